Context: an optimization exercise on an open-source flow, tuned for small area and a short achievable clock period. The choices shown serve that exercise and are no tape-out recipe.
Where RTL was checked, it was by simulation tests only, not by an equivalence proof against the original.
Runs are listed by start time; runs that overlapped did not see each other's results, and the first one shown may already differ from the original design.
Not every run is shown, and edits may drop behaviour that the tests do not exercise.
Function not checked in runs 4 and 5: the RTL went through the layout flow alone.

File: config.mk
export PLATFORM = sky130hd
export DESIGN_NAME = sh4a_mac
export DESIGN_NICKNAME = sh4a_mac
export VERILOG_FILES = /design/flow/design.v
export SDC_FILE = /design/flow/constraint.sdc
export NUM_CORES = 4
export LEC_CHECK = 0
export CAP_MARGIN = 20
export CORE_MARGIN = 2
export CORE_UTILIZATION = 40
export SLEW_MARGIN = 20
File: constraint.sdc
create_clock -name core_clock -period 9.5 [get_ports {clk}]
set_input_delay 1.9000 -clock core_clock [delete_from_list [all_inputs] [get_ports {clk}]]
set_output_delay 1.9000 -clock core_clock [all_outputs]
set_load 0.01 [all_outputs]
File: design.v
module sh4a_mac(
    input clk,
    input [31:0] mul_src1,
    input [31:0] mul_src2,
    input [63:0] add_src1,
    input [63:0] add_src2,
    output reg [63:0] result
);
reg [63:0] add_src1_latch;
reg [63:0] add_src2_latch;
reg [63:0] result_stage1;
always @(posedge clk) begin
    result_stage1 <= (mul_src1 * mul_src2);
    add_src1_latch <= add_src1;
    add_src2_latch <= add_src2;
end
always @(posedge clk) begin
    result <= result_stage1 + add_src1_latch + add_src2_latch;
end
endmodule
File: run.sh
#!/bin/bash
# synth_recipe.tcl (not shown) runs the flow's synth.tcl, then flattens the netlist and writes it again
# the make line also repeats each setting of config.mk as NAME=value (left out here)
make -C /OpenROAD-flow-scripts/flow DESIGN_CONFIG=/design/flow/config.mk WORK_HOME=/design/flow/orfs CLKGATE_MAP_FILE= SYNTH_SCRIPT=/design/flow/synth_recipe.tcl finish
==> results of run 1 <==
## Yosys cell counts, drive strengths merged (3+ instances only)
master     n  area, um2
a21o      81        608
nor2b      8       52.6
fa       960      19200
o31ai     14        138
a31oi     23        186
and3      19        119
and2     581       3630
o221ai     3       26.3
o211ai    12        100
o41ai      3       41.3
o21a      11       82.6
o21bai    22        165
ha       325       4070
xor2      46        403
nor3      21        105
xnor2     75        657
nand3     26        130
a211oi     6       50.1
nor2      61        229
inv      886       3330
clkbuf   224        842
o21ai     69        372
a21oi    141        724
or3        5       36.3
nand2b     5       31.3
and4       6       52.6
o2bb2ai    3       26.3
a21boi     8       60.1
nand4     33        206
or2        5       31.3
a221oi     5       67.6
nor3b      3       33.8
a221o      3       30.0
dfxtp    256       5120
buf       12       58.8
nand2    550       2070
## per-layer routing
layer,vias up,share of wire (%)
li1,14100,-
met1,15600,48
met2,1005,43
met3,108,7.6
met4,12,1.3
met5,-,0.058
## final cells by class
type                            instances  area (um2)
Fill cell                           10200       58000
Multi-Input combinational cell       3167       34100
Sequential cell                       256        5120
Timing Repair Buffer                  423        4220
Inverter                              886        3330
Tap cell                             1403        1760
Clock buffer                           25         593
Clock inverter                         16         218
Antenna cell                            2        5.00
## how the worst max path moves through the flow
stage	from	to	slack, ns	cells past startpoint
after floorplan	mul_src1[25]	result_stage1[52]	0.98	23
after global placement	mul_src2[7]	result_stage1[57]	-0.14	25
after detailed placement	mul_src2[19]	result_stage1[52]	-0.12	23
after CTS	mul_src2[19]	result_stage1[52]	0.45	23
after global routing	mul_src2[19]	result_stage1[48]	0.06	23
final	mul_src2[19]	result_stage1[52]	0.40	23
## sequential cells by signal (all words and copies together), names as in the netlist
signal	count
add_src2_latch	64
result_stage1	64
result	64
add_src1_latch	64
## tightest hold or removal path: stages, from the launching register on
cell,delay (ns)
dfxtp_1,0.30
inv_1,0.06
fa_1,0.15
inv_1,0.04
## cell families after synthesis
kind of cell | Yosys count | share of synthesized area (%)
multiplexers | 1 | 0.0231
buffers and inverters | 1122 | 9.73
AND/OR/NAND/NOR | 1333 | 15.7
flip-flops | 256 | 11.8
AO/OA/AOI/OAI | 427 | 6.70
adder cells (fa/ha/maj) | 1285 | 53.6
XOR/XNOR | 121 | 2.44
## stage by stage
step | instance area [um2] | utilization, % | hold WS (ns)
2_1_floorplan | 43400 | - | 0.549
3_3_place_gp | 48500 | 45.2 | 0.561
3_5_place_dp | 48500 | 45.2 | 0.578
4_1_cts | 49300 | 45.9 | 0.587
5_1_grt | 49300 | 45.9 | 0.627
6_report | 49300 | 45.9 | 0.582
==> flow_summary.toml, run 1 <==
[critical_path]
cp_cell_sequence = "clkdlybuf4s50_1 > buf_4 > nand2_1 > fa_1 > fa_1 > inv_1 > fa_1 > fa_1 > fa_1 > fa_1 > fa_1 > inv_1 > fa_1 > inv_1 > ha_1 > a21o_1 > a21oi_1 > o21ai_0 > a221oi_1 > o31ai_4 > a221oi_4 > o31ai_1 > xor2_1"
crit_fanout = 17
r2r_slack_ns = 5.36
critPathTopFamily = "adder cells"
rr_worst_depth = 15
end_kind = "flip-flop"
crit_required_ns = 9.91
critical_path_class = "input pin to flip-flop"
path_buf_inv = 5
worstPathArrival_ns = 9.51
r2r-start = "add_src1_latch[0]"
critPathMaxStageDelay_ns = 0.85
path_common_cell = "fa_1"
r2r_end = "result[63]"
cp_slowest_cell = "clkdlybuf4s50_1"
start_kind = "input pin"

[worst_hold_path]
hold_end = "result[0]"
whs_path_depth = 3
holdCritPathClass = "flip-flop to flip-flop"
hold_start = "result_stage1[0]"

[clock_tree]
cts_buffer_depth = 3
cts_hold_buf = 0
clk_pin_slew_ns = 0.07
cts_sinks = 256
cts_tree = "yes"
cts-buffers-inserted = 23
root_buffer = "clkbuf_16"
cts.repair.resized = 0
htree_levels = 1
post_cts_buffers = 0
clk-insertion-delay-late_ns = 0.53

[sta]
tns_ns = 0
report.final.slew_viol_count = 0
layout_min_cycle_time_ns = 9.10
finalWorstSetupSlack_ns = 0.404
worst_pin_slew_ns = 0.659
min_period_over_period_pct = 95.7
hold_violations = 0
rsz0062_at_grt = "no"
max_freq_ghz = 0.110
max-slew-margin-rel_pct = 55.9
finalClockSkew_ns = 0.0101
finalSetupViolCount = 0

[cells_and_area]
nets = 6235
instances_no_fill = 6178
drive_gt1_share_pct = 5.17
final_cell_mix = "fa_1 (960), inv_1 (886), and2_1 (581)"
final_common_cell = "fa_1"
area_growth_pct = 13.6

[logic_synthesis]
syn_avg_cell_area_um2 = 9.55
ys_seq_area_share_pct = 11.8
async_reset_ff_share_pct = 0
synth_seq_cells = 256
synth-edff-count = 0
yosys_warnings = 1
synthesis.instances = 4545
ys.flop_type = "dfxtp_1"
syn_nets = 6023
yosysUniqueCellTypes = 83
syn_area_um2 = 43400

[global_route]
grt_pass1_wl_mm = 190
grt-busiest-layer = "met2"
grt_usage_pct = 21.8
grt_pass1_vias = 32800
grt.overflow.total = 0
grt.met2_usage_pct = 33.4
grt_max_degree = 33
grt_use_met3_pct = 3.56
antenna_found_initial = 8
met1_usage_pct = 32.9

[floorplanning]
die-area_um2 = 111000
rows = 120
floorplan.initialDensity_pct = 40.4
die_height_um = 333
ios = 257
die_w_um = 333
core_area_um2 = 107000

[detailed_routing]
firstDrtPassIters = 5
drt-initial-drc-count = 2201
drc = 0
wl_per_cell_um = 19.3
drt_wl_total_mm = 119
via_count = 30800
antenna_left = 0
vias_per_cell = 4.99

[placement]
port_buffers = 256
place_ws_ns = -0.117
gp_congestion = 0.886
placedCellCount = 6135
dp_hpwl_mm = 101

[run_status]
status = "complete, no violations"

[job]
cap_viol_max_count = 0
Power of run 1 is left out: the tool's default activity adds up to more than one toggle a clock period on the data nets, which glitch-free logic cannot reach.
==> run 2: too many edits to list; what changed since run 1 <==
design.v: 20 -> 2564 lines; modules unchanged: 0
  sh4a_mac: edited, 20 -> 2564 lines, shown in part
==> module sh4a_mac, changes in run 2, first 30 of 2567 lines <==
@@ -8,13 +8,2557 @@
 );
-reg [63:0] add_src1_latch;
-reg [63:0] add_src2_latch;
-reg [63:0] result_stage1;
+wire one0 = mul_src2[0] ^ 1'b0;
+wire two1 = (mul_src2[0] & 1'b0 & ~mul_src2[1]) | (~mul_src2[0] & ~1'b0 & mul_src2[1]);
+wire neg2 = mul_src2[1];
+wire pp3 = (((one0 & mul_src1[0])) ^ neg2);
+wire pp4 = (((one0 & mul_src1[1]) | (two1 & mul_src1[0])) ^ neg2);
+wire pp5 = (((one0 & mul_src1[2]) | (two1 & mul_src1[1])) ^ neg2);
+wire pp6 = (((one0 & mul_src1[3]) | (two1 & mul_src1[2])) ^ neg2);
+wire pp7 = (((one0 & mul_src1[4]) | (two1 & mul_src1[3])) ^ neg2);
+wire pp8 = (((one0 & mul_src1[5]) | (two1 & mul_src1[4])) ^ neg2);
+wire pp9 = (((one0 & mul_src1[6]) | (two1 & mul_src1[5])) ^ neg2);
+wire pp10 = (((one0 & mul_src1[7]) | (two1 & mul_src1[6])) ^ neg2);
+wire pp11 = (((one0 & mul_src1[8]) | (two1 & mul_src1[7])) ^ neg2);
+wire pp12 = (((one0 & mul_src1[9]) | (two1 & mul_src1[8])) ^ neg2);
+wire pp13 = (((one0 & mul_src1[10]) | (two1 & mul_src1[9])) ^ neg2);
+wire pp14 = (((one0 & mul_src1[11]) | (two1 & mul_src1[10])) ^ neg2);
+wire pp15 = (((one0 & mul_src1[12]) | (two1 & mul_src1[11])) ^ neg2);
+wire pp16 = (((one0 & mul_src1[13]) | (two1 & mul_src1[12])) ^ neg2);
+wire pp17 = (((one0 & mul_src1[14]) | (two1 & mul_src1[13])) ^ neg2);
+wire pp18 = (((one0 & mul_src1[15]) | (two1 & mul_src1[14])) ^ neg2);
+wire pp19 = (((one0 & mul_src1[16]) | (two1 & mul_src1[15])) ^ neg2);
+wire pp20 = (((one0 & mul_src1[17]) | (two1 & mul_src1[16])) ^ neg2);
+wire pp21 = (((one0 & mul_src1[18]) | (two1 & mul_src1[17])) ^ neg2);
+wire pp22 = (((one0 & mul_src1[19]) | (two1 & mul_src1[18])) ^ neg2);
+wire pp23 = (((one0 & mul_src1[20]) | (two1 & mul_src1[19])) ^ neg2);
+wire pp24 = (((one0 & mul_src1[21]) | (two1 & mul_src1[20])) ^ neg2);
removed: run.sh
==> flow/run.sh (new file) <==
#!/bin/bash
# Standard ORFS layout, with Yosys's pre-mapping ABC pass skipped (so the
# full-adder extraction sees clean polarities) and a tighter repair target.
set -euo pipefail
bash standard.sh SYNTH_ARGS=-noabc SETUP_SLACK_MARGIN=5 finish > standard.log 2>&1
==> standard.sh (new file) <==
#!/bin/bash
# synth_recipe.tcl (not shown) runs the flow's synth.tcl, then flattens the netlist and writes it again
# the make line also repeats each setting of config.mk as NAME=value (left out here)
make -C /OpenROAD-flow-scripts/flow DESIGN_CONFIG=/design/flow/config.mk WORK_HOME=/design/flow/orfs CLKGATE_MAP_FILE= SYNTH_SCRIPT=/design/flow/synth_recipe.tcl "${@:-finish}"
==> run 2 against run 1 <==
Compared with the run above:
- setup slack improved by 4.2 ns
- critical endpoint is now result[57]
- sequential share of layout area increased by 9.2 points
- final cell count decreased by 28%
==> flow_summary.toml, run 2 <==
[critical_path]
r2r-start = "r0_c38_2"
path_buf_inv = 1
r2r_end = "result[57]"
cp_slowest_cell = "fa_1"
path_common_cell = "fa_1"
critPathMaxStageDelay_ns = 0.52
worstPathArrival_ns = 5.39
critPathTopFamily = "adder cells"
r2r_slack_ns = 4.65
critical_path_class = "flip-flop to flip-flop"
crit_fanout = 8
rr_worst_depth = 16
start_kind = "flip-flop"
cp_cell_sequence = "fa_2 > fa_2 > fa_1 > fa_1 > fa_1 > ha_4 > and2_1 > and3_1 > a221oi_4 > nand3_1 > o31ai_2 > o21ai_4 > buf_12 > and3_4 > o22ai_2 > xnor2_1"
end_kind = "flip-flop"
crit_required_ns = 10.04

[clock_tree]
root_buffer = "clkbuf_16"
cts-buffers-inserted = 49
cts_sinks = 406
clk_pin_slew_ns = 0.06
htree_levels = 2
clk-insertion-delay-late_ns = 0.62
cts_tree = "yes"
cts_buffer_depth = 3

[floorplanning]
core_area_um2 = 87000
ios = 257
floorplan.initialDensity_pct = 40.5
die_height_um = 301
die_w_um = 301
rows = 108
die-area_um2 = 90600

[logic_synthesis]
synth_seq_cells = 406
syn_nets = 4116
synth-edff-count = 0
yosys_warnings = 1
synthesis.instances = 3210
synth.area.mux_share_pct = 0.479
synth_most_common_cell = "fa_1"
synth_top_area_share_pct = 33.3
yosys.area_share.xor_xnor_pct = 14.4
syn_area_um2 = 35300
syn_avg_cell_area_um2 = 11.0
ys.flop_type = "dfxtp_1"
synth_area_leaders = "fa_1 (33%), dfxtp_1 (23%), xnor2_1 (13%), a22oi_1 (9.9%), ha_1 (4.5%)"
async_reset_ff_share_pct = 0
synth-simple-area-share_pct = 3.35
synth_area_leader_cell = "fa_1"
synth_top_family_by_area = "adder cells"
ys_top_cells_by_count = "fa_1 (587), xnor2_1 (525), a22oi_1 (465), dfxtp_1 (406), clkbuf_1 (278)"
yosysUniqueCellTypes = 73
ys_seq_area_share_pct = 23.0
synthAdderAreaFrac_pct = 37.8
synth-compound-area-share_pct = 15.6

[detailed_routing]
vias_per_cell = 5.93
drt-initial-drc-count = 3091
drt_wl_total_mm = 131
drc = 0
via_count = 26500
wl_per_cell_um = 29.4
antenna_left = 0
firstDrtPassIters = 6

[cells_and_area]
largest_reg_flops = 64
drive_gt1_share_pct = 12.3
area_growth_pct = 17.4
fillers = 7939
final_common_cell = "fa_1"
instances_no_fill = 4466
top_register = "result"
final_cell_mix = "fa_1 (555), xnor2_1 (522), a22oi_1 (465)"
nets = 4177

[worst_hold_path]
hold_start = "r0_c0_1"
hold_end = "result[0]"
holdCritPathClass = "flip-flop to flip-flop"
whs_path_depth = 1

[sta]
max-slew-margin-rel_pct = 19.8
tns_ns = 0
report.final.slew_viol_count = 0
finalClockSkew_ns = 0.0229
hold_ws_ns = 0.473
finalSetupViolCount = 0
hold_violations = 0
max_freq_ghz = 0.206
worst_pin_slew_ns = 1.20
layout_min_cycle_time_ns = 4.85
min_period_over_period_pct = 51.1
rsz0062_at_grt = "yes"

[placement]
gp_congestion = 0.879
dp_hpwl_mm = 85.5
placedCellCount = 4331
port_buffers = 256

[global_route]
grt.overflow.total = 0
grt_pass1_wl_mm = 189
grt_pass1_vias = 27800
grt_usage_pct = 28.7
grt_max_degree = 65
antenna_found_initial = 2

[run_status]
status = "complete, no violations"

[job]
cap_viol_max_count = 0
-- run 2: cell count changes after synthesis, moves of 26 or more --
cell,change
buf_1,+31
fa_1,-373
dfxtp_1,+150
clkbuf_1,+55
a21o_1,-54
nand2_1,-449
inv_1,-709
xnor2_1,+450
a22oi_1,+464
o21ai_0,-26
and2_1,-541
ha_1,-199
a21oi_1,-46
-- run 2: layout make-up --
type | instances | area [um2] | area share (%)
antenna | 1 | 2.50 | 0.00604
clock buffer | 59 | 1330 | 3.22
clock inverter | 31 | 378 | 0.912
inverter | 177 | 664 | 1.60
multi-input combinational | 2302 | 26300 | 63.5
sequential | 406 | 8140 | 19.6
tap | 1155 | 1450 | 3.49
timing repair buffer | 335 | 3150 | 7.59
-- run 2: kinds of logic (layout without fill, tap and decap cells) --
| kind of cell | after synthesis | count (layout) |
|---|---|---|
| compound gates | 751 | 751 |
| xor+xnor | 578 | 578 |
| fa+ha+maj | 713 | 713 |
| buf+inv | 502 | 602 |
| flops | 406 | 406 |
| mux | 15 | 15 |
| other cells | 0 | 1 |
| simple gates | 245 | 245 |
-- run 2: stage by stage --
step	setup slack, ns	cell area (um2)	utilization, %
after floorplan	4.97	35300	-
after global placement	3.86	38200	43.9
after detailed placement	3.86	38200	43.9
after CTS	4.71	41100	47.2
after global routing	4.59	41400	47.6
final	4.65	41400	47.6
-- run 2: what timing repair did --
item / 4_1_cts / 5_1_grt
setup endpoints to repair: 277 / 166
cloned: 0 / 0
gates resized for setup: 186 / 48
hold buffers: 0 / 0
hold endpoints to repair: 0 / 0
buffers inserted: 34 / 10
pin swaps: 58 / 27
-- run 2: layer usage --
layer / track usage, % / routed length [um] / vias up
li1: - / - / 10900
met1: 37.1 / 51200 / 13400
met2: 44.0 / 58100 / 1796
met3: 8.05 / 14900 / 383
met4: 14.2 / 7040 / 2
met5: 0 / 11 / -
-- run 2: worst max path at each step --
stage                            end  cells after the start      from  slack, ns
after floorplan           result[62]                     15  r0_c31_0       4.97
after global placement    result[61]                     14  r0_c33_0       3.86
after CTS                 result[57]                     16  r0_c37_2       4.71
after global routing      result[57]                     16  r0_c37_2       4.59
after detailed placement  result[61]                     13  r0_c26_3       3.86
final                     result[57]                     16  r0_c38_2       4.65
-- run 2: worst register-to-register path: cells and delay by family (launching register included) --
family / cells / cell delay [ns]
buffers and inverters: 1 / 0.15
AO/OA/AOI/OAI: 4 / 0.88
adder cells (fa/ha/maj): 6 / 2.51
XOR/XNOR: 1 / 0.13
AND/OR/NAND/NOR: 4 / 0.68
flip-flops: 1 / 0.42
Power of run 2 is left out for the same reason.
==> run 3: changes to the inputs <==
==> run.sh (new file) <==
#!/bin/bash
# synth_recipe.tcl (not shown) runs the flow's synth.tcl, then flattens the netlist and writes it again
# the make line also repeats each setting of config.mk as NAME=value (left out here)
make -C /OpenROAD-flow-scripts/flow DESIGN_CONFIG=/design/flow/config.mk WORK_HOME=/design/flow/orfs CLKGATE_MAP_FILE= SYNTH_SCRIPT=/design/flow/synth_recipe.tcl finish
--- a/config.mk
+++ b/config.mk
@@ -10,2 +10,3 @@
 export CORE_UTILIZATION = 40
+export SETUP_SLACK_MARGIN = 5
 export SLEW_MARGIN = 20
removed: flow/run.sh
removed: standard.sh
==> run 3 against run 2 <==
Compared with the run above:
- still clean
- fmax is 3.2% higher
- synthesized cell count rose by 16%
- critical path depth shrank 2
- sequential share of layout area shrank 1.3 points
- clock skew shrank 0.0066 ns
- cell area rose by 7.2%
==> flow_summary.toml, run 3 <==
[run_status]
status = "complete, no violations"

[clock_tree]
root_buffer = "clkbuf_16"
cts_hold_buf = 0
clk-insertion-delay-late_ns = 0.63
cts-buffers-inserted = 49
cts_tree = "yes"
cts_sinks = 406
htree_levels = 2
clk_pin_slew_ns = 0.06
cts_buffer_depth = 3

[floorplanning]
die_height_um = 308
floorplan.initialDensity_pct = 40.4
die-area_um2 = 95100
rows = 111
ios = 257
core_area_um2 = 91700
die_w_um = 308

[worst_hold_path]
holdCritPathClass = "flip-flop to flip-flop"

[placement]
post_dp_cell_area_um2 = 40300
gp_congestion = 0.930
port_buffers = 256
place_ws_ns = 3.41
dp_hpwl_mm = 90.5

[cells_and_area]
top_register = "result"
multi_input_area_um2 = 26400
design_area_um2 = 44400
drive_gt1_share_pct = 11.3
area_growth_pct = 19.9
largest_reg_flops = 64
final_cell_mix = "inv_1 (669), fa_1 (562), xnor2_1 (521)"
utilization_pct = 48.5
final_common_cell = "inv_1"
regArea_um2 = 8140
fillers = 8385
nets = 4746

[detailed_routing]
wl_per_cell_um = 27.8
wl_met2_mm = 61.1
met3_length_mm = 17.6
vias_per_cell = 5.71
top_layer_used = "met4"
firstDrtPassIters = 6
via_count = 28900
drt_wl_total_mm = 141
drt-initial-drc-count = 3464
antenna_left = 0
m1WireLength_mm = 54.3
drc = 0

[logic_synthesis]
syn_avg_cell_area_um2 = 9.96
ys_seq_area_share_pct = 21.9
synth_area_leaders = "fa_1 (32%), dfxtp_1 (22%), xnor2_1 (12%), a22oi_1 (9.4%), inv_1 (6.9%)"
syn_nets = 4624
synth_most_common_cell = "inv_1"
synthesis.instances = 3718
synth_area_leader_cell = "fa_1"
async_reset_ff_share_pct = 0
ys.flop_type = "dfxtp_1"
synth-edff-count = 0
yosys_warnings = 1
ys_top_cells_by_count = "inv_1 (680), fa_1 (587), xnor2_1 (527), a22oi_1 (466), dfxtp_1 (406)"
syn_area_um2 = 37000
synth_seq_cells = 406
synth_top_area_share_pct = 31.7
yosysUniqueCellTypes = 61

[sta]
max-slew-margin-rel_pct = 30.0
rsz0062_at_grt = "yes"
max_freq_ghz = 0.213
hold_violations = 0
finalSetupViolCount = 0
worst_pin_slew_ns = 1.05
report.final.slew_viol_count = 0
min_period_over_period_pct = 49.5
finalWorstSetupSlack_ns = 4.80
finalClockSkew_ns = 0.0163
layout_min_cycle_time_ns = 4.70
tns_ns = 0

[critical_path]
worstPathArrival_ns = 5.20
crit_required_ns = 10.00
critical_path_class = "flip-flop to flip-flop"
r2r_slack_ns = 4.80
crit_fanout = 6
start_kind = "flip-flop"
end_kind = "flip-flop"

[global_route]
grt.overflow.total = 0
grt_pass1_vias = 29900
grt_usage_pct = 29.3
antenna_found_initial = 1
grt_max_degree = 65
grt_pass1_wl_mm = 202

[job]
cap_viol_max_count = 0
## run 3: logic make-up after synthesis
logic type	count (synthesis)	synth area share, %
DFF	406	21.9
xor gates and xnor gates	578	13.7
AOI/OAI and AO/OA	767	14.7
buffers and inverters	1013	10.3
and+or+nand+nor	226	2.97
muxes	15	0.456
adders and majority gates	713	36.0
## run 3: path summary, 6_finish.rpt
| kind | from | endpoint | depth (start not counted) |
|---|---|---|---|
| max | r0_c37_1 | result[55] | 14 |
| min | r0_c0_1 | result[0] | 1 |
| max reg2reg | r0_c37_1 | result[55] | 14 |
| min reg2reg | r0_c0_1 | result[0] | 1 |
## run 3: routing by layer
layer / up-vias / global-route usage, %
met5: - / 0
met4: 0 / 14.1
met3: 472 / 9.53
met2: 1976 / 44.4
met1: 14400 / 37.8
li1: 12000 / -
## run 3: worst max-delay path, stage by stage, from the launching register on
cell and delay [ns]:
dfxtp_2 0.32, fa_1 0.54, fa_2 0.38, fa_2 0.36
fa_1 0.52, inv_2 0.04, fa_2 0.61, inv_2 0.07
ha_4 0.31, nand4_1 0.14, or2_4 0.31, buf_4 0.16
o41ai_4 0.43, a41oi_2 0.20, xnor2_2 0.18
## run 3: what timing repair did
action	4_1_cts	5_1_grt
setup endpoints to repair	326	103
setup buffers	37	31
pin swaps	71	67
gates resized for setup	218	85
gates cloned	7	2
## run 3: area by class of cell
cell class | instances | area share (%)
Antenna cell | 2 | 0.0113
Clock buffer | 64 | 3.12
Clock inverter | 24 | 1.15
Inverter | 695 | 6.01
Multi-Input combinational cell | 2303 | 59.3
Sequential cell | 406 | 18.3
Tap cell | 1186 | 3.34
Timing Repair Buffer | 385 | 8.70
## run 3: per-stage QoR
stage          instances  hold slack [ns]
2_1_floorplan       3718            0.420
3_3_place_gp        4898            0.433
3_5_place_dp        4898            0.433
4_1_cts             5030            0.446
5_1_grt             5064            0.454
6_report            5065            0.444
Power of run 3 is left out for the same reason.
==> run 4: changes to the inputs <==
--- a/design.v
+++ b/design.v
@@ -6,3 +6,3 @@
     input [63:0] add_src2,
-    output reg [63:0] result
+    output [63:0] result
 );
@@ -2562,3 +2562,109 @@
 wire [63:0] t_c = {w1865, w1862, w1861, w1856, w1855, w1848, w1847, w1838, w1837, w1826, w1825, w1814, w1813, w1800, w1799, w1782, w1781, w1764, w1763, w1744, w1743, w1722, w1721, w1698, w1697, w1672, w1671, w1644, w1643, w1629, w1615, w1601, w1587, w1575, w1563, w1551, w1539, w1529, w1519, w1509, w1499, w1491, w1483, w1475, w1467, w1459, w1453, w1447, w1441, w1435, w1429, w1425, w1421, w1417, w1413, w1411, w1409, w1407, r0_c5_1, r0_c4_1, r0_c3_1, r0_c2_1, r0_c1_1, r0_c0_1};
-always @(posedge clk) result <= t_s + t_c;
+wire [40:0] lo_sum = {1'b0, t_s[39:0]} + {1'b0, t_c[39:0]};
+reg [39:0] res_lo;
+reg res_cin;
+reg hs_40;
+reg hs_41;
+reg hs_42;
+reg hs_43;
+reg hs_44;
+reg hs_45;
+reg hs_46;
+reg hs_47;
+reg hs_48;
+reg hs_49;
+reg hs_50;
+reg hs_51;
+reg hs_52;
+reg hs_53;
+reg hs_54;
+reg hs_55;
+reg hs_56;
+reg hs_57;
+reg hs_58;
+reg hs_59;
+reg hs_60;
+reg hs_61;
+reg hs_62;
+reg hs_63;
+reg hc_40;
+reg hc_41;
+reg hc_42;
+reg hc_43;
+reg hc_44;
+reg hc_45;
+reg hc_46;
+reg hc_47;
+reg hc_48;
+reg hc_49;
+reg hc_50;
+reg hc_51;
+reg hc_52;
+reg hc_53;
+reg hc_54;
+reg hc_55;
+reg hc_56;
+reg hc_57;
+reg hc_58;
+reg hc_59;
+reg hc_60;
+reg hc_61;
+reg hc_62;
+reg hc_63;
+always @(posedge clk) begin
+    res_lo <= lo_sum[39:0];
+    res_cin <= lo_sum[40];
+    hs_40 <= t_s[40];
+    hs_41 <= t_s[41];
+    hs_42 <= t_s[42];
+    hs_43 <= t_s[43];
+    hs_44 <= t_s[44];
+    hs_45 <= t_s[45];
+    hs_46 <= t_s[46];
+    hs_47 <= t_s[47];
+    hs_48 <= t_s[48];
+    hs_49 <= t_s[49];
+    hs_50 <= t_s[50];
+    hs_51 <= t_s[51];
+    hs_52 <= t_s[52];
+    hs_53 <= t_s[53];
+    hs_54 <= t_s[54];
+    hs_55 <= t_s[55];
+    hs_56 <= t_s[56];
+    hs_57 <= t_s[57];
+    hs_58 <= t_s[58];
+    hs_59 <= t_s[59];
+    hs_60 <= t_s[60];
+    hs_61 <= t_s[61];
+    hs_62 <= t_s[62];
+    hs_63 <= t_s[63];
+    hc_40 <= t_c[40];
+    hc_41 <= t_c[41];
+    hc_42 <= t_c[42];
+    hc_43 <= t_c[43];
+    hc_44 <= t_c[44];
+    hc_45 <= t_c[45];
+    hc_46 <= t_c[46];
+    hc_47 <= t_c[47];
+    hc_48 <= t_c[48];
+    hc_49 <= t_c[49];
+    hc_50 <= t_c[50];
+    hc_51 <= t_c[51];
+    hc_52 <= t_c[52];
+    hc_53 <= t_c[53];
+    hc_54 <= t_c[54];
+    hc_55 <= t_c[55];
+    hc_56 <= t_c[56];
+    hc_57 <= t_c[57];
+    hc_58 <= t_c[58];
+    hc_59 <= t_c[59];
+    hc_60 <= t_c[60];
+    hc_61 <= t_c[61];
+    hc_62 <= t_c[62];
+    hc_63 <= t_c[63];
+end
+wire [23:0] hi_s = {hs_63, hs_62, hs_61, hs_60, hs_59, hs_58, hs_57, hs_56, hs_55, hs_54, hs_53, hs_52, hs_51, hs_50, hs_49, hs_48, hs_47, hs_46, hs_45, hs_44, hs_43, hs_42, hs_41, hs_40};
+wire [23:0] hi_c = {hc_63, hc_62, hc_61, hc_60, hc_59, hc_58, hc_57, hc_56, hc_55, hc_54, hc_53, hc_52, hc_51, hc_50, hc_49, hc_48, hc_47, hc_46, hc_45, hc_44, hc_43, hc_42, hc_41, hc_40};
+wire [24:0] hi_sum = {hi_s, res_cin} + {hi_c, res_cin};
+assign result = {hi_sum[24:1], res_lo};
 endmodule
==> flow/run.sh (new file) <==
#!/bin/bash
# Standard ORFS layout, with Yosys's pre-mapping ABC pass skipped (so the
# full-adder extraction sees clean polarities) and a tighter repair target.
set -euo pipefail
bash standard.sh SYNTH_ARGS=-noabc SETUP_SLACK_MARGIN=5 finish > standard.log 2>&1
==> standard.sh (new file) <==
#!/bin/bash
# synth_recipe.tcl (not shown) runs the flow's synth.tcl, then flattens the netlist and writes it again
# the make line also repeats each setting of config.mk as NAME=value (left out here)
make -C /OpenROAD-flow-scripts/flow DESIGN_CONFIG=/design/flow/config.mk WORK_HOME=/design/flow/orfs CLKGATE_MAP_FILE= SYNTH_SCRIPT=/design/flow/synth_recipe.tcl "${@:-finish}"
--- a/config.mk
+++ b/config.mk
@@ -10,3 +10,2 @@
 export CORE_UTILIZATION = 40
-export SETUP_SLACK_MARGIN = 5
 export SLEW_MARGIN = 20
removed: run.sh
==> run 4 against run 3 <==
Compared with the run above:
- register-to-register slack better by 0.28 ns
- clock skew grew 0.0079 ns
- still clean
- critical endpoint is now result[57]
- clock-buffer cell count increased by 12
- hold slack got worse by 0.012 ns
- routed wire length down 10%
- global-route usage decreased by 1.6 points
- core utilization down 1.3 points
- first-iteration DRC count decreased by 23%
- setup slack got worse by 0.42 ns
==> flow_summary.toml, run 4 <==
[cells_and_area]
final_common_cell = "fa_1"
area_growth_pct = 16.3
drive_gt1_share_pct = 9.62
diodes = 0
largest_reg_flops = 40
top_register = "res_lo"
final_cell_mix = "fa_1 (584), xnor2_1 (528), a22oi_1 (466)"
nets = 4127

[clock_tree]
cts_sinks = 431
root_buffer = "clkbuf_16"
cts_hold_buf = 0
cts_buffer_depth = 3
clk_pin_slew_ns = 0.06
clk-insertion-delay-late_ns = 0.62
cts_tree = "yes"
cts-buffers-inserted = 54
htree_levels = 2

[sta]
tns_ns = 0
report.final.slew_viol_count = 0
min_period_over_period_pct = 54.0
hold_ws_ns = 0.433
max-slew-margin-rel_pct = 22.1
rsz0062_at_grt = "yes"
worst_pin_slew_ns = 1.17
max_freq_ghz = 0.195
finalSetupViolCount = 0
layout_min_cycle_time_ns = 5.13
hold_violations = 0
finalClockSkew_ns = 0.0242

[floorplanning]
rows = 108
ios = 257
core_area_um2 = 87200
die-area_um2 = 90700
floorplan.initialDensity_pct = 40.5
die_w_um = 301
die_height_um = 301

[critical_path]
crit_fanout = 3
rr_worst_depth = 14
worstPathArrival_ns = 3.23
r2r_slack_ns = 5.08
start_kind = "flip-flop"
end_kind = "primary output"
r2r_end = "res_cin"
crit_required_ns = 7.60
critical_path_class = "flip-flop to primary output"
r2r-start = "r0_c19_0"

[worst_hold_path]
hold_end = "hc_63"
whs_path_depth = 1
holdCritPathClass = "flip-flop to flip-flop"
hold_start = "r0_c63_0"

[logic_synthesis]
synthesis.instances = 3140
ys_seq_area_share_pct = 24.4
synth_seq_cells = 431
synth_area_leaders = "fa_1 (33%), dfxtp_1 (24%), xnor2_1 (13%), a22oi_1 (9.9%), ha_1 (4.5%)"
syn_nets = 4047
yosys_warnings = 1
syn_area_um2 = 35300
async_reset_ff_share_pct = 0
ys_top_cells_by_count = "fa_1 (588), xnor2_1 (529), a22oi_1 (466), dfxtp_1 (431), clkbuf_1 (279)"
ys.flop_type = "dfxtp_1"
synth_top_area_share_pct = 33.3
synth-edff-count = 0
synth_area_leader_cell = "fa_1"
syn_avg_cell_area_um2 = 11.3
yosysUniqueCellTypes = 69
synth_most_common_cell = "fa_1"

[run_status]
status = "complete, no violations"

[detailed_routing]
drc = 0
antenna_left = 0
vias_per_cell = 5.84
wl_per_cell_um = 28.7
firstDrtPassIters = 6
drt_wl_total_mm = 127
drt-initial-drc-count = 2662
via_count = 25800

[placement]
dp_hpwl_mm = 79.3
gp_congestion = 0.903
port_buffers = 256

[global_route]
grt_pass1_wl_mm = 185
grt.overflow.total = 0
grt_usage_pct = 27.7
grt_max_degree = 49
grt_pass1_vias = 27700
antenna_found_initial = 0

[job]
cap_viol_max_count = 0
## run 4: worst max-delay path by stage
stage	startpoint	cells after the start	end	slack [ns]
global placement	mul_src2[1]	9	r0_c33_6	3.72
detailed placement	mul_src2[1]	8	r0_c32_7	3.67
CTS	hc_40	11	result[57]	4.39
global route	hc_40	11	result[57]	4.25
finish	hc_40	11	result[57]	4.37
floorplan	mul_src2[1]	11	r0_c33_6	5.04
## run 4: metal layers
metal	up-vias	part of all wire [%]	GRT usage [%]
li1	10700	-	-
met1	13200	39	35.7
met2	1618	47	44.9
met3	361	9.9	6.35
met4	0	4.6	11.9
met5	-	0	0
## run 4: through the flow
stage	area [um2]	instances	utilization, %	setup slack, ns
global route	41100	4418	47.1	4.25
detailed placement	38400	4289	44.1	3.67
finish	41100	4418	47.1	4.37
global placement	38400	4289	44.1	3.72
CTS	40800	4406	46.9	4.39
floorplan	35300	3140	-	5.04
## run 4: repair_timing
action,in CTS,in global routing
endpoints found under the hold margin,0,0
setup endpoints to repair,290,105
gates cloned,1,0
setup buffers,17,12
pin swaps,28,14
gates resized for setup,139,37
## run 4: logic make-up (layout without fill, tap and decap cells)
| group | count (synthesis) | after routing | synth area share (%) |
|---|---|---|---|
| mux | 18 | 18 | 0.567 |
| fa+ha+maj | 714 | 714 | 37.8 |
| flops | 431 | 431 | 24.4 |
| compound gates | 717 | 717 | 15.0 |
| simple gates | 206 | 206 | 2.87 |
| buf+inv | 482 | 605 | 5.13 |
| xor+xnor | 572 | 572 | 14.2 |
## run 4: cell type report
type	count	area [um2]
Timing Repair inverter	1	5.00
Sequential cell	431	8630
Multi-Input combinational cell	2227	25400
Clock inverter	23	348
Inverter	174	661
Fill cell	7924	46100
Clock buffer	76	1590
Tap cell	1155	1450
Timing Repair Buffer	331	3010
## run 4: critical path: stages (launching register included)
cell and delay [ns]:
dfxtp_2 0.33, fa_2 0.41, a21oi_4 0.23, o21ai_4 0.11
a2111oi_4 0.36, nor2_4 0.09, a31oi_4 0.21, buf_12 0.14
o21bai_2 0.09, or4_1 0.40, nand3_1 0.08, buf_2 0.14
Power of run 4 is left out for the same reason.
==> run 5: changes to the inputs <==
==> flow/run.sh (replaced) <==
#!/bin/bash
# Standard ORFS layout, with Yosys's pre-mapping ABC pass skipped (so the
# full-adder extraction sees clean polarities), a tighter repair target and
# plain buffers on the ports.
set -euo pipefail
bash standard.sh SYNTH_ARGS=-noabc SETUP_SLACK_MARGIN=5 \
  "BUFFER_PORTS_ARGS=-buffer_cell sky130_fd_sc_hd__buf_1" finish > standard.log 2>&1
==> run 5 against run 4 <==
Compared with the run above:
- core utilization down 1.8 points
- fmax up 0.53%
- routed wire length down 2.8%
- synthesized cell count unchanged
- global-route usage down 0.96 points
- critical path depth unchanged
- setup slack better by 0.027 ns
- cell area down 3.8%
- first-iteration DRC count up 4.7%
- critical path type unchanged
==> flow_summary.toml, run 5 <==
[floorplanning]
rows = 108
floorplan.initialDensity_pct = 40.5
core_area_um2 = 87200
die_w_um = 301
die-area_um2 = 90700
die_height_um = 301
ios = 257

[cells_and_area]
final_common_cell = "fa_1"
largest_reg_flops = 40
area_growth_pct = 11.9
final_cell_mix = "fa_1 (583), xnor2_1 (526), a22oi_1 (466)"
drive_gt1_share_pct = 9.20
diodes = 0
nets = 4119
top_register = "res_lo"
utilization_pct = 45.3

[sta]
finalWorstSetupSlack_ns = 4.40
layout_min_cycle_time_ns = 5.10
report.final.slew_viol_count = 0
finalSetupViolCount = 0
max-slew-margin-rel_pct = 19.9
max_freq_ghz = 0.196
hold_violations = 0
finalClockSkew_ns = 0.0365
hold_ws_ns = 0.431
tns_ns = 0
rsz0062_at_grt = "yes"
min_period_over_period_pct = 53.7
worst_pin_slew_ns = 1.20

[critical_path]
r2r_slack_ns = 5.09
crit_fanout = 3
end_kind = "primary output"
critPathMaxStageDelay_ns = 0.42
cp_slowest_cell = "or4_1"
critPathTopFamily = "compound AO/OA/AOI/OAI gates"
critPathCapture = "result[57]"
worstPathArrival_ns = 3.20
crit_required_ns = 7.60
start_kind = "flip-flop"
path_buf_inv = 2
r2r_end = "res_cin"
cp_cell_sequence = "fa_2 > a21oi_4 > o21ai_4 > a2111oi_4 > nor2_4 > a31oi_4 > buf_12 > o21bai_4 > or4_1 > nand3_2 > buf_6"
cp.depth = 11
rr_worst_depth = 13
critical_path_class = "flip-flop to primary output"
r2r-start = "r0_c24_3"
startpoint = "hs_40"

[clock_tree]
root_buffer = "clkbuf_16"
cts_hold_buf = 0
cts_tree = "yes"
cts-buffers-inserted = 51
clk-insertion-delay-late_ns = 0.62
cts_buffer_depth = 3
htree_levels = 2
cts_sinks = 431
clk_pin_slew_ns = 0.06

[logic_synthesis]
syn_avg_cell_area_um2 = 11.3
async_reset_ff_share_pct = 0
synth_most_common_cell = "fa_1"
ys_top_cells_by_count = "fa_1 (588), xnor2_1 (529), a22oi_1 (466), dfxtp_1 (431), clkbuf_1 (279)"
synth_top_area_share_pct = 33.3
synth.area.mux_share_pct = 0.567
ys.flop_type = "dfxtp_1"
ys_seq_area_share_pct = 24.4
synthAdderAreaFrac_pct = 37.8
syn_nets = 4047
synth_area_leader_cell = "fa_1"
yosys.area_share.xor_xnor_pct = 14.2
yosysUniqueCellTypes = 69
yosys_warnings = 1
syn_area_um2 = 35300
synth-simple-area-share_pct = 2.87
synth-edff-count = 0
synth-compound-area-share_pct = 15.0
synth_area_leaders = "fa_1 (33%), dfxtp_1 (24%), xnor2_1 (13%), a22oi_1 (9.9%), ha_1 (4.5%)"
synth_top_family_by_area = "adder cells"
synth_seq_cells = 431
synthesis.instances = 3140

[global_route]
grt_pass1_vias = 26900
grt_max_degree = 62
grt_pass1_wl_mm = 179
grt_usage_pct = 26.8
antenna_found_initial = 1
grt.overflow.total = 0

[detailed_routing]
drc = 0
via_count = 25600
drt-initial-drc-count = 2787
antenna_left = 0
vias_per_cell = 5.81
drt_wl_total_mm = 123
wl_per_cell_um = 27.9
firstDrtPassIters = 7

[worst_hold_path]
hold_start = "r0_c63_0"
holdCritPathClass = "flip-flop to flip-flop"

[placement]
port_buffers = 256
gp_congestion = 0.886
place_ws_ns = 3.40
dp_hpwl_mm = 77.7

[run_status]
status = "complete, no violations"

[job]
cap_viol_max_count = 0
[run 5: cell count changes in the layout (fill, tap and decap cells not counted), moves of 3 or more]
cell and change:
ha_2 +5, ha_4 -4, buf_1 +215, dlygate4sd2_1 -3
clkbuf_8 -7, clkbuf_16 -5, clkbuf_1 +4, buf_2 -24
clkinv_2 -3, buf_4 -4, clkdlybuf4s50_1 -212, clkbuf_2 +21
[run 5: cell type report]
cell class / instances / area [um2]
Multi-Input combinational cell: 2227 / 25400
Tap cell: 1155 / 1450
Clock buffer: 70 / 1410
Fill cell: 8112 / 47600
Timing Repair Buffer: 326 / 1640
Inverter: 174 / 657
Clock inverter: 20 / 323
Timing Repair inverter: 1 / 5.00
Sequential cell: 431 / 8630
[run 5: routing by layer]
layer  global-route usage [%]  wire length, um  share of wire, %  vias to the layer above
met2                     43.3            58000                47                     1609
met5                        0                8            0.0065                        -
li1                         -                -                 -                    10700
met1                     34.9            47800                39                    13000
met3                     5.99            12400                10                      318
met4                     10.4             4740               3.9                        2
[run 5: logic make-up after synthesis]
kind of cell	Yosys count
AOI/OAI and AO/OA	717
xor gates and xnor gates	572
adders and majority gates	714
buffers and inverters	482
DFF	431
muxes	18
and+or+nand+nor	206
[run 5: worst register-to-register path, cell delays in order (launching register included)]
cell       delay, ns
dfxtp_1         0.33
fa_1            0.50
fa_1            0.44
fa_2            0.59
fa_1            0.41
ha_1            0.27
a2111oi_2       0.40
o21ai_1         0.17
a221oi_2        0.30
a2bb2oi_1       0.22
o21ai_2         0.12
o41ai_2         0.30
buf_4           0.17
o21ai_1         0.08
[run 5: worst min-delay path by stage]
| stage | endpoint | slack, ns | cells after the start |
|---|---|---|---|
| finish | hc_63 | 0.43 | 1 |
| detailed placement | hc_63 | 0.43 | 1 |
| floorplan | hc_63 | 0.41 | 1 |
| CTS | hc_63 | 0.44 | 1 |
| global route | hc_63 | 0.46 | 1 |
| global placement | hc_63 | 0.42 | 1 |
[run 5: metrics by stage]
| stage | instance area, um2 | instances |
|---|---|---|
| finish | 39500 | 4404 |
| global route | 39500 | 4404 |
| CTS | 39200 | 4393 |
| detailed placement | 37000 | 4293 |
| global placement | 37000 | 4293 |
| floorplan | 35300 | 3140 |
[run 5: timing repair]
| action | 4_1_cts | 5_1_grt |
|---|---|---|
| hold endpoints to repair | 0 | 0 |
| endpoints found under the setup margin | 306 | 128 |
| resized for setup | 71 | 61 |
| cloned | 1 | 0 |
| pin swaps | 19 | 27 |
| buffers inserted | 9 | 11 |
Power of run 5 is left out for the same reason.
--- run 6: outline of the changes from run 5 ---
design.v: 2670 -> 2437 lines; modules unchanged: 0
  sh4a_mac: edited, 2670 -> 2437 lines, shown in part
==> module sh4a_mac as of run 6, first 32 of 2437 lines <==
module sh4a_mac(
    input clk,
    input [31:0] mul_src1,
    input [31:0] mul_src2,
    input [63:0] add_src1,
    input [63:0] add_src2,
    output [63:0] result
);
wire one0 = mul_src2[0] ^ 1'b0;
wire two1 = (mul_src2[0] & 1'b0 & ~mul_src2[1]) | (~mul_src2[0] & ~1'b0 & mul_src2[1]);
wire neg2 = mul_src2[1];
wire pp3 = (((one0 & mul_src1[0])) ^ neg2);
wire pp4 = (((one0 & mul_src1[1]) | (two1 & mul_src1[0])) ^ neg2);
wire pp5 = (((one0 & mul_src1[2]) | (two1 & mul_src1[1])) ^ neg2);
wire pp6 = (((one0 & mul_src1[3]) | (two1 & mul_src1[2])) ^ neg2);
wire pp7 = (((one0 & mul_src1[4]) | (two1 & mul_src1[3])) ^ neg2);
wire pp8 = (((one0 & mul_src1[5]) | (two1 & mul_src1[4])) ^ neg2);
wire pp9 = (((one0 & mul_src1[6]) | (two1 & mul_src1[5])) ^ neg2);
wire pp10 = (((one0 & mul_src1[7]) | (two1 & mul_src1[6])) ^ neg2);
wire pp11 = (((one0 & mul_src1[8]) | (two1 & mul_src1[7])) ^ neg2);
wire pp12 = (((one0 & mul_src1[9]) | (two1 & mul_src1[8])) ^ neg2);
wire pp13 = (((one0 & mul_src1[10]) | (two1 & mul_src1[9])) ^ neg2);
wire pp14 = (((one0 & mul_src1[11]) | (two1 & mul_src1[10])) ^ neg2);
wire pp15 = (((one0 & mul_src1[12]) | (two1 & mul_src1[11])) ^ neg2);
wire pp16 = (((one0 & mul_src1[13]) | (two1 & mul_src1[12])) ^ neg2);
wire pp17 = (((one0 & mul_src1[14]) | (two1 & mul_src1[13])) ^ neg2);
wire pp18 = (((one0 & mul_src1[15]) | (two1 & mul_src1[14])) ^ neg2);
wire pp19 = (((one0 & mul_src1[16]) | (two1 & mul_src1[15])) ^ neg2);
wire pp20 = (((one0 & mul_src1[17]) | (two1 & mul_src1[16])) ^ neg2);
wire pp21 = (((one0 & mul_src1[18]) | (two1 & mul_src1[17])) ^ neg2);
wire pp22 = (((one0 & mul_src1[19]) | (two1 & mul_src1[18])) ^ neg2);
wire pp23 = (((one0 & mul_src1[20]) | (two1 & mul_src1[19])) ^ neg2);
==> flow/run.sh (replaced) <==
#!/bin/bash
# The standard ORFS layout (standard.sh) with three settings changed:
#  - SYNTH_ARGS=-noabc: skip the ABC pass inside Yosys's generic synth script, so
#    the full-adder extraction that follows sees the carry-save tree with clean
#    polarities (otherwise it adds hundreds of inverters around the adder cells);
#    the registers and the final technology mapping are unchanged.
#  - SETUP_SLACK_MARGIN=5: repair timing against a tighter target.
#  - port buffers are plain buf_1 cells (every port still gets its own buffer).
set -euo pipefail
bash standard.sh SYNTH_ARGS=-noabc SETUP_SLACK_MARGIN=5 \
  "BUFFER_PORTS_ARGS=-buffer_cell sky130_fd_sc_hd__buf_1" finish > standard.log 2>&1
==> run 6 against run 5 <==
Compared with the run above:
- clock-buffer cell count decreased by 6
- core utilization up 1.5 points
- fmax rose by 14%
- register-to-register slack about the same
- global-route usage grew 1.7 points
- cell area rose by 1.2%
- routed wire length is 6.7% higher
- critical endpoint is now r0_c23_4
==> flow_summary.toml, run 6 <==
[run_status]
status = "complete, no violations"

[worst_hold_path]
holdCritPathClass = "flip-flop to flip-flop"

[floorplanning]
die_w_um = 298
floorplan.initialDensity_pct = 40.5
rows = 107
core_area_um2 = 85300
ios = 257
die-area_um2 = 88700
die_height_um = 298

[global_route]
grt_pass1_wl_mm = 187
grt_max_degree = 51
antenna_found_initial = 5
grt_usage_pct = 28.5
grt_pass1_vias = 27600
grt.overflow.total = 0

[cells_and_area]
fillers = 7928
nets = 4195
drive_gt1_share_pct = 15.9
largest_reg_flops = 48
regArea_um2 = 7070
final_cell_mix = "xnor2_1 (534), fa_1 (486), a22oi_1 (353), dfxtp_1 (353), buf_1 (220)"
multi_input_area_um2 = 26700
design_area_um2 = 40000
top_register = "res_lo"
area_growth_pct = 15.8
largestRegisters = "res_lo x48, res_hi0 x16, res_hi1 x16"
final_common_cell = "xnor2_1"

[detailed_routing]
drc = 0
via_count = 26600
drt-initial-drc-count = 3049
wl_per_cell_um = 29.4
firstDrtPassIters = 6
drt_wl_total_mm = 131
antenna_left = 0
vias_per_cell = 5.96

[logic_synthesis]
yosysUniqueCellTypes = 73
ys_top_cells_by_count = "fa_1 (589), xnor2_1 (535), a22oi_1 (465), dfxtp_1 (353), clkbuf_1 (281)"
synth-edff-count = 0
ys_seq_area_share_pct = 20.5
synth_most_common_cell = "fa_1"
synth_area_leaders = "fa_1 (34%), dfxtp_1 (20%), xnor2_1 (14%), a22oi_1 (10%), ha_1 (4.6%)"
async_reset_ff_share_pct = 0
syn_nets = 4113
synth_area_leader_cell = "fa_1"
synth_top_area_share_pct = 34.2
synthesis.instances = 3204
ys.flop_type = "dfxtp_1"
synth_seq_cells = 353
syn_avg_cell_area_um2 = 10.8
syn_area_um2 = 34500
yosys_warnings = 1

[clock_tree]
root_buffer = "clkbuf_16"
cts_sinks = 353
cts_tree = "yes"
clk-insertion-delay-late_ns = 0.60
cts_buffer_depth = 3
clk_pin_slew_ns = 0.06
cts-buffers-inserted = 46
htree_levels = 2

[sta]
max-slew-margin-rel_pct = 19.3
report.final.slew_viol_count = 0
finalClockSkew_ns = 0.0307
worst_pin_slew_ns = 1.21
hold_violations = 0
tns_ns = 0
hold_ws_ns = 0.443
max_freq_ghz = 0.223
min_period_over_period_pct = 47.2
layout_min_cycle_time_ns = 4.48
finalSetupViolCount = 0
rsz0062_at_grt = "yes"

[critical_path]
start_kind = "input pin"
worstPathArrival_ns = 4.93
crit_fanout = 31
crit_required_ns = 9.95
end_kind = "flip-flop"
critical_path_class = "input pin to flip-flop"

[job]
cap_viol_max_count = 0

[placement]
post_dp_cell_area_um2 = 36900
dp_hpwl_mm = 84.1
gp_congestion = 0.908
port_buffers = 256
==> run 6: cell count changes in the layout (fill, tap and decap cells not counted), sizes merged, moves of 11 or more <==
cell | previous run | this run
dfxtp | 431 | 353
inv | 175 | 188
o21ai | 28 | 55
buf | 301 | 320
a22o | 0 | 18
a21oi | 67 | 97
nand2 | 72 | 99
xor2 | 43 | 20
o31ai | 23 | 2
nor2 | 34 | 51
mux2i | 2 | 21
nand3 | 14 | 28
mux2 | 16 | 32
o22ai | 13 | 2
==> run 6: kinds of logic (layout without fill, tap and decap cells) <==
logic type                 after synthesis  in the layout  synth area share, %
AOI/OAI and AO/OA                      755            755                 15.7
buffers and inverters                  511            628                 5.71
xor gates and xnor gates               555            555                 14.1
muxes                                   52             53                 1.62
and+or+nand+nor                        262            262                 3.61
DFF                                    353            353                 20.5
adders and majority gates              716            716                 38.8
other                                    0              5                    0
==> run 6: worst paths after layout <==
kind | from | endpoint | slack, ns | depth (start not counted)
setup / recovery | mul_src2[5] | r0_c23_4 | 5.02 | 10
hold reg to reg | r0_c0_1 | res_lo[0] | 0.44 | 1
hold / removal | r0_c0_1 | res_lo[0] | 0.44 | 1
setup reg to reg | r0_c34_1 | res_cin | 5.10 | 12
==> run 6: worst max-delay path, stage by stage <==
cell and delay, ns:
clkbuf_2 0.20, buf_12 0.23, inv_1 0.13, ha_4 0.18, mux2_8 0.43, a22oi_2 0.19
xnor2_1 0.14, fa_1 0.56, fa_1 0.46, fa_1 0.48
==> run 6: stage by stage <==
step                      setup WS, ns  std cells  util, %
after global routing              4.96       4468     46.9
after detailed placement          3.32       4332     43.3
after global placement            3.36       4332     43.3
final                             5.02       4471     46.9
after CTS                         5.00       4430     46.1
after floorplan                   4.96       3204        -
==> run 6: cell type report <==
| cell class | instances | area share [%] |
|---|---|---|
| well taps | 1144 | 3.58 |
| clock buffers | 64 | 3.43 |
| inverters | 189 | 1.78 |
| repair buffers | 355 | 5.90 |
| flip-flops and latches | 353 | 17.7 |
| diodes | 5 | 0.0313 |
| multi-input cells | 2341 | 66.8 |
| clock inverters | 20 | 0.801 |
==> run 6: routing by layer <==
| layer | share of wire, % | GRT usage [%] | up-vias |
|---|---|---|---|
| li1 | - | - | 10900 |
| met1 | 39 | 37.4 | 13500 |
| met2 | 43 | 42.8 | 1837 |
| met3 | 13 | 9.50 | 400 |
| met4 | 4.7 | 12.4 | 4 |
| met5 | 0.017 | 0 | - |
==> run 6: repair_timing <==
action / 4_1_cts / 5_1_grt
hold buffers: 0 / 0
endpoints found under the hold margin: 0 / 0
setup endpoints to repair: 248 / 116
gates cloned: 0 / 6
pin swaps: 10 / 11
buffers inserted: 14 / 30
gates resized for setup: 70 / 38
Power of run 6 is left out for the same reason.
==> run 7: changes to the inputs <==
--- a/design.v
+++ b/design.v
@@ -2422,14 +2422,14 @@
 wire [63:0] t_c = {w1865, w1863, w1862, w1859, w1858, w1853, w1852, w1845, w1844, w1837, w1836, w1829, w1828, w1819, w1818, w1807, w1806, w1793, w1792, w1779, w1778, w1763, w1762, w1745, w1744, w1725, w1724, w1705, w1704, w1694, w1684, w1674, w1664, w1656, w1648, w1640, w1632, w1624, w1616, w1608, w1602, w1596, w1590, w1584, w1578, w1574, w1570, w1566, w1562, w1558, w1556, w1554, w1552, w1550, w1548, w1546, w1544, r0_c6_1, r0_c5_1, r0_c4_1, r0_c3_1, r0_c2_1, r0_c1_1, r0_c0_1};
-wire [48:0] lo_sum = {1'b0, t_s[47:0]} + {1'b0, t_c[47:0]};
-wire [15:0] hi_sum0 = t_s[63:48] + t_c[63:48];
-wire [16:0] hi_sum1_w = {t_s[63:48], 1'b1} + {t_c[63:48], 1'b1};
-reg [47:0] res_lo;
+wire [56:0] lo_sum = {1'b0, t_s[55:0]} + {1'b0, t_c[55:0]};
+wire [7:0] hi_sum0 = t_s[63:56] + t_c[63:56];
+wire [8:0] hi_sum1_w = {t_s[63:56], 1'b1} + {t_c[63:56], 1'b1};
+reg [55:0] res_lo;
 reg res_cin;
-reg [15:0] res_hi0;
-reg [15:0] res_hi1;
+reg [7:0] res_hi0;
+reg [7:0] res_hi1;
 always @(posedge clk) begin
-    res_lo <= lo_sum[47:0];
-    res_cin <= lo_sum[48];
+    res_lo <= lo_sum[55:0];
+    res_cin <= lo_sum[56];
     res_hi0 <= hi_sum0;
-    res_hi1 <= hi_sum1_w[16:1];
+    res_hi1 <= hi_sum1_w[8:1];
 end
==> flow/run.sh (replaced) <==
#!/bin/bash
# The standard ORFS layout (standard.sh) with these settings changed:
#  - SYNTH_ARGS=-noabc: skip the ABC pass inside Yosys's generic synth script, so
#    the full-adder extraction that follows sees the carry-save tree with clean
#    polarities (otherwise it adds hundreds of inverters around the adder cells);
#    the registers and the final technology mapping are unchanged.
#  - SETUP_SLACK_MARGIN=4.9: repair timing against a tighter target.
#  - port buffers are plain buf_1 cells (every port still gets its own buffer).
#  - a denser floorplan (CORE_UTILIZATION 65, PLACE_DENSITY 0.76).
set -euo pipefail
bash standard.sh SYNTH_ARGS=-noabc SETUP_SLACK_MARGIN=4.9 \
  "BUFFER_PORTS_ARGS=-buffer_cell sky130_fd_sc_hd__buf_1" \
  CORE_UTILIZATION=65 PLACE_DENSITY=0.76 finish > standard.log 2>&1
==> run 7 against run 6 <==
Compared with the run above:
- non-clock buffer count shrank 8
- sequential share of layout area grew 0.66 points
- still clean on timing, DRC and antenna
- critical endpoint is now r0_c26_5
- global-route usage grew 16 points
- largest cell class unchanged
- critical path depth shrank 1
- highest routed layer unchanged
==> flow_summary.toml, run 7 <==
[run_status]
status = "complete, no violations"

[logic_synthesis]
async_reset_ff_share_pct = 0
synthesis.instances = 3138
ys_seq_area_share_pct = 20.3
ys_top_cells_by_count = "fa_1 (589), xnor2_1 (549), a22oi_1 (465), dfxtp_1 (345), clkbuf_1 (291)"
yosys_warnings = 1
syn_nets = 4047
synth-edff-count = 0
synth_area_leaders = "fa_1 (35%), dfxtp_1 (20%), xnor2_1 (14%), a22oi_1 (10%), ha_1 (4.7%)"
synth_area_leader_cell = "fa_1"
synth_most_common_cell = "fa_1"
synth_top_area_share_pct = 34.7
syn_area_um2 = 34000
yosysUniqueCellTypes = 58
syn_avg_cell_area_um2 = 10.8
synth_seq_cells = 345
ys.flop_type = "dfxtp_1"

[critical_path]
r2r-start = "r0_c33_0"
cp_cell_sequence = "clkbuf_2 > buf_4 > buf_8 > mux2_8 > a22oi_1 > xnor2_1 > fa_1 > fa_1 > fa_1"
crit_required_ns = 9.95
start_kind = "input pin"
end_kind = "flip-flop"
worstPathArrival_ns = 5.09
cp_slowest_cell = "mux2_8"
startpoint = "mul_src2[17]"
path_common_cell = "fa_1"
critical_path_class = "input pin to flip-flop"
crit_fanout = 31
critPathMaxStageDelay_ns = 0.54

[global_route]
antenna_found_initial = 4
grt_pass1_vias = 28800
grt_usage_pct = 44.3
grt_max_degree = 69
grt.overflow.total = 0
grt_pass1_wl_mm = 175

[cells_and_area]
largestRegisters = "res_lo x56, res_hi0 x8, res_hi1 x8"
final_common_cell = "xnor2_1"
design_area_um2 = 37700
largest_reg_flops = 56
nets = 4115
drive_gt1_share_pct = 9.58
instances_no_fill = 3919
top_register = "res_lo"
final_cell_mix = "xnor2_1 (549), fa_1 (546), a22oi_1 (452)"
area_growth_pct = 10.8

[worst_hold_path]
holdCritPathClass = "flip-flop to flip-flop"
hold_start = "r0_c0_1"

[clock_tree]
clk-insertion-delay-late_ns = 0.59
cts_sinks = 345
cts-buffers-inserted = 42
htree_levels = 2
cts_buffer_depth = 3
root_buffer = "clkbuf_16"
clk_pin_slew_ns = 0.06
cts_tree = "yes"

[placement]
port_buffers = 256
dp_hpwl_mm = 76.4
placedCellCount = 3814
post_dp_cell_area_um2 = 35300
gp_congestion = 0.981
place_ws_ns = 3.66

[floorplanning]
floorplan.initialDensity_pct = 66.0
die_height_um = 233
rows = 83
core_area_um2 = 51500
die-area_um2 = 54200
die_w_um = 233
ios = 257

[sta]
report.final.slew_viol_count = 0
finalClockSkew_ns = 0.0254
finalWorstSetupSlack_ns = 4.85
max-slew-margin-rel_pct = 37.5
tns_ns = 0
finalSetupViolCount = 0
hold_violations = 0
max_freq_ghz = 0.215
layout_min_cycle_time_ns = 4.65
rsz0062_at_grt = "yes"
worst_pin_slew_ns = 0.929
min_period_over_period_pct = 48.9

[detailed_routing]
drt-initial-drc-count = 3849
firstDrtPassIters = 10
drt_wl_total_mm = 123
vias_per_cell = 7.03
wl_per_cell_um = 31.4
via_count = 27600
drc = 0
antenna_left = 0

[job]
cap_viol_max_count = 0
-- run 7: cell count changes in the layout (fill, tap and decap cells not counted), moves of 15 or more --
| cell | delta |
|---|---|
| nand2_1 | -18 |
| o22ai_1 | +26 |
| a22o_1 | -17 |
| nand3_1 | -19 |
| mux2i_1 | -21 |
| fa_1 | +60 |
| o21ai_0 | -22 |
| buf_1 | +19 |
| fa_2 | -60 |
| nor2_1 | -18 |
| xnor2_1 | +15 |
| a22oi_1 | +99 |
| a22oi_2 | -99 |
-- run 7: final timing paths --
path                              endpoint  slack (ns)  cells after the start
worst max-delay path              r0_c26_5        4.85                      9
worst min-delay path             res_lo[0]        0.49                      1
worst max register to register  res_lo[55]        4.98                     13
worst min register to register   res_lo[0]        0.49                      1
-- run 7: area by class of cell --
cell class | instances | area (um2)
flip-flops and latches | 345 | 6910
well taps | 680 | 851
multi-input cells | 2284 | 25700
inverters | 186 | 698
clock inverters | 10 | 159
repair buffers | 347 | 2060
diodes | 3 | 7.51
fillers | 3694 | 13800
clock buffers | 64 | 1310
-- run 7: repair_timing --
| item | 4_1_cts | 5_1_grt |
|---|---|---|
| endpoints found under the setup margin | 247 | 104 |
| pin swaps | 1 | 8 |
| hold buffers | 0 | 0 |
| resized for setup | 70 | 55 |
| setup buffers | 0 | 20 |
| cloned | 0 | 8 |
-- run 7: cells by family after synthesis --
group                      share of synthesized area [%]
xor gates and xnor gates                            14.9
AOI/OAI and AO/OA                                   15.8
DFF                                                 20.3
buffers and inverters                               5.67
muxes                                              0.762
and+or+nand+nor                                     3.16
adders and majority gates                           39.3
-- run 7: worst max-delay path, delay by kind of cell --
family          cells  cell delay [ns]
compound gates      1             0.24
xor+xnor            1             0.13
fa+ha+maj           3             1.47
buf+inv             3             0.75
mux                 1             0.54
-- run 7: routing by layer --
layer | up-vias | GRT usage [%] | wire length, um
met5 | - | 0 | 10
met4 | 2 | 23.2 | 8430
met3 | 754 | 17.4 | 20100
met2 | 2567 | 65.8 | 52000
met1 | 13600 | 56.0 | 42600
li1 | 10700 | - | -
-- run 7: per-stage QoR --
| step | util [%] | hold slack (ns) |
|---|---|---|
| global route | 73.1 | 0.494 |
| finish | 73.1 | 0.493 |
| floorplan | - | 0.420 |
| CTS | 71.9 | 0.484 |
| detailed placement | 68.5 | 0.465 |
| global placement | 68.5 | 0.444 |
Power of run 7 is left out for the same reason.
==> run 8: changes to the inputs <==
--- a/flow/run.sh
+++ b/flow/run.sh
@@ -6,3 +6,3 @@
 #    the registers and the final technology mapping are unchanged.
-#  - SETUP_SLACK_MARGIN=4.9: repair timing against a tighter target.
+#  - SETUP_SLACK_MARGIN=5: repair timing against a tighter target.
 #  - port buffers are plain buf_1 cells (every port still gets its own buffer).
@@ -10,3 +10,3 @@
 set -euo pipefail
-bash standard.sh SYNTH_ARGS=-noabc SETUP_SLACK_MARGIN=4.9 \
+bash standard.sh SYNTH_ARGS=-noabc SETUP_SLACK_MARGIN=5 \
   "BUFFER_PORTS_ARGS=-buffer_cell sky130_fd_sc_hd__buf_1" \
==> run 8 against run 7 <==
Compared with the run above:
- critical path depth increased by 2
- final cell count increased by 0.74%
- clock-buffer cell count decreased by 10
- sequential cell count unchanged
- cell area increased by 4.1%
- first-iteration DRC count increased by 4.3%
- sequential share of layout area decreased by 0.73 points
- die area unchanged
- synthesized cell count unchanged
- fmax increased by 1.3%
==> flow_summary.toml, run 8 <==
[detailed_routing]
drc = 0
antenna_left = 0
vias_per_cell = 7.06
via_count = 27900
firstDrtPassIters = 14
wl_per_cell_um = 32.2
drt-initial-drc-count = 4016
drt_wl_total_mm = 127

[sta]
worst_pin_slew_ns = 1.28
report.final.slew_viol_count = 0
max_freq_ghz = 0.218
rsz0062_at_grt = "yes"
layout_min_cycle_time_ns = 4.59
finalSetupViolCount = 0
hold_ws_ns = 0.445
tns_ns = 0
hold_violations = 0
max-slew-margin-rel_pct = 14.5
finalClockSkew_ns = 0.0270
min_period_over_period_pct = 48.3

[logic_synthesis]
yosys_warnings = 1
syn_avg_cell_area_um2 = 10.8
syn_area_um2 = 34000
synth_seq_cells = 345
synth_area_leaders = "fa_1 (35%), dfxtp_1 (20%), xnor2_1 (14%), a22oi_1 (10%), ha_1 (4.7%)"
ys_top_cells_by_count = "fa_1 (589), xnor2_1 (549), a22oi_1 (465), dfxtp_1 (345), clkbuf_1 (291)"
async_reset_ff_share_pct = 0
synth_top_area_share_pct = 34.7
synth_area_leader_cell = "fa_1"
ys_seq_area_share_pct = 20.3
synth-edff-count = 0
ys.flop_type = "dfxtp_1"
synthesis.instances = 3138
syn_nets = 4047
yosysUniqueCellTypes = 58
synth_most_common_cell = "fa_1"

[critical_path]
end_kind = "flip-flop"
worstPathArrival_ns = 5.07
crit_required_ns = 9.98
crit_fanout = 31
critical_path_class = "input pin to flip-flop"
start_kind = "input pin"

[placement]
dp_hpwl_mm = 76.6
gp_congestion = 0.988
port_buffers = 256
post_dp_cell_area_um2 = 35900

[floorplanning]
ios = 257
die_w_um = 233
core_area_um2 = 51500
floorplan.initialDensity_pct = 66.0
die_height_um = 233
die-area_um2 = 54200
rows = 83

[cells_and_area]
regArea_um2 = 6910
drive_gt1_share_pct = 16.9
final_cell_mix = "xnor2_1 (544), fa_1 (479), dfxtp_1 (345)"
area_growth_pct = 15.4
top_register = "res_lo"
design_area_um2 = 39200
fillers = 3379
largestRegisters = "res_lo x56, res_hi0 x8, res_hi1 x8"
nets = 4146
largest_reg_flops = 56
multi_input_area_um2 = 26600
final_common_cell = "xnor2_1"

[global_route]
grt_pass1_wl_mm = 176
grt_usage_pct = 44.4
grt_max_degree = 69
grt.overflow.total = 0
antenna_found_initial = 3
grt_pass1_vias = 29000

[clock_tree]
clk-insertion-delay-late_ns = 0.62
cts_sinks = 345
cts_tree = "yes"
cts_hold_buf = 0
cts_buffer_depth = 3
root_buffer = "clkbuf_16"
clk_pin_slew_ns = 0.07
cts-buffers-inserted = 42
htree_levels = 2

[job]
cap_viol_max_count = 0

[worst_hold_path]
holdCritPathClass = "flip-flop to flip-flop"

[run_status]
status = "complete, no violations"
==> run 8: worst paths after layout <==
check	startpoint	endpoint	cells after the start	slack, ns
max	mul_src2[7]	r0_c40_5	11	4.91
min	r0_c0_1	res_lo[0]	1	0.45
max reg2reg	r0_c36_0	res_lo[53]	15	5.03
min reg2reg	r0_c0_1	res_lo[0]	1	0.45
==> run 8: through the flow <==
stage	utilization (%)	worst slack (ns)	std cells
2_1_floorplan	-	4.96	3138
3_3_place_gp	69.7	3.49	3798
3_5_place_dp	69.7	3.40	3798
4_1_cts	74.2	4.99	3892
5_1_grt	76.2	4.89	3947
6_report	76.2	4.91	3948
==> run 8: critical path: stages <==
cell	delay (ns)
buf_8	0.23
buf_12	0.23
inv_1	0.12
ha_4	0.18
mux2_8	0.43
a22oi_1	0.28
xnor2_1	0.17
fa_1	0.54
inv_1	0.07
fa_1	0.40
fa_1	0.48
==> run 8: routing by layer <==
metal  vias to the layer above  wire length [um]  track usage (%)
li1                      10700                 -                -
met3                       815             20800             16.0
met1                     13700             43400             56.8
met2                      2622             53000             65.2
met5                         -               211             1.01
met4                        12              9790             25.9
==> run 8: logic make-up after synthesis <==
logic type | count (synthesis) | share of synthesized area (%)
DFF | 345 | 20.3
and+or+nand+nor | 217 | 3.16
adders and majority gates | 716 | 39.3
buffers and inverters | 511 | 5.67
muxes | 23 | 0.762
AOI/OAI and AO/OA | 747 | 15.8
xor gates and xnor gates | 579 | 14.9
==> run 8: layout make-up <==
cell class	instances	area share (%)
sequential	345	17.6
inverter	186	1.79
timing repair buffer	373	6.58
clock buffer	54	3.11
tap	680	2.17
clock inverter	19	0.823
antenna	2	0.0128
multi-input combinational	2289	67.9
==> run 8: what timing repair did <==
item                       CTS  global route
cloned                       2            16
pin swaps                    8            11
setup endpoints to repair  262           113
gates resized for setup     93            59
setup buffers               19            38
Power of run 8 is left out for the same reason.
--- run 9: outline of the changes from run 8 ---
design.v: 2437 -> 2905 lines; modules unchanged: 0
  sh4a_mac: edited, 2437 -> 2905 lines, shown in part
==> module sh4a_mac as of run 9, first 54 of 2905 lines <==
module sh4a_mac(
    input clk,
    input [31:0] mul_src1,
    input [31:0] mul_src2,
    input [63:0] add_src1,
    input [63:0] add_src2,
    output [63:0] result
);
wire one0 = mul_src2[0] ^ 1'b0;
wire two1 = (mul_src2[0] & 1'b0 & ~mul_src2[1]) | (~mul_src2[0] & ~1'b0 & mul_src2[1]);
wire neg2 = mul_src2[1];
wire ne3 = mul_src2[1] & ~(mul_src2[0] & 1'b0);
wire x4 = mul_src1[0] ^ neg2;
wire x5 = mul_src1[1] ^ neg2;
wire x6 = mul_src1[2] ^ neg2;
wire x7 = mul_src1[3] ^ neg2;
wire x8 = mul_src1[4] ^ neg2;
wire x9 = mul_src1[5] ^ neg2;
wire x10 = mul_src1[6] ^ neg2;
wire x11 = mul_src1[7] ^ neg2;
wire x12 = mul_src1[8] ^ neg2;
wire x13 = mul_src1[9] ^ neg2;
wire x14 = mul_src1[10] ^ neg2;
wire x15 = mul_src1[11] ^ neg2;
wire x16 = mul_src1[12] ^ neg2;
wire x17 = mul_src1[13] ^ neg2;
wire x18 = mul_src1[14] ^ neg2;
wire x19 = mul_src1[15] ^ neg2;
wire x20 = mul_src1[16] ^ neg2;
wire x21 = mul_src1[17] ^ neg2;
wire x22 = mul_src1[18] ^ neg2;
wire x23 = mul_src1[19] ^ neg2;
wire x24 = mul_src1[20] ^ neg2;
wire x25 = mul_src1[21] ^ neg2;
wire x26 = mul_src1[22] ^ neg2;
wire x27 = mul_src1[23] ^ neg2;
wire x28 = mul_src1[24] ^ neg2;
wire x29 = mul_src1[25] ^ neg2;
wire x30 = mul_src1[26] ^ neg2;
wire x31 = mul_src1[27] ^ neg2;
wire x32 = mul_src1[28] ^ neg2;
wire x33 = mul_src1[29] ^ neg2;
wire x34 = mul_src1[30] ^ neg2;
wire x35 = mul_src1[31] ^ neg2;
wire pp36 = (one0 & x4) | (two1 & neg2);
wire pp37 = (one0 & x5) | (two1 & x4);
wire pp38 = (one0 & x6) | (two1 & x5);
wire pp39 = (one0 & x7) | (two1 & x6);
wire pp40 = (one0 & x8) | (two1 & x7);
wire pp41 = (one0 & x9) | (two1 & x8);
wire pp42 = (one0 & x10) | (two1 & x9);
wire pp43 = (one0 & x11) | (two1 & x10);
wire pp44 = (one0 & x12) | (two1 & x11);
wire pp45 = (one0 & x13) | (two1 & x12);
==> flow/run.sh (replaced) <==
#!/bin/bash
# The standard ORFS layout (standard.sh) with these settings changed:
#  - SYNTH_ARGS=-noabc: skip the ABC pass inside Yosys's generic synth script, so
#    the full-adder extraction that follows sees the carry-save tree with clean
#    polarities (otherwise it adds hundreds of inverters around the adder cells);
#    the registers and the final technology mapping are unchanged.
#  - ABC_AREA=1: the final ABC mapping uses ORFS's other script (gives faster adders).
#  - SETUP_SLACK_MARGIN=5.3: repair timing against a tighter target.
#  - port buffers are plain buf_1 cells (every port still gets its own buffer).

set -euo pipefail
bash standard.sh SYNTH_ARGS=-noabc ABC_AREA=1 SETUP_SLACK_MARGIN=5.3 \
  "BUFFER_PORTS_ARGS=-buffer_cell sky130_fd_sc_hd__buf_1" finish > standard.log 2>&1
==> run 9 against run 8 <==
Compared with the run above:
- critical endpoint is now r0_c47_2
- clock skew is 0.023 ns higher
- still clean on timing, DRC and antenna
- fmax rose by 7.8%
- sequential cell count shrank 30
- via count grew 0.90%
- hold slack improved by 0.012 ns
- sequential share of layout area decreased by 2.0 points
- register-to-register slack gained 0.51 ns
- non-clock buffer count is 4 lower
- synthesized cell count up 18%
- first-iteration DRC count is 28% lower
- final cell count increased by 28%
==> flow_summary.toml, run 9 <==
[run_status]
status = "complete, no violations"

[cells_and_area]
multi_input_area_um2 = 26600
largest_reg_flops = 56
final_cell_mix = "fa_1 (533), nand2_1 (529), xnor2_1 (460)"
regArea_um2 = 6310
top_register = "res_lo"
design_area_um2 = 40400
fillers = 8218
instances_no_fill = 5071
final_common_cell = "fa_1"
nets = 4836
largestRegisters = "res_lo x56, res_hi0 x8, res_hi1 x8"
area_growth_pct = 17.0
drive_gt1_share_pct = 13.0

[logic_synthesis]
synth_most_common_cell = "fa_1"
ys_seq_area_share_pct = 18.2
ys_top_cells_by_count = "fa_1 (589), nand2_1 (550), inv_1 (497), o22ai_1 (478), xnor2_1 (476)"
yosysUniqueCellTypes = 36
syn_avg_cell_area_um2 = 9.35
ys.flop_type = "dfxtp_1"
syn_area_um2 = 34600
async_reset_ff_share_pct = 0
synth-edff-count = 0
synth_seq_cells = 315
synth_area_leaders = "fa_1 (34%), dfxtp_1 (18%), xnor2_1 (12%), o22ai_1 (8.7%), nand2_1 (6.0%)"
synthesis.instances = 3695
synth_top_area_share_pct = 34.1
synth_area_leader_cell = "fa_1"
syn_nets = 4636
yosys_warnings = 1

[sta]
report.final.slew_viol_count = 0
max_freq_ghz = 0.235
tns_ns = 0
finalWorstSetupSlack_ns = 5.25
rsz0062_at_grt = "yes"
hold_violations = 0
max-slew-margin-rel_pct = 36.7
finalSetupViolCount = 0
worst_pin_slew_ns = 0.946
finalClockSkew_ns = 0.0500
layout_min_cycle_time_ns = 4.25
min_period_over_period_pct = 44.8

[critical_path]
crit_fanout = 7
start_kind = "input pin"
r2r_slack_ns = 5.54
startpoint = "mul_src2[11]"
crit_required_ns = 9.95
end_kind = "flip-flop"
path_common_cell = "fa_2"
cp_slowest_cell = "a22oi_2"
r2r_end = "res_lo[47]"
worstPathArrival_ns = 4.70
critPathMaxStageDelay_ns = 0.48
cp_cell_sequence = "clkbuf_4 > buf_12 > ha_4 > nand2_4 > nand2_8 > a22oi_2 > fa_2 > inv_1 > fa_2 > fa_2 > fa_1"
r2r-start = "r0_c32_0"
critical_path_class = "input pin to flip-flop"
rr_worst_depth = 12

[clock_tree]
cts-buffers-inserted = 39
htree_levels = 2
clk_pin_slew_ns = 0.06
root_buffer = "clkbuf_16"
cts_sinks = 315
cts_tree = "yes"
clk-insertion-delay-late_ns = 0.60
cts_hold_buf = 0
cts_buffer_depth = 3

[detailed_routing]
antenna_left = 0
drt_wl_total_mm = 130
wl_per_cell_um = 25.6
drc = 0
via_count = 28100
drt-initial-drc-count = 2898
vias_per_cell = 5.54
firstDrtPassIters = 6

[worst_hold_path]
hold_end = "res_lo[0]"
holdCritPathClass = "flip-flop to flip-flop"
hold_start = "r0_c0_0"
whs_path_depth = 1

[placement]
gp_congestion = 0.961
dp_hpwl_mm = 95.5
post_dp_cell_area_um2 = 37300
placedCellCount = 4924
place_ws_ns = 3.92
port_buffers = 256

[job]
cap_viol_max_count = 0

[floorplanning]
die-area_um2 = 88800
core_area_um2 = 85400
floorplan.initialDensity_pct = 40.5
ios = 257
die_height_um = 298
die_w_um = 298
rows = 107

[global_route]
grt_pass1_wl_mm = 187
grt_usage_pct = 28.5
grt_max_degree = 37
grt_pass1_vias = 29100
grt.overflow.total = 0
antenna_found_initial = 6
run 9: changes by cell type after synthesis, sizes merged, moves of 52 or more:
cell	previous run	this run
inv	186	503
xnor2	549	476
clkbuf	291	79
nand2	81	557
buf	34	142
a22oi	465	17
nand3	10	62
o22ai	28	478
nor2	33	128
run 9: final cells by class:
cell class                      instances  share of cell area [%]
Timing Repair Buffer                  369                    6.18
Clock inverter                         19                   0.560
Timing Repair inverter                 11                   0.220
Inverter                              505                    5.54
Multi-Input combinational cell       2654                    65.7
Sequential cell                       315                    15.6
Antenna cell                            1                 0.00619
Clock buffer                           53                    2.69
Tap cell                             1144                    3.54
run 9: critical path, delay by kind of cell:
kind,cells,cell delay [ns]
buf+inv,3,0.40
fa+ha+maj,5,1.68
simple gates,2,0.23
compound gates,1,0.48
run 9: cell families (layout without fill, tap and decap cells):
family,Yosys count,count (layout),share of synthesized area (%)
flops,315,315,18.2
buf+inv,726,957,8.38
other cells,0,1,0
xor+xnor,529,529,13.4
mux,8,8,0.261
compound gates,580,580,10.3
simple gates,789,789,9.51
fa+ha+maj,748,748,39.9
run 9: metrics by stage:
| step | hold WS, ns | util [%] |
|---|---|---|
| floorplan | 0.420 | - |
| global placement | 0.433 | 43.6 |
| detailed placement | 0.449 | 43.6 |
| CTS | 0.463 | 46.9 |
| global route | 0.486 | 47.3 |
| finish | 0.458 | 47.3 |
run 9: worst max-delay path by stage:
stage / end / slack [ns]
floorplan: r0_c29_4 / 5.18
global placement: r0_c15_2 / 3.89
detailed placement: r0_c46_3 / 3.92
CTS: r0_c46_3 / 5.26
global route: r0_c25_4 / 5.28
finish: r0_c47_2 / 5.25
run 9: metal layers:
layer	routed length, um	global-route usage (%)	share of wire [%]	up-vias
met5	50	0	0.039	-
met4	7310	13.6	5.6	8
met3	13900	7.65	11	370
met2	58100	45.1	45	1639
met1	50300	36.1	39	13800
li1	-	-	-	12300
run 9: repair_timing:
action	4_1_cts	5_1_grt
buffers inserted	39	9
hold endpoints to repair	0	0
pin swaps	6	21
endpoints found under the setup margin	212	67
gates resized for setup	159	82
cloned	17	9
Power of run 9 is left out for the same reason.
==> run 10: changes to the inputs <==
--- a/flow/run.sh
+++ b/flow/run.sh
@@ -9,5 +9,6 @@
 #  - port buffers are plain buf_1 cells (every port still gets its own buffer).
-
+#  - a denser floorplan (CORE_UTILIZATION 60, PLACE_DENSITY 0.72).
 set -euo pipefail
 bash standard.sh SYNTH_ARGS=-noabc ABC_AREA=1 SETUP_SLACK_MARGIN=5.3 \
-  "BUFFER_PORTS_ARGS=-buffer_cell sky130_fd_sc_hd__buf_1" finish > standard.log 2>&1
+  "BUFFER_PORTS_ARGS=-buffer_cell sky130_fd_sc_hd__buf_1" \
+  CORE_UTILIZATION=60 PLACE_DENSITY=0.72 finish > standard.log 2>&1
==> run 10 against run 9 <==
Compared with the run above:
- first-iteration DRC count grew 20%
- critical path depth grew 1
- clock skew grew 0.00096 ns
- core utilization grew 23 points
- sequential share of layout area grew 0.32 points
- non-clock buffer count shrank 9
- hold slack gained 0.0060 ns
- still clean on timing, DRC and antenna
==> flow_summary.toml, run 10 <==
[cells_and_area]
drive_gt1_share_pct = 12.4
final_common_cell = "nand2_1"
instances_no_fill = 4669
top_register = "res_lo"
largest_reg_flops = 56
fillers = 4486
nets = 4822
final_cell_mix = "nand2_1 (533), fa_1 (531), xnor2_1 (467)"
area_growth_pct = 14.6
largestRegisters = "res_lo x56, res_hi0 x8, res_hi1 x8"

[clock_tree]
htree_levels = 2
root_buffer = "clkbuf_16"
clk_pin_slew_ns = 0.06
clk-insertion-delay-late_ns = 0.61
cts-buffers-inserted = 39
cts_hold_buf = 0
cts_sinks = 315
cts_tree = "yes"
cts_buffer_depth = 3

[global_route]
grt_pass1_vias = 29000
grt.overflow.total = 0
grt_usage_pct = 39.9
antenna_found_initial = 7
grt_max_degree = 37
grt_pass1_wl_mm = 176

[logic_synthesis]
synthesis.instances = 3695
synth_most_common_cell = "fa_1"
syn_avg_cell_area_um2 = 9.35
synth_area_leader_cell = "fa_1"
ys_seq_area_share_pct = 18.2
syn_area_um2 = 34600
ys_top_cells_by_count = "fa_1 (589), nand2_1 (550), inv_1 (497), o22ai_1 (478), xnor2_1 (476)"
syn_nets = 4636
yosysUniqueCellTypes = 36
ys.flop_type = "dfxtp_1"
synth_top_area_share_pct = 34.1
synth-edff-count = 0
async_reset_ff_share_pct = 0
synth_seq_cells = 315
yosys_warnings = 1
synth_area_leaders = "fa_1 (34%), dfxtp_1 (18%), xnor2_1 (12%), o22ai_1 (8.7%), nand2_1 (6.0%)"

[critical_path]
critPathMaxStageDelay_ns = 0.53
start_kind = "input pin"
critical_path_class = "input pin to flip-flop"
crit_fanout = 15
worstPathArrival_ns = 4.80
cp_cell_sequence = "clkbuf_4 > buf_12 > buf_4 > ha_2 > nand2_1 > nand2_4 > inv_16 > o22ai_2 > fa_2 > fa_2 > fa_2 > fa_2"
cp_slowest_cell = "fa_2"
crit_required_ns = 10.02
r2r_slack_ns = 5.46
end_kind = "flip-flop"
path_common_cell = "fa_2"

[sta]
tns_ns = 0
finalSetupViolCount = 0
rsz0062_at_grt = "yes"
finalClockSkew_ns = 0.0509
hold_ws_ns = 0.464
report.final.slew_viol_count = 0
max-slew-margin-rel_pct = 32.3
worst_pin_slew_ns = 1.00
hold_violations = 0
min_period_over_period_pct = 45.0
layout_min_cycle_time_ns = 4.28
max_freq_ghz = 0.234

[detailed_routing]
antenna_left = 0
vias_per_cell = 6.13
drc = 0
via_count = 28600
drt-initial-drc-count = 3490
firstDrtPassIters = 8
wl_per_cell_um = 25.5
drt_wl_total_mm = 119

[floorplanning]
rows = 87
floorplan.initialDensity_pct = 60.9
ios = 257
die-area_um2 = 59500
die_w_um = 244
die_height_um = 244
core_area_um2 = 56700

[job]
cap_viol_max_count = 0

[placement]
dp_hpwl_mm = 89.0
port_buffers = 256
gp_congestion = 0.993
placedCellCount = 4535

[worst_hold_path]
holdCritPathClass = "flip-flop to flip-flop"

[run_status]
status = "complete, no violations"
==> run 10: worst max-delay path: cells and delay by family <==
kind	cells	cell delay, ns
compound gates	1	0.09
fa+ha+maj	5	1.95
simple gates	2	0.25
buf+inv	4	0.60
==> run 10: metal layers <==
metal | part of all wire, % | global-route usage (%) | up-vias | wire length [um]
met3 | 12 | 11.8 | 543 | 14900
li1 | - | - | 12300 | -
met5 | 0.034 | 0 | - | 40
met1 | 36 | 49.1 | 13800 | 42500
met2 | 44 | 61.5 | 2044 | 52400
met4 | 7.9 | 25.4 | 6 | 9410
==> run 10: metrics by stage <==
step / worst slack (ns) / area [um2] / utilization [%]
after detailed placement: 3.83 / 36800 / 64.9
after floorplan: 5.18 / 36300 / -
final: 5.22 / 39600 / 69.9
after global placement: 3.88 / 36800 / 64.9
after CTS: 5.26 / 39300 / 69.3
after global routing: 5.23 / 39600 / 69.8
==> run 10: path summary, 6_finish.rpt <==
path	startpoint	cells past startpoint	end
worst min register to register	r0_c0_1	1	res_lo[0]
worst max register to register	r0_c32_0	13	res_lo[50]
worst max-delay path	mul_src2[15]	12	r0_c33_4
worst min-delay path	r0_c0_1	1	res_lo[0]
==> run 10: area by class of cell <==
type / instances / area (um2) / area share (%)
clock inverter: 15 / 163 / 0.411
multi-input combinational: 2654 / 26400 / 66.7
tap: 756 / 946 / 2.39
clock buffer: 54 / 1140 / 2.89
timing repair buffer: 360 / 2350 / 5.92
sequential: 315 / 6310 / 15.9
antenna: 4 / 10.0 / 0.0253
timing repair inverter: 6 / 47.5 / 0.120
inverter: 505 / 2220 / 5.60
==> run 10: kinds of logic (layout without fill, tap and decap cells) <==
family,after synthesis,count (layout),synth area share [%]
AO/OA/AOI/OAI,580,580,10.3
XOR/XNOR,529,529,13.4
adder cells (fa/ha/maj),748,748,39.9
buffers and inverters,726,940,8.38
flip-flops,315,315,18.2
multiplexers,8,8,0.261
other,0,4,0
AND/OR/NAND/NOR,789,789,9.51
==> run 10: what timing repair did <==
item                                    CTS  global route
resized for setup                       141            57
endpoints found under the setup margin  221            61
pin swaps                                 4             7
buffers inserted                         24            18
cloned                                   13             6
Power of run 10 is left out for the same reason.
==> run 11: changes to the inputs <==
==> flow/run.sh (replaced) <==
#!/bin/bash
# The standard ORFS layout (standard.sh) with these settings changed:
#  - SYNTH_ARGS=-noabc: skip the ABC pass inside Yosys's generic synth script, so
#    the full-adder extraction that follows sees the carry-save tree with clean
#    polarities (otherwise it adds hundreds of inverters around the adder cells);
#    the registers and the final technology mapping are unchanged.
#  - ABC_AREA=1: the final ABC mapping uses ORFS's other script (gives faster adders).
#  - SETUP_SLACK_MARGIN=5.4: repair timing against a tighter target.
#  - port buffers are plain buf_1 cells (every port still gets its own buffer).

set -euo pipefail
bash standard.sh SYNTH_ARGS=-noabc ABC_AREA=1 SETUP_SLACK_MARGIN=5.4 \
  "BUFFER_PORTS_ARGS=-buffer_cell sky130_fd_sc_hd__buf_1" finish > standard.log 2>&1
==> run 11 against run 10 <==
Compared with the run above:
- hold slack worse by 0.0090 ns
- first-iteration DRC count fell by 17%
- highest routed layer unchanged
- sequential share of layout area shrank 0.89 points
- die area up 49%
- largest cell class unchanged
==> flow_summary.toml, run 11 <==
[critical_path]
end_kind = "flip-flop"
crit_required_ns = 10.01
crit_fanout = 16
worstPathArrival_ns = 4.70
rr_worst_depth = 12
r2r_slack_ns = 5.58
critical_path_class = "input pin to flip-flop"
r2r_end = "res_lo[42]"
start_kind = "input pin"
r2r-start = "r0_c32_0"

[clock_tree]
htree_levels = 2
cts-buffers-inserted = 40
root_buffer = "clkbuf_16"
clk_pin_slew_ns = 0.06
cts_hold_buf = 0
cts_sinks = 315
cts_tree = "yes"
cts_buffer_depth = 3
clk-insertion-delay-late_ns = 0.58

[cells_and_area]
top_register = "res_lo"
final_common_cell = "nand2_1"
largestRegisters = "res_lo x56, res_hi0 x8, res_hi1 x8"
drive_gt1_share_pct = 18.6
regArea_um2 = 6310
largest_reg_flops = 56
final_cell_mix = "nand2_1 (517), fa_1 (470), inv_1 (448)"
instances_no_fill = 5092
area_growth_pct = 21.4
fillers = 8011
multi_input_area_um2 = 27700
nets = 4863

[logic_synthesis]
synthesis.instances = 3695
synth_most_common_cell = "fa_1"
syn_nets = 4636
synth_seq_cells = 315
synth_area_leaders = "fa_1 (34%), dfxtp_1 (18%), xnor2_1 (12%), o22ai_1 (8.7%), nand2_1 (6.0%)"
async_reset_ff_share_pct = 0
synth_top_area_share_pct = 34.1
ys_top_cells_by_count = "fa_1 (589), nand2_1 (550), inv_1 (497), o22ai_1 (478), xnor2_1 (476)"
syn_area_um2 = 34600
yosysUniqueCellTypes = 36
synth_area_leader_cell = "fa_1"
ys_seq_area_share_pct = 18.2
synth-edff-count = 0
ys.flop_type = "dfxtp_1"
yosys_warnings = 1
syn_avg_cell_area_um2 = 9.35

[floorplanning]
die_height_um = 298
floorplan.initialDensity_pct = 40.5
ios = 257
die_w_um = 298
die-area_um2 = 88800
core_area_um2 = 85400
rows = 107

[sta]
finalWorstSetupSlack_ns = 5.32
finalSetupViolCount = 0
max_freq_ghz = 0.239
max-slew-margin-rel_pct = 38.1
tns_ns = 0
layout_min_cycle_time_ns = 4.18
hold_ws_ns = 0.455
hold_violations = 0
finalClockSkew_ns = 0.0196
rsz0062_at_grt = "yes"
min_period_over_period_pct = 44.0
report.final.slew_viol_count = 0
worst_pin_slew_ns = 0.918

[worst_hold_path]
whs_path_depth = 1
holdCritPathClass = "flip-flop to flip-flop"
hold_start = "r0_c0_1"
hold_end = "res_lo[0]"

[detailed_routing]
vias_per_cell = 5.55
wl_per_cell_um = 25.6
drt_wl_total_mm = 130
drc = 0
antenna_left = 0
drt-initial-drc-count = 2905
firstDrtPassIters = 6
via_count = 28300

[placement]
placedCellCount = 4924
gp_congestion = 0.946
dp_hpwl_mm = 95.3
place_ws_ns = 3.78
port_buffers = 256

[run_status]
status = "complete, no violations"

[global_route]
grt_max_degree = 36
grt.overflow.total = 0
grt_pass1_wl_mm = 190
grt_pass1_vias = 29400
antenna_found_initial = 5
grt_usage_pct = 28.9

[job]
cap_viol_max_count = 0
==> run 11: cell count changes in the layout (fill, tap and decap cells not counted), moves of 16 or more <==
cell,change
fa_1,-61
fa_2,+61
nand2_1,-16
o22ai_1,-79
o22ai_2,+66
xnor2_1,-36
xnor2_2,+34
==> run 11: worst max path at each step <==
stage                       from  endpoint  slack (ns)  depth (start not counted)
global route        mul_src2[19]  r0_c49_2        5.28                         12
detailed placement  mul_src2[15]  r0_c29_4        3.78                         11
floorplan            mul_src2[1]  r0_c29_4        5.18                         13
global placement    mul_src2[15]  r0_c33_4        3.84                         12
finish              mul_src2[27]  r0_c33_4        5.32                         11
CTS                 mul_src2[19]  r0_c33_4        5.32                         11
==> run 11: repair_timing <==
item	CTS	global route
gates cloned	29	6
pin swaps	11	24
setup buffers	43	22
endpoints found under the setup margin	225	76
gates resized for setup	232	134
==> run 11: layout make-up <==
type | instances | area share [%]
Tap cell | 1144 | 3.41
Sequential cell | 315 | 15.0
Timing Repair inverter | 20 | 0.507
Timing Repair Buffer | 386 | 6.52
Clock buffer | 47 | 2.50
Antenna cell | 2 | 0.0119
Multi-Input combinational cell | 2654 | 66.0
Inverter | 505 | 5.36
Clock inverter | 19 | 0.650
==> run 11: metal layers <==
metal	GRT usage [%]	share of wire (%)	up-vias
li1	-	-	12400
met1	36.8	39	13900
met2	45.6	45	1591
met3	8.15	11	365
met4	13.5	5.6	6
met5	0	0.028	-
==> run 11: through the flow <==
step | utilization (%) | cell area, um2
finish | 49.1 | 42000
global route | 49.1 | 42000
CTS | 48.2 | 41200
detailed placement | 44.5 | 38000
global placement | 44.5 | 38000
floorplan | - | 37200
==> run 11: logic make-up (layout without fill, tap and decap cells) <==
logic type                 count (synthesis)  in the layout  synth area share, %
muxes                                      8              8                0.261
DFF                                      315            315                 18.2
other                                      0              2                    0
xor gates and xnor gates                 529            529                 13.4
AOI/OAI and AO/OA                        580            580                 10.3
and+or+nand+nor                          789            789                 9.51
adders and majority gates                748            748                 39.9
buffers and inverters                    726            977                 8.38
==> run 11: critical path, cell delays in order <==
cell,delay (ns)
clkbuf_4,0.16
buf_12,0.14
ha_1,0.20
nand2_1,0.11
nand2_4,0.15
inv_16,0.14
o22ai_2,0.09
fa_2,0.44
fa_2,0.41
fa_2,0.40
fa_2,0.54
Power of run 11 is left out for the same reason.

-- afterwards: timing with drivers on the ports --
No port has a modelled driver above. Below, the same layouts with a new extraction and two added sets of constraints. Step 1 assumes that a clkbuf_16 drives the clock port and a buf_2 every other input. Step 2 moves the port delays by t, midway between the first and last clock arrival at a register: inputs arrive t later, outputs are due t later. That takes back most of the time a late clock gives input paths. Three values: ideal ports, drivers, drivers and shift; two values: the first two.
| run | t, ns | setup WS [ns] | worst register clock-pin slew, ns |
|---|---|---|---|
| run 1 | 0.591 | 0.404 / 0.442 / -0.149 | 0.07 / 0.07 |
| run 2 | 0.677 | 4.648 / 4.648 / 4.383 | 0.07 / 0.07 |
| run 3 | 0.688 | 4.798 / 4.798 / 4.358 | 0.07 / 0.07 |
| run 4 | 0.675 | 4.375 / 4.309 / 4.388 | 0.06 / 0.06 |
| run 5 | 0.671 | 4.402 / 4.333 / 4.408 | 0.07 / 0.07 |
| run 6 | 0.653 | 5.020 / 5.060 / 4.407 | 0.07 / 0.07 |
| run 7 | 0.648 | 4.853 / 4.889 / 4.241 | 0.07 / 0.07 |
| run 8 | 0.673 | 4.914 / 4.933 / 4.260 | 0.08 / 0.08 |
| run 9 | 0.640 | 5.246 / 5.235 / 4.595 | 0.07 / 0.07 |
| run 10 | 0.651 | 5.222 / 5.217 / 4.566 | 0.07 / 0.07 |
| run 11 | 0.637 | 5.316 / 5.302 / 4.666 | 0.07 / 0.07 |
Met with ideal ports but missed after step 2: setup timing in run 1. The setup slack of run 10, which loses most, moves by -0.005 ns with the drivers and by -0.656 ns with both steps.
